Background: an optimization exercise with open tools, aiming at small area. Do not read the settings as production practice.
RTL that was checked went through simulation tests only; none was proved equivalent to the original.
The runs stand in the order in which they began. Some may have run side by side, so a run need not build on the results above it, and the first need not be the original design.
Some runs may be left out. An edit can pass the tests and still lose a function that they never use.
The RTL of run 1 was laid out without a check of its function.
The flow treats the clock pin as an ideal source, which a real chip does not have.

File: design/flow/design.v
`timescale 1ns / 1ps
module hz_counter(
	input wire clk_100kHz,
	input wire rst,
	input wire sig_source,
	input wire tick_1Hz,
	output reg [13:0] sig_Hz
    );
	localparam [19:0] N = 20'd1000000;
	reg src_d;
	reg sig_state;
	reg [16:0] sig_Hz_reg;
	reg [16:0] sig_count;
	wire sig_rise = sig_source & ~src_d;
	wire [17:0] sig_period = {1'b0, sig_count} + 18'd1;
	wire [19:0] sig_quot = N / sig_period;
	always @ (posedge clk_100kHz) begin
		src_d <= sig_source;
	end 
	always @ (posedge clk_100kHz) begin
		if (rst) 
			sig_state <= 1'b0;
		else if (sig_rise) 
			sig_state <= ~sig_state;
	end 
	always @(posedge clk_100kHz) begin
		if (rst)
			sig_count <= 0;
		else if (sig_state) 
			sig_count <= sig_count + 1;
		else 
			sig_count <= 0;
	end 
	always @ (posedge clk_100kHz) begin 
		if (rst)
			sig_Hz_reg <= 0;
		else if (sig_rise && sig_state)
			sig_Hz_reg <= sig_quot[16:0];
	end 
	always @ (posedge clk_100kHz) begin
		if (rst)
			sig_Hz <= 0;
		else if (tick_1Hz)
			sig_Hz <= sig_Hz_reg / 10;
	end 
endmodule
File: design/flow/run.sh
#!/bin/bash
# synth_recipe.tcl (not shown) runs the flow's synth.tcl, then flattens the netlist and writes it again
# the make line also repeats each setting of config.mk as NAME=value (left out here)
make -C /OpenROAD-flow-scripts/flow DESIGN_CONFIG=/design/flow/config.mk WORK_HOME=/design/flow/orfs CLKGATE_MAP_FILE= SYNTH_SCRIPT=/design/flow/synth_recipe.tcl finish
File: design/flow/constraint.sdc
create_clock -name core_clock -period 50.0 [get_ports {clk_100kHz}]
set_input_delay 10.0000 -clock core_clock [delete_from_list [all_inputs] [get_ports {clk_100kHz}]]
set_output_delay 10.0000 -clock core_clock [all_outputs]
set_load 0.01 [all_outputs]
File: design/flow/config.mk
export PLATFORM = sky130hd
export DESIGN_NAME = hz_counter
export DESIGN_NICKNAME = hz_counter
export VERILOG_FILES = /design/flow/design.v
export SDC_FILE = /design/flow/constraint.sdc
export NUM_CORES = 4
export LEC_CHECK = 0
export CAP_MARGIN = 20
export CORE_MARGIN = 2
export CORE_UTILIZATION = 40
export SLEW_MARGIN = 20
==> summary.txt, run 1 <==
Worst hold path:
- The class of the most critical hold timing path is reg -> reg.

Floorplan:
- The core region is 0.0356 mm².
- The height of the die is 194 µm.
- The number of I/O pins is 18.
- In this run the core area contains 69 standard-cell rows.
- The die is around 190 µm wide.
- For this configuration, the core starts out at a cell density of about two fifths.
- The die footprint is 0.0376 mm².

STA:
- The transition time at the pin with the least slew margin is 1030 ps.
- The worst path meets setup with 6530 ps of slack.
- The final clock period utilization by the worst path is 86.9%.
- The max-slew violation count is 0.
- The worst pin sits at a relative slew slack of between 30 and 40%.
- On the final layout, the worst hold slack is ~480 ps.
- The sum of negative setup slack is 0 ps.
- After layout, the minimum clock period comes to 43470 ps.
- The number of endpoints with negative hold slack in the final report was 0.
- The fmax is 0.0230 GHz.
- Setup repair after global routing left no endpoint under its margin.
- The number of setup violations in the final report is 0.
- The setup clock skew after layout is 10.3 ps.

Detailed routing:
- The final routed DRC violation total is 0.
- The final route contains around 16000 vias.
- Dividing the detail-routed wire length by the instance count gives approximately 19 µm.
- The number of routed nets with antenna violations is 0.
- After the first detailed-routing iteration, the DRC count stood at 1492.
- Dividing the detail-routed via count by the number of cells gives 6.25.
- The total wire length is about 50000 µm.
- The first detailed-routing pass took 6 iterations.

Clocking:
- Counting the buffers created by CTS gives 5.
- Gates resized during post-CTS repair numbered 0.
- For the worst-skew pair, the clock arrives at the later sink with an insertion delay of 300 ps.
- The number of H-tree levels is 2.
- The maximum count of clock buffers along a single path is 2.
- In this run, post-CTS hold repair placed 0 buffers.
- CTS saw 49 sinks.
- The tree is rooted in a sky130_fd_sc_hd__clkbuf_16.
- TritonCTS built the clock tree.
- After clock tree synthesis, the clock-pin slew on the worst setup and hold paths is around 70 ps.
- Buffers added to address setup during post-CTS repair amount to 0.

Synthesis:
- The synthesized netlist occupies a cell area of 0.0144 mm².
- After synthesis, the most frequently instantiated cells are 217 x sky130_fd_sc_hd__nand2_1, 211 x sky130_fd_sc_hd__nor2_1, 187 x sky130_fd_sc_hd__a21oi_1, 173 x sky130_fd_sc_hd__ha_1, 153 x sky130_fd_sc_hd__o21ai_0.
- The share of synthesized area in the top cell type comes to 15.0%.
- The post-synth net total is 2275.
- In this run, synthesis inferred 0 flip-flops with an integrated enable.
- For this run, the number of Yosys warnings is 1.
- Of all flip-flops after synthesis, the portion carrying an async set or reset was 0%.
- The library cell with the largest summed area after synthesis is sky130_fd_sc_hd__ha_1.
- After synthesis, the cell types taking the most area are sky130_fd_sc_hd__ha_1 15%, sky130_fd_sc_hd__dfxtp_1 6.8%, sky130_fd_sc_hd__a21oi_1 6.5%, sky130_fd_sc_hd__nand2_1 5.7%, sky130_fd_sc_hd__xnor2_1 5.6%.
- The share of the Yosys chip area taken by registers is 6.81%.
- Dividing the synthesized area by the synthesized cell count gives 6.87 µm².
- In the synthesized netlist the dominant register cell turns out to be sky130_fd_sc_hd__dfxtp_1.
- The number of different library cells in the post-synthesis netlist is around 120.
- The number of standard cells after synthesis is 2098.
- The library cell with the highest instance count after synthesis is sky130_fd_sc_hd__nand2_1.
- The synthesized flop and latch total is 49.

GRT:
- The leftover overflow at the end of global routing is 0.
- The number of antenna violations at the first check in global routing is 0.
- The via count of the first global-routing pass is roughly 14000.
- The total global routing track utilization is 25.0%.
- The largest net degree at the start of global routing is 65.
- The first global-routing pass estimated 77800 µm of wire.

Worst setup path:
- The number of buffers and inverters on the critical path is 9.
- Data on the critical path arrives at its endpoint at 43660 ps.
- The kind of end point of the critical path is a flop.
- The peak fanout along the critical path is 25.
- In this design, the critical path's most frequently occurring cell is sky130_fd_sc_hd__o21ai_0.
- The slowest stage cell on the critical path is sky130_fd_sc_hd__o21bai_2.
- The critical path is of the reg -> reg type.
- The cell family contributing the most delay on the critical path is compound AO/OA/AOI/OAI gates.
- The data required time at the worst endpoint is 50190 ps.
- The largest stage delay on the critical path is approximately 860 ps.
- The worst setup path is launched from a flop.

Final layout:
- The number of flip-flops under the largest register name is 30.
- In the final design database the tool counted 2237 nets.
- From synthesis to final layout, the design area changed by 5.25%.
- The filler cell count is 3708.
- The post-route netlist has about 6.6% of its cells at a drive strength greater than 1.
- The number of inserted diodes is 0.
- The post-route cell area is 0.0152 mm².

Placed design:
- The cell area reported after detailed placement is about 0.015 mm².
- Buffers placed on the I/O ports in this run total 17.
- Routability-driven placement finished with a final weighted congestion of roughly 0.96.
- Detailed placement finished with a half-perimeter wire length of 37100 µm.
- At the placement stage, the worst setup path has a slack of between 7000 and 8000 ps.

Run status:
- The run finished with no timing, DRC or antenna violations.

Flow run:
- The number of maximum-capacitance constraint violations is 0.
==> layout make-up <==
| class | instances | area (µm²) | share of cell area (%) |
|---|---|---|---|
| clock inverter | 1 | 7.51 | 0.0495 |
| tap | 461 | 577 | 3.80 |
| sequential | 49 | 982 | 6.47 |
| inverter | 104 | 390 | 2.57 |
| clock buffer | 7 | 133 | 0.874 |
| multi-input combinational | 1853 | 12700 | 83.6 |
| timing repair buffer | 47 | 395 | 2.61 |
==> worst paths after layout <==
kind	slack [ps]	start	cells after the start	to
worst max-delay path	6530	sig_count[1]$_SDFF_PP0_	166	sig_Hz_reg[1]$_SDFFE_PP0P_
worst min-delay path	480	sig_Hz[13]$_SDFFE_PP0P_	2	sig_Hz[13]$_SDFFE_PP0P_
worst max register to register	6530	sig_count[1]$_SDFF_PP0_	166	sig_Hz_reg[1]$_SDFFE_PP0P_
worst min register to register	480	sig_Hz[13]$_SDFFE_PP0P_	2	sig_Hz[13]$_SDFFE_PP0P_
==> layout by cell type (no fill, tap or decap), types with 17 or more instances in the layout <==
| master | count |
|---|---|
| sky130_fd_sc_hd__clkdlybuf4s50_1 | 17 |
| sky130_fd_sc_hd__o21a_1 | 54 |
| sky130_fd_sc_hd__nor2_1 | 211 |
| sky130_fd_sc_hd__dfxtp_1 | 48 |
| sky130_fd_sc_hd__o211ai_1 | 24 |
| sky130_fd_sc_hd__mux2i_1 | 21 |
| sky130_fd_sc_hd__xor2_1 | 34 |
| sky130_fd_sc_hd__nor2b_1 | 20 |
| sky130_fd_sc_hd__a31oi_1 | 30 |
| sky130_fd_sc_hd__o21ai_0 | 153 |
| sky130_fd_sc_hd__nand2_1 | 217 |
| sky130_fd_sc_hd__mux2_2 | 29 |
| sky130_fd_sc_hd__nand4_1 | 28 |
| sky130_fd_sc_hd__inv_1 | 100 |
| sky130_fd_sc_hd__or3_1 | 18 |
| sky130_fd_sc_hd__a211oi_1 | 26 |
| sky130_fd_sc_hd__nand2b_1 | 25 |
| sky130_fd_sc_hd__buf_4 | 30 |
| sky130_fd_sc_hd__ha_1 | 173 |
| sky130_fd_sc_hd__nand3_1 | 53 |
| sky130_fd_sc_hd__a21oi_1 | 186 |
| sky130_fd_sc_hd__xnor2_1 | 88 |
| sky130_fd_sc_hd__nor3_1 | 55 |
| sky130_fd_sc_hd__and3_1 | 26 |
| sky130_fd_sc_hd__a21o_1 | 64 |
==> metal layers <==
layer  vias to the layer above  share of wire, %  GRT usage [%]
met3                        80               6.2           2.10
li1                       7737                 -              -
met2                       600                45           40.9
met4                         0               2.6           6.73
met1                      7348                46           35.1
met5                         -                 0              0
==> kinds of logic after synthesis <==
| logic type | Yosys count | synth area share (%) |
|---|---|---|
| mux | 52 | 3.98 |
| compound gates | 743 | 34.8 |
| xor+xnor | 133 | 8.24 |
| flops | 49 | 6.81 |
| simple gates | 751 | 25.4 |
| buf+inv | 196 | 5.63 |
| fa+ha+maj | 174 | 15.1 |
==> tightest hold or removal path, stage by stage, from the launching register on <==
cell	delay (ps)
sky130_fd_sc_hd__dfxtp_1	310
sky130_fd_sc_hd__nand2b_1	70
sky130_fd_sc_hd__a21oi_1	50
==> per-stage QoR <==
stage,std cells,utilization [%]
floorplan,2098,-
global placement,2514,42.3
detailed placement,2514,42.3
CTS,2522,42.6
global route,2522,42.6
finish,2522,42.6
Power of run 1 is left out: the tool's default activity adds up to more than one toggle a clock period on the data nets, which glitch-free logic cannot reach.
==> run 2: changes to the inputs <==
==> design/flow/design.v (replaced) <==
`timescale 1ns / 1ps
module hz_counter(
	input wire clk_100kHz,
	input wire rst,
	input wire sig_source,
	input wire tick_1Hz,
	output reg [13:0] sig_Hz
    );
	localparam [16:0] N = 17'd100000;
	reg src_d;
	reg sig_state;
	reg [16:0] cnt;
	reg [15:0] rem;
	reg [3:0] scnt;
	reg [3:0] step;
	reg [13:0] quot;
	wire sig_rise = sig_source & ~src_d;
	wire m_end   = ~rst & sig_rise & sig_state;
	wire m_start = ~rst & sig_rise & ~sig_state;
	wire busy = (step != 4'd0);
	wire last = (step == 4'd15);
	wire [3:0] bidx = 4'd15 - step;
	wire [16:0] t = {rem, N[bidx]};
	wire [17:0] diff = {1'b0, t} + {1'b0, ~cnt};
	wire ge = diff[17];
	wire [15:0] rem_nx = ge ? diff[15:0] : t[15:0];
	reg [13:0] small_q;
	always @(*) begin
		case (cnt[2:0])
			3'd0: small_q = 14'd8249;
			3'd1: small_q = 14'd10678;
			3'd2: small_q = 14'd7118;
			3'd3: small_q = 14'd11892;
			3'd4: small_q = 14'd6892;
			3'd5: small_q = 14'd3559;
			default: small_q = 14'd1178;
		endcase
	end
	wire is_small = (cnt[16:3] == 14'd0) && (cnt[2:0] != 3'd7);
	always @ (posedge clk_100kHz) begin
		src_d <= sig_source;
	end
	always @ (posedge clk_100kHz) begin
		if (rst)
			sig_state <= 1'b0;
		else if (sig_rise)
			sig_state <= ~sig_state;
	end
	always @(posedge clk_100kHz) begin
		if (m_end) begin
			if (busy)
				cnt <= {13'd0, scnt};
		end else if (busy && !last) begin
			cnt <= cnt;
		end else if (m_start) begin
			cnt <= 17'd0;
		end else if (sig_state) begin
			if (busy)
				cnt <= {13'd0, scnt} + 17'd1;
			else
				cnt <= cnt + 17'd1;
		end
	end
	always @(posedge clk_100kHz) begin
		if (m_start)
			scnt <= 4'd0;
		else
			scnt <= scnt + 4'd1;
	end
	always @(posedge clk_100kHz) begin
		if (rst)
			step <= 4'd0;
		else if (m_end)
			step <= 4'd1;
		else if (busy)
			step <= step + 4'd1;
	end
	always @(posedge clk_100kHz) begin
		if (m_end)
			rem <= N[16:15];
		else
			rem <= rem_nx;
	end
	always @(posedge clk_100kHz) begin
		if (rst)
			quot <= 14'd0;
		else if (busy) begin
			if (last && is_small)
				quot <= small_q;
			else
				quot <= {quot[12:0], ge};
		end
	end
	always @ (posedge clk_100kHz) begin
		if (rst)
			sig_Hz <= 0;
		else if (tick_1Hz)
			sig_Hz <= quot;
	end
endmodule
==> run 2 against run 1 <==
Effect of this change: utilization is 2.5 points higher; register-to-register slack gained 40000 ps; global-route usage fell by 7.7 points; worst setup slack improved by 32000 ps; sequential share of layout area up 28 points; clock-buffer cell count up 2; critical path depth is 159 lower; synthesized area fell by 71%; clock skew is essentially flat; cell area down 70%; cell count fell by 75%; highest routed layer unchanged.
==> summary.txt, run 2 <==
STA:
- On the final layout, the worst hold slack is 474 ps.
- The final worst-path setup slack is 38150 ps.
- Setup repair after global routing left no endpoint under its margin.
- After layout, the worst path uses 23.7% of the clock period.
- The sum of negative setup slack is 0 ps.
- The worst pin sits at a relative slew slack of 30.0%.
- The number of setup violations in the final report is 0.
- The number of endpoints with negative hold slack in the final report is 0.
- The fmax is 0.0844 GHz.
- The max-slew violation count is 0.
- Between clock sinks in the finished design, the worst skew comes to between 10 and 15 ps.
- For the pin with the worst max-slew slack, the measured transition is 1050 ps.
- The shortest clock period the worst path allows after layout is around 12000 ps.

Synthesis:
- The proportion of register bits with asynchronous set or reset after synthesis is 0%.
- After synthesis, the netlist uses 57 different library cells.
- The number of standard cells after synthesis is 489.
- The most instantiated flip-flop cell in the synthesis netlist is sky130_fd_sc_hd__dfxtp_1.
- Synthesis produced a netlist with a net count of 520.
- The library cell with the largest summed area after synthesis is sky130_fd_sc_hd__dfxtp_1.
- The synthesized netlist occupies a cell area of about 0.0042 mm².
- By instance count, the leading cell after synthesis is sky130_fd_sc_hd__dfxtp_1.
- The commonest cells after synthesis are 54 x sky130_fd_sc_hd__dfxtp_1, 48 x sky130_fd_sc_hd__nor2_1, 47 x sky130_fd_sc_hd__nand2_1, 36 x sky130_fd_sc_hd__a21oi_1.
- The synthesized flop and latch total is 71.
- Sequential elements use 38.0% of the synthesized area.
- The share of Yosys cell area claimed by the top area cell type is between 20% and 30%.
- Yosys attributes the largest share of cell area to sky130_fd_sc_hd__dfxtp_1 26%, sky130_fd_sc_hd__edfxtp_1 12%, sky130_fd_sc_hd__ha_1 7.8%, sky130_fd_sc_hd__a21oi_1 4.3%, sky130_fd_sc_hd__nor2_1 4.3%.
- For this run, the number of Yosys warnings is 1.
- The synthesized area divided by synthesized cell count is 8.56 µm².
- Yosys mapped a number of flops with a built-in enable equal to 17.

Clocking:
- The CTS tree is built.
- The H-tree generated during clock tree synthesis spans 3 levels.
- Post-CTS repair changed the size of 0 cells.
- The longest clock path from root to sink contains 2 buffers.
- The hold buffer count at CTS is 0.
- The post-CTS setup buffer count is 0.
- The cell at the root of the clock tree is sky130_fd_sc_hd__clkbuf_8.
- The clock latency on the worst-skew pair is around 350 ps.
- Clock-pin slew was measured on the worst setup and hold paths at 80 ps.
- The number of buffers inserted during clock tree synthesis is 9.
- The clock drives 71 sinks.

Final layout:
- The share of post-route cells with drive strength above 1 is 6.21%.
- The number of flip-flops under the largest register name is 17.
- The share of the core filled with cells in the final layout is 45.2%.
- The most common cell after layout, fill and taps aside is sky130_fd_sc_hd__dfxtp_1.
- In the layout the commonest cells are 54 x sky130_fd_sc_hd__dfxtp_1, 48 x sky130_fd_sc_hd__nor2_1, 47 x sky130_fd_sc_hd__nand2_1.
- The number of inserted diodes is 0.
- The final layout contains 525 nets.
- The largest registers in the layout are cnt: 17 flops, rem: 16 flops.
- Compared with the post-synthesis result, the final layout area differs by 10.4%.
- Ranked by flip-flop count, first place goes to cnt.

Worst setup path:
- The source of the worst register-to-register timing path is step[0]$_SDFFE_PP0P_.
- The endpoint of the worst-slack reg-to-reg timing path is rem[13]$_SDFF_PP0_.
- The worst reg-to-reg path cell count is 11.
- The peak fanout along the critical path is 17.
- STA classifies the critical path endpoint as a flop.
- The kind of launch point of the worst setup path is an input pin.
- STA puts the critical path data arrival time at 11940 ps.
- The reg-to-reg setup timing slack is 46680 ps.
- In this run the worst setup path begins at sig_source.
- The setup path with the least slack is of type in -> reg.
- The data required time at the worst endpoint is 50090 ps.

Placed design:
- The final HPWL from detailed placement is 6800 µm.
- Input and output buffers added on the ports amount to 17.
- The worst setup slack after placement is 37810 ps.
- The placer congestion estimate is ~0.83.

Detailed routing:
- The starting DRC count in detailed routing is 163.
- The number of routed nets with antenna violations is 0.
- The first TritonRoute pass finished after 5 iterations.
- The average wire per cell in the routed design is 14.6 µm.
- The total wire length is about 9300 µm.
- The average via count per standard cell is 5.40.
- The total via count in the routed design is 3426.
- For this run, design rule violations remaining after detail routing come to 0.

Floorplan:
- The height of the die is 106 µm.
- Row generation in the floorplan step produced 37 rows.
- Once the floorplan was initialized, standard cells occupied 40.9% of the core.
- The number of I/O pins is 18.
- The core area is 0.0102 mm².
- The die extent in x is 106 µm.
- The die footprint is 0.0113 mm².

Worst hold path:
- The worst hold path terminates at rem[9]$_SDFF_PP0_.
- The beginning of the worst hold path is rem[8]$_SDFF_PP0_.
- The path class of the tightest hold or removal check is reg -> reg.
- The cell depth of the worst hold path is 2.

GRT:
- The via count of the first global-routing pass came to 3194.
- The number of antenna violations at the first check in global routing is 0.
- Global routing used 17.2% of the available tracks.
- The leftover overflow at the end of global routing is 0.
- The first global-routing pass estimated roughly 16000 µm of wire.
- The largest net degree at the start of global routing is 36.

Flow run:
- The number of maximum-capacitance constraint violations is 0.

Run status:
- The flow ran to the end and the layout has no timing, DRC or antenna violations.
-- run 2: cell types whose count changed after synthesis, moves of 74 or more --
| cell | delta |
|---|---|
| sky130_fd_sc_hd__a21oi_1 | -151 |
| sky130_fd_sc_hd__ha_1 | -147 |
| sky130_fd_sc_hd__inv_1 | -74 |
| sky130_fd_sc_hd__nand2_1 | -170 |
| sky130_fd_sc_hd__nor2_1 | -163 |
| sky130_fd_sc_hd__o21ai_0 | -146 |
-- run 2: cell families (layout without fill, tap and decap cells) --
kind of cell / after synthesis / after routing / synth area share [%]
simple gates: 177 / 177 / 20.7
compound gates: 120 / 120 / 18.9
flops: 71 / 71 / 38.0
buf+inv: 52 / 62 / 4.81
fa+ha+maj: 27 / 27 / 8.25
xor+xnor: 24 / 24 / 5.02
mux: 18 / 18 / 4.33
-- run 2: layer usage --
metal,up-vias,wire (µm),GRT usage [%]
li1,1775,-,-
met1,1599,4650,23.9
met2,46,4200,27.1
met3,6,325,2.58
met4,0,88,6.48
met5,-,0,0
-- run 2: metrics by stage --
step	area [µm²]	instances
6_report	4620	635
5_1_grt	4620	635
4_1_cts	4620	635
3_5_place_dp	4450	619
3_3_place_gp	4450	619
2_1_floorplan	4190	489
-- run 2: cell type report --
| class | instances | area (µm²) |
|---|---|---|
| Clock buffer | 9 | 124 |
| Clock inverter | 7 | 48.8 |
| Fill cell | 1015 | 5610 |
| Inverter | 26 | 97.6 |
| Multi-Input combinational cell | 366 | 2400 |
| Sequential cell | 71 | 1590 |
| Tap cell | 136 | 170 |
| Timing Repair Buffer | 20 | 193 |
-- run 2: how the worst max path moves through the flow --
stage                       endpoint  cells past startpoint
2_1_floorplan       cnt[0]$_DFFE_PP_                      6
3_3_place_gp   cnt[12]$_SDFFCE_PP0P_                      7
3_5_place_dp   cnt[15]$_SDFFCE_PP0P_                      7
4_1_cts        cnt[15]$_SDFFCE_PP0P_                      7
5_1_grt         cnt[4]$_SDFFCE_PP0P_                      7
6_report       cnt[15]$_SDFFCE_PP0P_                      7
-- run 2: worst max-delay path: stages --
cell and delay (ps):
sky130_fd_sc_hd__clkdlybuf4s50_1 470, sky130_fd_sc_hd__nor2b_1 230, sky130_fd_sc_hd__nor2b_1 320, sky130_fd_sc_hd__nand2_1 340, sky130_fd_sc_hd__o21ai_0 260, sky130_fd_sc_hd__a21oi_1 90
sky130_fd_sc_hd__buf_4 220
Power of run 2 is not shown: the default activity estimate is doubtful for this run.
==> run 3: changes to the inputs <==
==> design/flow/design.v (replaced) <==
`timescale 1ns / 1ps
module hz_counter(
	input wire clk_100kHz,
	input wire rst,
	input wire sig_source,
	input wire tick_1Hz,
	output reg [13:0] sig_Hz
    );
	reg src_d;
	reg sig_state;
	reg [16:0] cnt;
	reg [3:0] scnt;
	reg [15:0] rem;
	reg [14:0] quot;
	wire sig_rise = sig_source & ~src_d;
	wire m_end = ~rst & sig_rise & sig_state;
	wire busy = ~quot[14];
	wire last = busy & quot[13];
	wire z9 = ~|quot[13:9];
	wire z7 = z9 & ~quot[8] & ~quot[7];
	wire z5 = z7 & ~quot[6] & ~quot[5];
	wire z4 = z5 & ~quot[4];
	wire nbit = (z9 & quot[8]) | (z7 & quot[6]) | (z5 & quot[4]) | (z4 & quot[3]);
	wire [16:0] t = {rem, nbit};
	wire [16:0] b = busy ? ~t : 17'd0;
	wire [17:0] c;
	wire [16:0] s;
	assign c[0] = ~busy;
	genvar i;
	generate for (i = 0; i < 17; i = i + 1) begin : add
		assign s[i] = cnt[i] ^ b[i] ^ c[i];
		assign c[i+1] = (cnt[i] & b[i]) | (c[i] & (cnt[i] ^ b[i]));
	end endgenerate
	wire ge = ~c[17];                        
	wire [15:0] rem_nx = ge ? ~s[15:0] : t[15:0];
	wire [3:0] scnt_nx = sig_state ? scnt + 4'd1 : 4'd0;
	reg [13:0] small_q;
	always @(*) begin
		case (cnt[2:0])
			3'd0: small_q = 14'd0;
			3'd1: small_q = 14'd8249;
			3'd2: small_q = 14'd10678;
			3'd3: small_q = 14'd7118;
			3'd4: small_q = 14'd11892;
			3'd5: small_q = 14'd6892;
			3'd6: small_q = 14'd3559;
			default: small_q = 14'd1178;
		endcase
	end
	wire is_small = ~|cnt[16:3];
	reg [14:0] quot_nx;
	always @(*) begin
		if (rst)
			quot_nx = 15'h4000;
		else if (m_end)
			quot_nx = 15'd1;
		else if (last && is_small)
			quot_nx = {1'b1, small_q};
		else if (busy)
			quot_nx = {quot[13:0], ge};
		else
			quot_nx = quot;
	end
	always @ (posedge clk_100kHz) begin
		src_d <= sig_source;
	end
	always @ (posedge clk_100kHz) begin
		if (rst)
			sig_state <= 1'b0;
		else if (sig_rise)
			sig_state <= ~sig_state;
	end
	always @(posedge clk_100kHz) begin
		if (busy) begin
			if (m_end || last)
				cnt <= {13'd0, scnt_nx};
		end else if (sig_state)
			cnt <= s[16:0];
		else
			cnt <= 17'd0;
	end
	always @(posedge clk_100kHz) begin
		scnt <= scnt_nx;
	end
	always @(posedge clk_100kHz) begin
		if (m_end)
			rem <= 16'd6;
		else
			rem <= rem_nx;
	end
	always @(posedge clk_100kHz) begin
		quot <= quot_nx;
	end
	always @ (posedge clk_100kHz) begin
		if (rst || tick_1Hz)
			sig_Hz <= quot_nx[13:0];
	end
endmodule
==> run 3 against run 2 <==
Effect of this change: first-iteration DRC count fell by 48%; cell area down 22%; global-route usage shrank 2.7 points; via count decreased by 44%; non-clock buffer count decreased by 1; synthesized area fell by 23%; critical path depth is 3 lower; sequential share of layout area rose by 12 points; cell count fell by 37%; flip-flop and latch count fell by 3; critical path type unchanged; critical endpoint is now cnt[13]$_SDFFCE_PN0P_.
==> summary.txt, run 3 <==
Worst setup path:
- STA classifies the critical path startpoint as an input pin.
- The data required time at the worst endpoint is 49970 ps.
- The kind of end point of the critical path is a flop.
- Of all nets on the critical path, the largest fanout is 17.
- By startpoint and endpoint, the worst setup path is classified as in -> reg.
- For flop-to-flop paths, the worst setup slack is slightly above 40000 ps.
- Data arrives at the worst endpoint at between 10000 and 15000 ps.

Synthesis:
- The number of flops mapped to enable cells by yosys is 31.
- By count the netlist is led by 38 x sky130_fd_sc_hd__nor2_1, 37 x sky130_fd_sc_hd__dfxtp_1, 31 x sky130_fd_sc_hd__edfxtp_1, 31 x sky130_fd_sc_hd__mux2i_1, 18 x sky130_fd_sc_hd__or2_2.
- After synthesis, the mean cell area works out to 11.7 µm².
- The synthesized flop and latch total is 68.
- The library cell with the highest instance count after synthesis is sky130_fd_sc_hd__nor2_1.
- By area the synthesized netlist is led by sky130_fd_sc_hd__edfxtp_1 29%, sky130_fd_sc_hd__dfxtp_1 23%, sky130_fd_sc_hd__fa_1 9.9%, sky130_fd_sc_hd__mux2i_1 9.6%, sky130_fd_sc_hd__nor2_1 4.4%.
- The library cell with the largest summed area after synthesis is sky130_fd_sc_hd__edfxtp_1.
- After synthesis the cells add up to 0.00323 mm².
- The post-synth net total is between 200 and 300.
- For this run, the number of Yosys warnings is 1.
- The synthesized design devotes to its leading area cell type 28.8% of total area.
- The sequential cell area fraction in the yosys report is between 50% and 60%.
- The cell count after synthesis came out at 277.
- The most instantiated flip-flop cell in the synthesis netlist is sky130_fd_sc_hd__dfxtp_1.
- In the synthesized netlist the async set-or-reset flop fraction comes to 0%.
- The number of different library cells in the post-synthesis netlist is 37.

STA:
- The sum of negative setup slack is 0 ps.
- In this run the tightest slew margin relative to its limit is slightly below 30%.
- The fmax is 0.0870 GHz.
- The max-slew violation count is 0.
- The setup clock skew after layout is approximately 8.4 ps.
- The number of endpoints with negative hold slack in the final report is 0.
- The shortest clock period the worst path allows after layout is 11490 ps.
- Hold timing on the final database bottoms out at a slack of 474 ps.
- The worst path uses 23.0% of the clock period.
- Setup repair after global routing left no endpoint under its margin.
- The transition time at the pin with the least slew margin is 1050 ps.
- After layout, the worst setup slack is 38510 ps.
- Setup violations remaining at the end of the flow were counted as 0.

Final layout:
- The number of flip-flops under the largest register name is 17.
- The most common cell after layout, fill and taps aside is sky130_fd_sc_hd__nor2_1.
- The largest registers in the layout are cnt: 17 flops, rem: 16 flops, quot: 15 flops.
- After the last flow step, the layout net total stands at 313.
- The synthesis-to-layout area growth is 11.7%.
- The share of post-route cells with drive strength above 1 is 12.9%.
- The register containing the most flip-flops in the final layout is cnt.
- The multi-input gate area in the final layout is 0.00141 mm².
- In the layout the commonest cells are 38 x sky130_fd_sc_hd__nor2_1, 37 x sky130_fd_sc_hd__dfxtp_1, 31 x sky130_fd_sc_hd__mux2i_1, 31 x sky130_fd_sc_hd__edfxtp_1, 18 x sky130_fd_sc_hd__or2_2.
- The sequential cells in the finished layout cover a total of 0.00167 mm².
- The repair_antennas step left the layout with diodes totalling 0.
- Fill cells in the final layout number 719.

Worst hold path:
- The class of the most critical hold timing path is reg -> reg.

Detailed routing:
- The total wire length is 5550 µm.
- The starting DRC count in detailed routing is 84.
- Before antenna repair, the detailed router went through 4 iterations.
- The detailed-route wire length on metal 1 is 3030 µm.
- The highest metal layer with signal wires is met4.
- The average wire per cell in the routed design is approximately 14 µm.
- The total via count in the routed design is 1908.
- The detail route stage leaves a number of antenna-violating nets equal to 0.
- In the detailed route, the total length drawn on met2 is 2230 µm.
- The wire length on met3 is around 150 µm.
- The final routed DRC violation total is 0.
- The average via count per standard cell is 4.81.

Clocking:
- Clock-pin slew was measured on the worst setup and hold paths at around 60 ps.
- The maximum count of clock buffers along a single path is 2.
- The post-cts gate resize count is 0.
- The clock reaches the later pin of the worst-skew pair after ~340 ps.
- The cell at the root of the clock tree is sky130_fd_sc_hd__clkbuf_8.
- The clock net in this run drives a total of 68 sinks.
- The number of H-tree levels is 3.
- The number of buffers inserted during clock tree synthesis is 9.
- The hold buffer count at CTS is 0.
- Buffers added to address setup during post-CTS repair amount to 0.
- TritonCTS built the clock tree.

GRT:
- The via count of the first global-routing pass is 1934.
- The number of antenna violations at the first check in global routing is 0.
- The first global-routing pass estimated 9600 µm of wire.
- The leftover overflow at the end of global routing is 0.
- The largest net degree at the start of global routing is 25.
- The total global routing track utilization is 14.5%.

Placed design:
- The port buffer count is 17.
- After legalization and detailed placement, the total HPWL measured 3910 µm.
- The worst setup slack after placement is between 30000 and 40000 ps.
- The placer congestion estimate is 0.751.

Floorplan:
- The initial utilization of the core area, before any placement, comes to 41.6%.
- The die is 93.9 µm tall.
- The core area is 0.00777 mm².
- 18 I/O pins were placed.
- The die extent in x is 93.9 µm.
- The die footprint is 0.00882 mm².
- The cell row count is 32.

Run status:
- The flow ran to the end and the layout has no timing, DRC or antenna violations.

Flow run:
- The number of maximum-capacitance constraint violations is 0.
-- run 3: cell types whose count changed after synthesis, sizes merged, moves of 15 or more --
cell,before,now
o211ai,20,0
o21ai,18,1
ha,26,2
or2,0,18
fa,1,16
dfxtp,54,37
xnor2,20,5
nand3,25,2
nand2,47,10
a21oi,38,9
-- run 3: cell families after synthesis --
| group | share of synthesized area (%) |
|---|---|
| and+or+nand+nor | 14.5 |
| adders and majority gates | 10.7 |
| xor gates and xnor gates | 1.90 |
| buffers and inverters | 4.68 |
| muxes | 11.0 |
| AOI/OAI and AO/OA | 5.61 |
| DFF | 51.7 |
-- run 3: routing by layer --
layer	vias to the layer above	global-route usage [%]
met5	-	0
met4	0	7.25
met3	10	3.21
met2	23	20.1
met1	902	21.3
li1	973	-
-- run 3: cell type report --
type / instances / area share (%)
Clock buffer: 11 / 3.64
Inverter: 17 / 1.77
Sequential cell: 68 / 46.3
Tap cell: 102 / 3.53
Multi-Input combinational cell: 176 / 39.1
Clock inverter: 4 / 0.485
Timing Repair Buffer: 19 / 5.23
-- run 3: metrics by stage --
step                      util [%]  area [µm²]  instances
after floorplan                  -        3230        277
after global placement        44.4        3450        381
after detailed placement      44.6        3460        382
after CTS                     46.5        3610        397
after global routing          46.5        3610        397
final                         46.5        3610        397
-- run 3: critical path: stages --
cell                              delay (ps)
sky130_fd_sc_hd__clkdlybuf4s50_1         490
sky130_fd_sc_hd__nand3b_1                120
sky130_fd_sc_hd__or2_2                   330
sky130_fd_sc_hd__nand2_1                 510
-- run 3: path summary, 6_finish.rpt --
path	start	endpoint	cells after the start
setup reg to reg	quot[14]$_SDFF_PP1_	sig_Hz[0]$_DFFE_PP_	21
hold reg to reg	scnt[0]$_DFF_P_	scnt[0]$_DFF_P_	1
hold / removal	scnt[0]$_DFF_P_	scnt[0]$_DFF_P_	1
setup / recovery	sig_source	cnt[13]$_SDFFCE_PN0P_	4
Power of run 3 is not shown: the default activity estimate is doubtful for this run.
==> run 4: changes to the inputs <==
==> design/flow/flow/run.sh (new file) <==
#!/bin/bash
# Own layout flow: the standard ORFS flow (standard.sh) with
#  - synthesis: standard script, ABC with an area-oriented script
#  - port buffers: smallest buffer cell
#  - clock tree: settings in cts_args.txt
# Each tool's output goes to the ORFS logs under orfs/logs; make's output
# to flow_make.log here.
set -eo pipefail
F=$PWD/flow
CTS="$(cat $F/cts_args.txt)"
bash standard.sh \
  SYNTH_SCRIPT=$F/my_synth.tcl \
  MY_ABC_SCRIPT=$F/abc_area.script \
  "BUFFER_PORTS_ARGS=-buffer_cell sky130_fd_sc_hd__buf_1" \
  "CTS_ARGS=$CTS" \
  finish > flow_make.log 2>&1
==> design/flow/flow/abc_area.script (new file) <==
strash
dch
map -a
topo
==> design/flow/flow/cts_args.txt (new file) <==
-sink_clustering_enable -repair_clock_nets -buf_list sky130_fd_sc_hd__clkbuf_8 -root_buf sky130_fd_sc_hd__clkbuf_8 -sink_clustering_size 40 -sink_clustering_max_diameter 300 -dont_use_dummy_load
==> design/flow/flow/my_synth.tcl (new file) <==
# Standard synthesis (synth_recipe.tcl) with one change: ABC maps the
# combinational logic with the area-oriented script in MY_ABC_SCRIPT.
# Flip-flops are mapped by dfflibmap before ABC runs, so the registers
# (names, count, cell types) are those of the standard synthesis.
proc synth {args} { yosys synth -nofsm -noshare {*}$args }
proc abc {args} {
  set i [lsearch -exact $args -script]
  if { $i >= 0 } { lset args [expr {$i + 1}] $::env(MY_ABC_SCRIPT) }
  yosys abc {*}$args
}
source $::env(SCRIPTS_DIR)/synth.tcl
# left out here: clear keep_hierarchy, flatten, clean up, hide names made inside functions, write 1_2_yosys.v
==> design/flow/standard.sh (new file) <==
#!/bin/bash
# synth_recipe.tcl (not shown) runs the flow's synth.tcl, then flattens the netlist and writes it again
# the make line also repeats each setting of config.mk as NAME=value (left out here)
make -C /OpenROAD-flow-scripts/flow DESIGN_CONFIG=/design/flow/config.mk WORK_HOME=/design/flow/orfs CLKGATE_MAP_FILE= SYNTH_SCRIPT=/design/flow/synth_recipe.tcl "${@:-finish}"
removed: design/flow/run.sh
==> run 4 against run 3 <==
Effect of this change: synthesized area fell by 6.2%; critical path depth rose by 3; wire length rose by 5.9%; clock skew rose by 9.3 ps; critical path type unchanged; highest routed layer unchanged.
==> summary.txt, run 4 <==
GRT:
- For this run the aggregate overflow at the end of global routing stands at 0.
- The via count of the first global-routing pass is 2137.
- The largest net degree at the start of global routing is 24.
- The first global-routing pass estimated approximately 10000 µm of wire.
- Global routing consumed, over all layers together, 15.3% of the routing resources.
- The number of antenna violations at the first check in global routing came to 0.

Final layout:
- The largest registers in the layout are cnt: 17 flops, rem: 16 flops, quot: 15 flops.
- Once layout is complete, the cells apart from fillers number around 430.
- For this run, the post-layout net count is 359.
- In the layout the commonest cells are 60 x sky130_fd_sc_hd__nand2_1, 39 x sky130_fd_sc_hd__clkinv_1, 37 x sky130_fd_sc_hd__nor2_1, 37 x sky130_fd_sc_hd__dfxtp_1, 31 x sky130_fd_sc_hd__edfxtp_1.
- The share of post-route cells with drive strength above 1 is 7.46%.
- The most common cell after layout, fill and taps aside is sky130_fd_sc_hd__nand2_1.
- The synthesis-to-layout area growth is 10.5%.
- The number of inserted diodes is 0.
- The register with the most flip-flops in the layout has 17 of them.
- Counting flops per register, the top entry is cnt.

STA:
- The fmax is ~0.09 GHz.
- The worst path meets setup with about 39000 ps of slack.
- Adding up every negative setup slack in the final design gives 0 ps.
- The transition time at the pin with the least slew margin is 727 ps.
- The number of endpoints with negative hold slack in the final report is 0.
- Subtracting the final worst setup slack from the clock period gives around 11000 ps.
- Of the available clock period, the critical path in the final layout requires 22.4%.
- The worst slew margin relative to its limit is 51.4%.
- Setup violations remaining at the end of the flow were counted as 0.
- The max-slew violation count is 0.
- On the final layout, the worst clock skew is 17.7 ps.
- Hold timing on the final database bottoms out at a slack of 449 ps.
- Setup repair after global routing left no endpoint under its margin.

Clocking:
- The tree built by TritonCTS fans out to between 60 and 70 sinks.
- Counting along the longest clock path gives a buffer depth of 2.
- At the later pin of the worst-skew pair, clock insertion delay measures 330 ps.
- The post-cts gate resize count is 0.
- Clock tree synthesis selected as its root buffer the cell sky130_fd_sc_hd__clkbuf_8.
- Clock-pin slew was measured on the worst setup and hold paths at 60 ps.
- Once the clock tree was built, the setup fixing pass inserted 0 buffers.
- In this run, CTS created clock tree buffers numbering 9.
- The number of H-tree levels is 3.
- In this run, post-CTS hold repair placed 0 buffers.
- TritonCTS built the clock tree.

Synthesis:
- The library cell with the highest instance count after synthesis is sky130_fd_sc_hd__nand2_1.
- Summed over its instances, the top area cell type makes up 30.7% of the synthesized netlist area.
- The library cell with the largest summed area after synthesis is sky130_fd_sc_hd__edfxtp_1.
- The most instantiated flip-flop cell in the synthesis netlist is sky130_fd_sc_hd__dfxtp_1.
- The number of standard cells after synthesis is 308.
- The synthesized flop and latch total is 68.
- The netlist area before placement is between 0.003 and 0.004 mm².
- For this run, the number of Yosys warnings is 1.
- The proportion of register bits with asynchronous set or reset after synthesis is 0%.
- The number of nets handed over by synthesis was 330.
- Sorting the synthesized cells by area gives the leading types as sky130_fd_sc_hd__edfxtp_1 31%, sky130_fd_sc_hd__dfxtp_1 24%, sky130_fd_sc_hd__fa_1 11%, sky130_fd_sc_hd__nand2_1 7.4%, sky130_fd_sc_hd__a21oi_1 4.9%.
- The number of flops mapped to enable cells by yosys is 31.
- The sequential cell area fraction in the yosys report is 55.1%.
- By count the netlist is led by 60 x sky130_fd_sc_hd__nand2_1, 39 x sky130_fd_sc_hd__clkinv_1, 37 x sky130_fd_sc_hd__dfxtp_1, 37 x sky130_fd_sc_hd__nor2_1, 31 x sky130_fd_sc_hd__edfxtp_1.
- The synthesized netlist contains 23 unique library cells.
- The synthesized area divided by synthesized cell count is 9.86 µm².

Detailed routing:
- The final routed DRC violation total is 0.
- The average wire per cell in the routed design is 13.5 µm.
- In the routed layout, each cell is associated on average with a via count of 4.94.
- The starting DRC count in detailed routing is 83.
- The total via count in the routed design is 2143.
- The total wire length is 5880 µm.
- The first detailed-routing pass took 4 iterations.
- The number of routed nets with antenna violations is 0.

Floorplan:
- The floorplan step defined a die boundary enclosing 0.00830 mm².
- The core area is about 0.0073 mm².
- Row generation in the floorplan step produced 31 rows.
- The starting utilization of the core area is between 40% and 50%.
- The number of I/O pins is 18.
- The height of the die is 91.1 µm.
- The die extent in x is between 90 and 100 µm.

Worst setup path:
- The category of the critical setup timing path is in -> reg.
- The kind of launch point of the worst setup path is an input pin.
- The first element of the critical path is sig_source.
- The data required time at the worst endpoint is approximately 50000 ps.
- The startpoint identified for the worst register-to-register timing path is quot[14]$_SDFF_PP1_.
- The peak fanout along the critical path is 17.
- The worst setup path is captured at a flop.
- The data arrival time of the critical path is 11180 ps.

Placed design:
- The number of instances in the placed design is 425.
- During placement, the flow inserted port buffers numbering 17.
- Routability-driven placement finished with a final weighted congestion of 0.871.
- Summed over all nets, the half-perimeter wirelength after detailed placement is 4160 µm.
- The worst setup slack after placement is 38380 ps.

Worst hold path:
- The worst hold path begins at rem[3]$_SDFF_PP0_.
- The tightest min-delay check is of the reg -> reg type.

Flow run:
- The number of maximum-capacitance constraint violations is 0.

Run status:
- The run finished with no timing, DRC or antenna violations.
run 4: changes by cell type after synthesis, sizes merged, moves of 4 or more:
| cell | previous run | this run |
|---|---|---|
| a31oi | 0 | 4 |
| nand2 | 10 | 60 |
| and2 | 5 | 0 |
| buf | 10 | 0 |
| o21ai | 1 | 11 |
| mux2 | 4 | 0 |
| clkinv | 0 | 39 |
| a21oi | 9 | 30 |
| mux2i | 31 | 1 |
| a211oi | 9 | 5 |
| clkbuf | 6 | 0 |
| inv | 17 | 0 |
| xnor2 | 5 | 0 |
run 4: logic make-up after synthesis:
family | after synthesis | share of synthesized area (%)
adders and majority gates | 18 | 11.4
muxes | 1 | 0.330
DFF | 68 | 55.1
and+or+nand+nor | 123 | 17.1
buffers and inverters | 39 | 4.82
AOI/OAI and AO/OA | 58 | 11.0
xor gates and xnor gates | 1 | 0.289
run 4: final timing paths:
kind | to | slack (ps) | depth (start not counted)
setup / recovery | cnt[0]$_DFFE_PP_ | 38780 | 7
setup reg to reg | sig_Hz[0]$_DFFE_PP_ | 41080 | 22
hold / removal | rem[4]$_SDFF_PP0_ | 450 | 2
hold reg to reg | rem[4]$_SDFF_PP0_ | 450 | 2
run 4: layout make-up:
cell class	instances	area [µm²]
fillers	691	3940
flip-flops and latches	68	1670
multi-input cells	201	1220
inverters	39	146
clock buffers	9	124
well taps	99	124
repair buffers	18	71.3
run 4: critical path, stage by stage:
cell and delay [ps]:
sky130_fd_sc_hd__buf_1 90, sky130_fd_sc_hd__clkinv_1 60, sky130_fd_sc_hd__nor2_1 90, sky130_fd_sc_hd__clkinv_1 80
sky130_fd_sc_hd__nor2_1 180, sky130_fd_sc_hd__nand2_1 140, sky130_fd_sc_hd__nand2_1 540
run 4: through the flow:
stage,instance area (µm²),utilization (%)
4_1_cts,3350,46.0
3_5_place_dp,3230,44.3
6_report,3350,46.0
3_3_place_gp,3230,44.3
2_1_floorplan,3040,-
5_1_grt,3350,46.0
run 4: per-layer routing:
layer / up-vias / wire length (µm) / GRT usage [%]
li1: 1084 / - / -
met1: 1015 / 2830 / 20.2
met2: 37 / 2730 / 24.4
met3: 7 / 234 / 4.07
met4: 0 / 80 / 5.18
met5: - / 0 / 0
Power of run 4 is not shown: the default activity estimate is doubtful for this run.
==> run 5: changes to the inputs <==
==> design/flow/flow/run.sh (replaced) <==
#!/bin/bash
# Own layout flow: the standard ORFS flow (standard.sh) with
#  - synthesis: the standard script, but ABC maps with the area-oriented
#    script abc_area.script (registers are mapped before ABC, unchanged)
#  - port buffers: the smallest buffer cell
#  - clock: instead of TritonCTS's H-tree, clock_buf.tcl (run just before
#    CTS) drives the flip-flops from MYCLKN buffers placed at the centres of
#    position clusters of the clock pins; CTS then finds the clock already
#    buffered and leaves it.
# Each tool's output goes to its ORFS log under orfs/logs; make's output to
# flow_make.log here.
set -eo pipefail
F=$PWD/flow
export MYCLKN=${MYCLKN:-4}
export MYCLKBUF=${MYCLKBUF:-sky130_fd_sc_hd__clkbuf_8}
bash standard.sh \
  SYNTH_SCRIPT=$F/my_synth.tcl \
  MY_ABC_SCRIPT=$F/abc_area.script \
  "BUFFER_PORTS_ARGS=-buffer_cell sky130_fd_sc_hd__buf_1" \
  PRE_CTS_TCL=$F/clock_buf.tcl \
  finish > flow_make.log 2>&1
==> design/flow/flow/clock_buf.tcl (new file) <==
# Clock buffering: split the clock pins into MYCLKN groups by position
# (k-means) and drive each group from its own buffer at the group's centre.
set dbu [[ord::get_db_tech] getDbUnitsPerMicron]
set pins {}
foreach p [get_pins */CLK] {
  set inst [[sta::sta_to_db_pin $p] getInst]
  set bb [$inst getBBox]
  lappend pins [list $p [expr {([$bb xMin] + [$bb xMax]) / 2.0 / $dbu}] [expr {([$bb yMin] + [$bb yMax]) / 2.0 / $dbu}]]
}
set k $::env(MYCLKN)
# initial centres: spread along x
set sorted [lsort -real -index 1 $pins]
set n [llength $sorted]
set cents {}
for {set i 0} {$i < $k} {incr i} {
  set e [lindex $sorted [expr {int(($i + 0.5) * $n / $k)}]]
  lappend cents [list [lindex $e 1] [lindex $e 2]]
}
for {set it 0} {$it < 30} {incr it} {
  set groups {}
  for {set i 0} {$i < $k} {incr i} { lappend groups {} }
  foreach e $pins {
    set best 0; set bd 1e18
    for {set i 0} {$i < $k} {incr i} {
      set c [lindex $cents $i]
      set d [expr {abs([lindex $e 1] - [lindex $c 0]) + abs([lindex $e 2] - [lindex $c 1])}]
      if {$d < $bd} { set bd $d; set best $i }
    }
    lset groups $best [concat [lindex $groups $best] [list $e]]
  }
  set cents {}
  foreach g $groups {
    set sx 0; set sy 0
    foreach e $g { set sx [expr {$sx + [lindex $e 1]}]; set sy [expr {$sy + [lindex $e 2]}] }
    set m [llength $g]; if {$m == 0} { set m 1 }
    lappend cents [list [expr {$sx / $m}] [expr {$sy / $m}]]
  }
}
for {set i 0} {$i < $k} {incr i} {
  set g [lindex $groups $i]
  if {[llength $g] == 0} continue
  set loads {}
  foreach e $g { lappend loads [lindex $e 0] }
  set c [lindex $cents $i]
  puts "clock buffer $i at $c drives [llength $g] pins"
  insert_buffer -buffer_cell $::env(MYCLKBUF) -net clk_100kHz -load_pins $loads -buffer_name clkbuf_leaf_$i -net_name clknet_leaf_$i -location $c
}
--- a/design/flow/config.mk
+++ b/design/flow/config.mk
@@ -8,4 +8,4 @@
 export CAP_MARGIN = 20
 export CORE_MARGIN = 2
-export CORE_UTILIZATION = 40
+export CORE_UTILIZATION = 70
 export SLEW_MARGIN = 20
removed: design/flow/flow/cts_args.txt
==> run 5 against run 4 <==
Effect of this change: critical path depth unchanged; via count up 0.61%; critical path type unchanged; still clean; die area down 41%; cell area down 3.9%.
==> summary.txt, run 5 <==
Run status:
- The flow ran to the end and the layout has no timing, DRC or antenna violations.

Synthesis:
- Averaged over all synthesized cells, the footprint is 9.86 µm².
- By area the synthesized netlist is led by sky130_fd_sc_hd__edfxtp_1 31%, sky130_fd_sc_hd__dfxtp_1 24%, sky130_fd_sc_hd__fa_1 11%, sky130_fd_sc_hd__nand2_1 7.4%, sky130_fd_sc_hd__a21oi_1 4.9%.
- For this run, the number of Yosys warnings is 1.
- Summing every instance area after synthesis gives between 0.003 and 0.004 mm².
- Sequential elements use 55.1% of the synthesized area.
- The share of Yosys cell area claimed by the top area cell type is 30.7%.
- The number of nets handed over by synthesis was between 300 and 400.
- The library cell with the largest summed area after synthesis is sky130_fd_sc_hd__edfxtp_1.
- Sorting the synthesized cells by how often they occur yields 60 x sky130_fd_sc_hd__nand2_1, 39 x sky130_fd_sc_hd__clkinv_1, 37 x sky130_fd_sc_hd__dfxtp_1, 37 x sky130_fd_sc_hd__nor2_1, 31 x sky130_fd_sc_hd__edfxtp_1.
- The synthesized flop and latch total is 68.
- In the synthesized netlist the dominant register cell turns out to be sky130_fd_sc_hd__dfxtp_1.
- The proportion of register bits with asynchronous set or reset after synthesis is 0%.
- The library cell with the highest instance count after synthesis is sky130_fd_sc_hd__nand2_1.
- The number of different library cells in the post-synthesis netlist is 23.
- The number of flops mapped to enable cells by yosys is 31.
- The cell count after synthesis came out at 308.

Final layout:
- Counting flops per register, the top entry is cnt.
- In the final layout, the share of cells above drive strength 1 is a little over 6%.
- In the layout the commonest cells are 60 x sky130_fd_sc_hd__nand2_1, 39 x sky130_fd_sc_hd__clkinv_1, 37 x sky130_fd_sc_hd__nor2_1, 37 x sky130_fd_sc_hd__dfxtp_1, 31 x sky130_fd_sc_hd__edfxtp_1.
- In the final layout, the registers with the most flip-flops are cnt: 17 flops, rem: 16 flops, quot: 15 flops.
- For this run, the number of standard cells in the final layout without fillers is 380.
- The register with the most flip-flops in the layout has 17 of them.
- The number of inserted diodes is 0.
- The synthesis-to-layout area growth is 6.22%.
- Leaving out fill and tap cells, the most frequent cell in the layout is sky130_fd_sc_hd__nand2_1.
- The final layout contains 354 nets.

Worst setup path:
- The worst setup path is launched from an input pin.
- The data required time at the worst endpoint is 49800 ps.
- The worst setup path is captured at a flop.
- For the worst setup path, the data arrival time is roughly 11000 ps.
- The source of the worst register-to-register timing path is quot[4]$_DFF_P_.
- The worst reg-to-reg path cell count is 27.
- The reg-to-reg setup timing slack is around 40000 ps.
- The category of the critical setup timing path is in -> reg.
- In this run the critical register-to-register path is captured at sig_Hz[0]$_DFFE_PP_.
- Of all nets on the critical path, the largest fanout is 17.

Clocking:
- The post-CTS setup buffer count is 0.
- Clock-pin slew was measured on the worst setup and hold paths at 100 ps.
- The clock latency on the worst-skew pair is 160 ps.
- The post-cts gate resize count is 0.
- Hold repair after CTS inserted 0 buffers.

STA:
- The transition time at the pin with the least slew margin is around 770 ps.
- The number of endpoints with negative hold slack in the final report is 0.
- Between clock sinks in the finished design, the worst skew comes to 22.9 ps.
- The shortest clock period the worst path allows after layout is roughly 11000 ps.
- Of the available clock period, the critical path in the final layout requires 22.7%.
- The sum of negative setup slack is 0 ps.
- The fmax is 0.0880 GHz.
- The worst slew margin relative to its limit is between 40 and 50%.
- Setup repair after global routing left no endpoint under its margin.
- Setup slack on the critical path of the routed design comes to 38640 ps.
- The max-slew violation count came to 0.
- The number of setup violations in the final report is 0.

Floorplan:
- The die footprint is slightly below 0.005 mm².
- In this run the horizontal extent of the chip is around 70 µm.
- The cell row count is 23.
- For this configuration, the core starts out at a cell density of 74.3%.
- 18 I/O pins were placed.
- In this run the standard cell core region covers 0.00409 mm².
- The height of the die is 69.9 µm.

Worst hold path:
- For hold timing, the worst endpoint is rem[9]$_SDFF_PP0_.
- The class of the most critical hold timing path is reg -> reg.
- The worst hold path begins at rem[8]$_SDFF_PP0_.
- Counting instances, the worst hold path has a depth of 2.

Detailed routing:
- The iteration count of the initial detailed-routing pass is 5.
- The final routed DRC violation total is 0.
- After detailed routing, the number of vias per cell comes to 5.67.
- The number of routed nets with antenna violations is 0.
- The total wire length is between 5000 and 6000 µm.
- The average wire per cell in the routed design is 14.8 µm.
- The total via count in the routed design is 2156.
- The starting DRC count in detailed routing is 152.

Placed design:
- Once placement completed, the tool counted placed cells totaling 376.
- The placer congestion estimate is 0.912.
- Input and output buffers added on the ports amount to 17.
- Summed over all nets, the half-perimeter wirelength after detailed placement is 4080 µm.
- At the placement stage, the worst setup path has a slack of between 30000 and 40000 ps.

Flow run:
- The number of maximum-capacitance constraint violations is 0.

GRT:
- The via count of the first global-routing pass came to between 2000 and 2500.
- The leftover overflow at the end of global routing is 0.
- The number of antenna violations at the first check in global routing is 0.
- Entering global routing, the biggest net connects 28 pins.
- The total global routing track utilization is 24.5%.
- The first global-routing pass estimated roughly 9700 µm of wire.
## run 5: stage by stage
| step | utilization (%) | area [µm²] | hold WS (ps) |
|---|---|---|---|
| 2_1_floorplan | - | 3040 | 430 |
| 3_3_place_gp | 77.6 | 3170 | 444 |
| 3_5_place_dp | 77.6 | 3170 | 446 |
| 4_1_cts | 78.9 | 3220 | 449 |
| 5_1_grt | 78.9 | 3220 | 481 |
| 6_report | 78.9 | 3220 | 458 |
## run 5: logic make-up (layout without fill, tap and decap cells)
group                      count (synthesis)  in the layout  synth area share [%]
and+or+nand+nor                          123            123                  17.1
muxes                                      1              1                 0.330
AOI/OAI and AO/OA                         58             58                  11.0
DFF                                       68             68                  55.1
adders and majority gates                 18             18                  11.4
xor gates and xnor gates                   1              1                 0.289
buffers and inverters                     39             61                  4.82
## run 5: worst max-delay path by stage
stage               startpoint                     to  slack (ps)  cells after the start
detailed placement  sig_source  cnt[11]$_SDFFCE_PN0P_       38460                      7
finish              sig_source   cnt[8]$_SDFFCE_PN0P_       38640                      7
global placement    sig_source  cnt[14]$_SDFFCE_PN0P_       38530                      7
global route        sig_source   cnt[8]$_SDFFCE_PN0P_       38430                      7
floorplan           sig_source       cnt[0]$_DFFE_PP_       38780                      6
CTS                 sig_source  cnt[12]$_SDFFCE_PN0P_       38440                      7
## run 5: layout make-up, without the clock buffers
cell class	instances	area, µm²
fillers	287	862
inverters	39	146
multi-input cells	201	1220
flip-flops and latches	68	1670
well taps	50	62.6
repair buffers	18	71.3
## run 5: critical path: stages
cell and delay [ps]:
sky130_fd_sc_hd__buf_1 90, sky130_fd_sc_hd__clkinv_1 60, sky130_fd_sc_hd__nor2_1 100, sky130_fd_sc_hd__clkinv_1 80, sky130_fd_sc_hd__nor2_1 150, sky130_fd_sc_hd__nand2_1 140, sky130_fd_sc_hd__nand2_1 530
## run 5: layer usage
| layer | global-route usage [%] | vias to the layer above | share of wire (%) |
|---|---|---|---|
| met1 | 39.7 | 1023 | 49 |
| li1 | - | 1074 | - |
| met4 | 3.21 | 0 | 1.3 |
| met3 | 1.15 | 5 | 4.6 |
| met2 | 38.4 | 54 | 45 |
| met5 | 0 | - | 0 |
Power of run 5 is not shown: the default activity estimate is doubtful for this run.
==> run 6: changes to the inputs <==
--- a/design/flow/design.v
+++ b/design/flow/design.v
@@ -35,31 +35,19 @@
 	wire [15:0] rem_nx = ge ? ~s[15:0] : t[15:0];
 	wire [3:0] scnt_nx = sig_state ? scnt + 4'd1 : 4'd0;
-	reg [13:0] small_q;
-	always @(*) begin
-		case (cnt[2:0])
-			3'd0: small_q = 14'd0;
-			3'd1: small_q = 14'd8249;
-			3'd2: small_q = 14'd10678;
-			3'd3: small_q = 14'd7118;
-			3'd4: small_q = 14'd11892;
-			3'd5: small_q = 14'd6892;
-			3'd6: small_q = 14'd3559;
-			default: small_q = 14'd1178;
-		endcase
-	end
+	wire [13:0] small_q =
+		(cnt[2:0] == 3'd0) ? 14'd0 :
+		(cnt[2:0] == 3'd1) ? 14'd8249 :
+		(cnt[2:0] == 3'd2) ? 14'd10678 :
+		(cnt[2:0] == 3'd3) ? 14'd7118 :
+		(cnt[2:0] == 3'd4) ? 14'd11892 :
+		(cnt[2:0] == 3'd5) ? 14'd6892 :
+		(cnt[2:0] == 3'd6) ? 14'd3559 :
+		                      14'd1178;
 	wire is_small = ~|cnt[16:3];
-	reg [14:0] quot_nx;
-	always @(*) begin
-		if (rst)
-			quot_nx = 15'h4000;
-		else if (m_end)
-			quot_nx = 15'd1;
-		else if (last && is_small)
-			quot_nx = {1'b1, small_q};
-		else if (busy)
-			quot_nx = {quot[13:0], ge};
-		else
-			quot_nx = quot;
-	end
+	wire [14:0] quot_nx =
+		rst   ? 15'h4000 :
+		m_end ? 15'd1 :
+		busy  ? ({quot[13:0], ge & ~is_small} | {1'b0, small_q & {14{last & is_small}}}) :
+		        quot;
 	always @ (posedge clk_100kHz) begin
 		src_d <= sig_source;
@@ -71,12 +59,9 @@
 			sig_state <= ~sig_state;
 	end
+	wire c_load = busy & (m_end | last);
+	wire c_hold = busy & ~(m_end | last);
+	wire c_inc = ~busy & sig_state;
 	always @(posedge clk_100kHz) begin
-		if (busy) begin
-			if (m_end || last)
-				cnt <= {13'd0, scnt_nx};
-		end else if (sig_state)
-			cnt <= s[16:0];
-		else
-			cnt <= 17'd0;
+		cnt <= ({17{c_hold}} & cnt) | ({17{c_inc}} & s[16:0]) | ({17{c_load}} & {13'd0, scnt_nx});
 	end
 	always @(posedge clk_100kHz) begin
==> design/flow/flow/abc_area.script (replaced) <==
strash
dc2
dch -f
map -a
topo
==> run 6 against run 5 <==
Effect of this change: synthesized cell count is 1.9% lower; via count shrank 0.14%; wire length down 1.2%; first-iteration DRC count shrank 3.3%; fmax fell by 1.5%; hold slack improved by 1.9 ps; cell count fell by 1.1%; cell area decreased by 4.4%; critical path type unchanged.
==> summary.txt, run 6 <==
Clocking:
- Clock latency on the worst-skew pair, taken at its later pin, is 160 ps.
- The hold buffer count at CTS is 0.
- After clock tree synthesis, the repair step resized 0 gates.
- The post-CTS setup buffer count is 0.
- Clock-pin slew was measured on the worst setup and hold paths at 100 ps.

Synthesis:
- The post-synth net total is 324.
- After synthesis the cells add up to approximately 0.0029 mm².
- After Yosys synthesis, full adders, half adders and majority gates account for between 10% and 20% of the synthesized area.
- In the post-synthesis netlist, the biggest area contributors are sky130_fd_sc_hd__dfxtp_1 38%, sky130_fd_sc_hd__edfxtp_1 15%, sky130_fd_sc_hd__fa_1 11%, sky130_fd_sc_hd__nand2_1 5.7%, sky130_fd_sc_hd__clkinv_1 5.3%.
- The library cell with the highest instance count after synthesis is sky130_fd_sc_hd__dfxtp_1.
- The post-synthesis share of cell area spent on and, or, nand and nor gates is 15.3%.
- The most instantiated flip-flop cell in the synthesis netlist is sky130_fd_sc_hd__dfxtp_1.
- The sequential cell area fraction in the yosys report is a little over half.
- The share of Yosys cell area claimed by the top area cell type is 37.5%.
- Of the post-synthesis cell area, the part taken by muxes is 0%.
- In the synthesized netlist the async set-or-reset flop fraction comes to 0%.
- Ranked by instance count, the synthesized netlist is headed by 54 x sky130_fd_sc_hd__dfxtp_1, 44 x sky130_fd_sc_hd__nand2_1, 41 x sky130_fd_sc_hd__clkinv_1, 27 x sky130_fd_sc_hd__nor2_1, 26 x sky130_fd_sc_hd__a21oi_1.
- Yosys mapped a number of flops with a built-in enable equal to 14.
- In this run, synthesis produced a sequential element count of 68.
- The synthesized netlist devotes roughly 15% of its cell area to compound gates.
- The largest family of logic cells by synthesized area is simple AND/OR/NAND/NOR gates.
- After synthesis, the netlist uses 22 different library cells.
- The synthesized area divided by synthesized cell count is 9.53 µm².
- After Yosys synthesis, XOR and XNOR cells account for 0.304% of the synthesized area.
- The number of standard cells after synthesis is 302.
- sky130_fd_sc_hd__dfxtp_1 takes more of the synthesized area than any other cell.
- For this run, the number of Yosys warnings is 1.

Floorplan:
- The die extent in x is a little under 70 µm.
- The die covers approximately 0.0046 mm².
- The number of I/O pins is 18.
- The starting utilization of the core area is 72.5%.
- The die is 68.1 µm tall.
- The floorplan has 23 rows.
- The core area is 0.00397 mm².

Final layout:
- The most common cell after layout, fill and taps aside is sky130_fd_sc_hd__dfxtp_1.
- The register containing the most flip-flops in the final layout is cnt.
- The repair_antennas step left the layout with diodes totalling 0.
- At the end of the flow, the number of nets in the layout was 350.
- The synthesis-to-layout area growth is 7.08%.
- In the final layout, the registers with the most flip-flops are cnt: 17 flops, rem: 16 flops, quot: 15 flops.
- The number of flip-flops under the largest register name is 17.
- In the final layout, the share of cells above drive strength 1 is under 10%.
- In the layout the commonest cells are 54 x sky130_fd_sc_hd__dfxtp_1, 44 x sky130_fd_sc_hd__nand2_1, 41 x sky130_fd_sc_hd__clkinv_1.

Worst setup path:
- The source of the worst register-to-register timing path is quot[3]$_DFF_P_.
- STA classifies the critical path startpoint as an input pin.
- Setup slack on the worst reg-to-reg path comes out at 41160 ps.
- The peak fanout along the critical path is 16.
- The slowest stage cell on the critical path is sky130_fd_sc_hd__nand2_1.
- The category of the critical setup timing path is in -> reg.
- Broken down by cell family, the worst path's largest delay share belongs to simple AND/OR/NAND/NOR gates.
- The critical path goes through buf_1 -> nand2_1 -> nor2_1 -> clkinv_1 -> nor2_1 -> buf_4 -> clkinv_1 -> nand2_1 -> o221ai_1.
- The data arrival time of the critical path is 11560 ps.
- STA classifies the critical path endpoint as a flop.
- STA puts the critical path data required time at 50030 ps.
- Counting both buffers and inverters, the worst setup path holds a total of 4.
- In this design, the stage delay of the slowest critical-path cell is about 480 ps.
- In this run the worst setup path begins at sig_source.

Detailed routing:
- After detailed routing, the total wire length is between 5000 and 6000 µm.
- For this block, the initial DRC count from the detailed router was 147.
- The average wire per cell in the routed design is 14.8 µm.
- The iteration count of the initial detailed-routing pass is 4.
- The average via count per standard cell is around 5.7.
- The final routed DRC violation total is 0.
- Once detail routing completed, the nets flagged for antenna violations numbered 0.
- Across all layers, the routed design uses approximately 2200 vias.

GRT:
- Global routing used 26.2% of the available tracks.
- The largest net degree at the start of global routing is 21.
- The number of antenna violations at the first check in global routing was 0.
- The leftover overflow at the end of global routing is 0.
- The global-route wire length before repair is 9450 µm.
- The via count of the first global-routing pass was 2090.

Worst hold path:
- The tightest min-delay check is of the reg -> reg type.
- The beginning of the worst hold path is rem[11]$_SDFF_PP0_.

STA:
- The max-slew violation count came to 0.
- The fmax is 0.0867 GHz.
- The setup clock skew after layout is between 15 and 20 ps.
- The number of endpoints with negative hold slack in the final report is 0.
- The shortest clock period the worst path allows after layout is 11530 ps.
- The sum of negative setup slack is 0 ps.
- Setup repair after global routing left no endpoint under its margin.
- The final clock period utilization by the worst path is 23.1%.
- The transition time at the pin with the least slew margin is 641 ps.
- Measured against its own limit, the worst slew margin works out to 57.0%.
- Setup violations remaining at the end of the flow were counted as 0.

Placed design:
- The congestion estimate from routability-driven global placement came to around 0.86.
- Buffers placed on the I/O ports in this run total 17.
- Detailed placement finished with a half-perimeter wire length of around 4000 µm.

Flow run:
- The number of maximum-capacitance constraint violations is 0.

Run status:
- The flow ran to the end and the layout has no timing, DRC or antenna violations.
==> run 6: cell types whose count changed after synthesis, moves of 3 or more <==
cell and delta:
sky130_fd_sc_hd__dfxtp_1 +17, sky130_fd_sc_hd__edfxtp_1 -17, sky130_fd_sc_hd__a21oi_1 -4, sky130_fd_sc_hd__nor3_1 +3
sky130_fd_sc_hd__a211oi_1 -4, sky130_fd_sc_hd__nor4_1 -5, sky130_fd_sc_hd__o21ai_0 +6, sky130_fd_sc_hd__nand3_1 +3
sky130_fd_sc_hd__o22ai_1 +12, sky130_fd_sc_hd__o221ai_1 +4, sky130_fd_sc_hd__nor2_1 -10, sky130_fd_sc_hd__nand2_1 -16
==> run 6: logic make-up after synthesis <==
group | after synthesis
compound gates | 73
buf+inv | 41
flops | 68
fa+ha+maj | 18
xor+xnor | 1
simple gates | 101
==> run 6: final timing paths <==
check / endpoint / cells after the start
setup reg to reg: sig_Hz[0]$_DFFE_PP_ / 29
hold / removal: rem[12]$_SDFF_PP0_ / 2
setup / recovery: cnt[0]$_DFF_P_ / 9
hold reg to reg: rem[12]$_SDFF_PP0_ / 2
==> run 6: final cells by class, without the clock buffers <==
cell class	instances	area (µm²)
inverters	41	154
well taps	50	62.6
flip-flops and latches	68	1500
repair buffers	20	86.3
multi-input cells	193	1220
fillers	283	888
==> run 6: worst register-to-register path, delay by kind of cell (launching register included) <==
family / cells / cell delay (ps)
and+or+nand+nor: 1 / 100
buffers and inverters: 4 / 610
AOI/OAI and AO/OA: 7 / 800
DFF: 1 / 340
adders and majority gates: 17 / 6740
==> run 6: stage by stage <==
stage                     hold WS (ps)  cells  utilization, %  setup slack (ps)  cell area (µm²)
final                              460    376            77.6             38470             3080
after global routing               469    376            77.6             38270             3080
after CTS                          452    376            77.6             38300             3080
after detailed placement           452    372            76.2             38290             3030
after global placement             449    372            76.2             38370             3030
after floorplan                    430    302               -             38290             2880
==> run 6: layer usage <==
metal | wire length, µm | vias to the layer above | global-route usage (%)
met4 | 97 | 0 | 5.75
met2 | 2960 | 45 | 49.6
met3 | 172 | 9 | 1.32
met1 | 2330 | 1028 | 32.7
met5 | 0 | - | 0
li1 | - | 1071 | -
Power of run 6 is not shown: the default activity estimate is doubtful for this run.
==> run 7: changes to the inputs <==
==> design/flow/flow/run.sh (replaced) <==
#!/bin/bash
# Own layout flow: the standard ORFS flow (standard.sh) with these changes.
#  - Synthesis: the standard script (my_synth.tcl = synth_recipe.tcl plus an
#    override of ABC's script). Flip-flops are mapped before ABC runs, so the
#    registers (names, count, cell types) are the standard synthesis's. The
#    synthesis is tried with each area-oriented ABC script abc_*.script (in
#    try_<name>/, log try_<name>.log) and the one giving the smallest cell
#    area is used for the layout.
#  - Port buffers: the smallest buffer cell (sky130_fd_sc_hd__buf_1).
#  - Clock: instead of TritonCTS's H-tree, clock_buf.tcl (run just before
#    CTS) drives the flip-flops from MYCLKN buffers, each at the centre of a
#    position cluster of clock pins; CTS then finds the clock already
#    buffered and leaves it.
# Each tool's output goes to its ORFS log under orfs/logs (try_*/logs for
# the synthesis trials); make's output to flow_make.log / try_<name>.log.
set -eo pipefail
F=$PWD/flow
export MYCLKN=${MYCLKN:-4}
export MYCLKBUF=${MYCLKBUF:-sky130_fd_sc_hd__clkbuf_8}

best=""
best_area=""
for sc in "$F"/abc_*.script; do
  name=$(basename "$sc" .script)
  if bash standard.sh SYNTH_SCRIPT="$F/my_synth.tcl" MY_ABC_SCRIPT="$sc" \
      WORK_HOME="$PWD/try_$name" synth > "try_$name.log" 2>&1; then
    stat="$PWD/try_$name/reports/$FLOW_PLATFORM/hz_counter/base/synth_stat.txt"
    area=$(sed -n "s/.*Chip area for module.*: *\([0-9.]*\).*/\1/p" "$stat" | tail -1)
    echo "$name $area" >> synth_trials.txt
    if [[ -n "$area" ]] && { [[ -z "$best_area" ]] || awk -v a="$area" -v b="$best_area" 'BEGIN{exit !(a < b)}'; }; then
      best=$sc
      best_area=$area
    fi
  else
    echo "$name failed" >> synth_trials.txt
  fi
done
echo "chosen $(basename "$best") $best_area" >> synth_trials.txt

bash standard.sh \
  SYNTH_SCRIPT="$F/my_synth.tcl" \
  MY_ABC_SCRIPT="$best" \
  "BUFFER_PORTS_ARGS=-buffer_cell sky130_fd_sc_hd__buf_1" \
  PRE_CTS_TCL="$F/clock_buf.tcl" \
  finish > flow_make.log 2>&1
==> design/flow/flow/abc_a1.script (new file) <==
strash
dch
map -a
topo
==> design/flow/flow/abc_b1.script (new file) <==
strash
dch -f
map -a
topo
==> design/flow/flow/abc_b3.script (new file) <==
strash
dc2
dch -f
map -a
topo
==> design/flow/flow/abc_b5.script (new file) <==
strash
&get -n
&st
&dch -f
&nf -a -R 1000
&put
topo
==> design/flow/flow/abc_c1.script (new file) <==
strash
dch -f
amap
topo
==> design/flow/flow/abc_c2.script (new file) <==
strash
dc2
dch -f
map -a
strash
dch -f
map -a
topo
==> design/flow/flow/abc_c6.script (new file) <==
strash
ifraig
dc2
dch -f
map -a
topo
removed: design/flow/flow/abc_area.script
==> run 7 against run 6 <==
Effect of this change: first-iteration DRC count rose by 24%; utilization fell by 0.51 points; flip-flop and latch count did not move.
==> summary.txt, run 7 <==
Run status:
- The run finished with no timing, DRC or antenna violations.

STA:
- The setup clock skew after layout is 23.3 ps.
- The fmax is between 0.08 and 0.09 GHz.
- Setup violations remaining at the end of the flow were counted as 0.
- The final clock period utilization by the worst path is 23.1%.
- The number of endpoints with negative hold slack in the final report is 0.
- The worst slew margin relative to its limit is 37.0%.
- In the final timing run, aggregate negative setup slack is 0 ps.
- The max-slew violation count is 0.
- The shortest clock period the worst path allows after layout is ~12000 ps.
- Setup repair after global routing left no endpoint under its margin.
- For the pin with the worst max-slew slack, the measured transition is around 950 ps.

Detailed routing:
- The average via count per standard cell is 5.78.
- The iteration count of the initial detailed-routing pass is 4.
- In the final routed layout, each cell accounts on average for 15.2 µm.
- The starting DRC count in detailed routing is 182.
- The count of nets left with antenna violations once routing finished came out at 0.
- In the routed design, unresolved DRC markers number 0.
- The total wire length is 5350 µm.
- The final route contains 2041 vias.

Worst setup path:
- The kind of launch point of the worst setup path is an input pin.
- At the worst endpoint, the arrival time is 11520 ps.
- The critical path goes through buf_1 -> nor2b_1 -> a21oi_1 -> clkinv_1 -> a211oi_1.
- The kind of end point of the critical path is a flop.
- The category of the critical setup timing path is in -> reg.
- Along the worst path, the maximum fanout reaches 9.
- The slowest stage cell on the critical path is sky130_fd_sc_hd__a21oi_1.
- The largest stage delay on the critical path is 500 ps.
- The data required time at the worst endpoint is ~50000 ps.

Clocking:
- The clock latency on the worst-skew pair is about 160 ps.
- The post-CTS setup buffer count is 0.
- The clock-pin slew on the worst setup and hold paths is 110 ps.
- The hold buffer count at CTS is 0.
- The post-cts gate resize count is 0.

Floorplan:
- The die extent in x is 67.7 µm.
- Measured along the y axis, the die boundary spans 67.7 µm.
- The floorplan has 23 rows.
- The die footprint is 0.00459 mm².
- During I/O placement, the number of pins put on the boundary was 18.
- The initial utilization of the core area, before any placement, comes to between 70 and 80%.
- After floorplanning, the core was sized to cover 0.00394 mm².

Final layout:
- The number of inserted diodes is 0.
- In the layout the commonest cells are 54 x sky130_fd_sc_hd__dfxtp_1, 44 x sky130_fd_sc_hd__nor2_1, 31 x sky130_fd_sc_hd__clkinv_1.
- cnt holds more flip-flops than any other register.
- The filler cell count is about 280.
- From synthesis to final layout, the design area changed by 6.91%.
- The library cell used most frequently in the layout, excluding fill and tap cells, is sky130_fd_sc_hd__dfxtp_1.
- Once layout is complete, the cells apart from fillers number 353.
- The register with the most flip-flops in the layout has 17 of them.
- The final net count is roughly 330.
- In the final layout, the registers with the most flip-flops are cnt: 17 flops, rem: 16 flops, quot: 15 flops.
- Cells with a size suffix above 1 make up 1.98% of the layout.

Placed design:
- Detailed placement finished with a half-perimeter wire length of 3770 µm.
- Routability-driven placement finished with a final weighted congestion of roughly 0.87.
- In this run, placement finished with an instance count of between 300 and 400.
- The port buffer count is 17.

Synthesis:
- For this run, the number of Yosys warnings is 1.
- The commonest cells after synthesis are 54 x sky130_fd_sc_hd__dfxtp_1, 44 x sky130_fd_sc_hd__nor2_1, 31 x sky130_fd_sc_hd__clkinv_1, 17 x sky130_fd_sc_hd__a21oi_1, 16 x sky130_fd_sc_hd__fa_1.
- The share of Yosys cell area claimed by the top area cell type is 38.0%.
- The number of standard cells after synthesis is 280.
- The number of flops mapped to enable cells by yosys is 14.
- The netlist area before placement is 0.00284 mm².
- The library cell with the highest instance count after synthesis is sky130_fd_sc_hd__dfxtp_1.
- The synthesized flop and latch total is 68.
- Each instance of the synthesized netlist takes up on average 10.2 µm².
- In this run, distinct cell masters in the synthesized netlist total 25.
- The proportion of register bits with asynchronous set or reset after synthesis is 0%.
- The largest total area in the synthesized netlist belongs to sky130_fd_sc_hd__dfxtp_1.
- Among all flip-flop cells after synthesis, the most frequent one is sky130_fd_sc_hd__dfxtp_1.
- Sequential cells were found to cover between 50% and 60% of the synthesized design area.
- Yosys attributes the largest share of cell area to sky130_fd_sc_hd__dfxtp_1 38%, sky130_fd_sc_hd__edfxtp_1 15%, sky130_fd_sc_hd__fa_1 11%, sky130_fd_sc_hd__nor2_1 5.8%, sky130_fd_sc_hd__clkinv_1 4.1%.
- The post-synth net total is just over 300.

GRT:
- Summed over all layers, the global routing overflow is 0.
- The via count of the first global-routing pass came to 2023.
- The number of antenna violations at the first check in global routing came to 0.
- The first global-routing pass estimated between 9000 and 10000 µm of wire.
- Entering global routing, the biggest net connects 40 pins.
- The total global routing track utilization is 25.7%.

Worst hold path:
- The class of the most critical hold timing path is reg -> reg.

Flow run:
- The tool flagged a number of max-cap violations equal to 0.
run 7: area by class of cell, without the clock buffers:
cell class                 instances  area (µm²)  area share (%)
tap                               50        62.6            2.06
timing repair buffer              19        78.8            2.59
inverter                          31         116            3.83
sequential                        68        1500            49.4
multi-input combinational        181        1230            40.3
run 7: worst max-delay path, delay by kind of cell:
family / cells / cell delay [ps]
simple gates: 1 / 150
compound gates: 2 / 920
buf+inv: 2 / 450
run 7: metal layers:
metal	GRT usage [%]	routed length [µm]
met1	35.8	2360
met2	43.4	2640
met3	2.17	206
met4	6.12	144
met5	0	0
run 7: path summary, 6_finish.rpt:
path	start	endpoint	slack (ps)	cells after the start
max	sig_source	sig_Hz[3]$_DFFE_PP_	38440	5
min reg2reg	scnt[3]$_DFF_P_	scnt[3]$_DFF_P_	460	2
max reg2reg	quot[4]$_DFF_P_	rem[6]$_SDFF_PP0_	41300	31
min	scnt[3]$_DFF_P_	scnt[3]$_DFF_P_	460	2
run 7: per-stage QoR:
step,setup WS (ps),util (%),instance area [µm²],hold slack (ps)
detailed placement,38380,75.7,2990,450
finish,38440,77.1,3040,456
floorplan,38430,-,2840,428
CTS,38340,77.1,3040,450
global route,38330,77.1,3040,487
global placement,38460,75.7,2990,450
run 7: kinds of logic (layout without fill, tap and decap cells):
logic type	Yosys count	in the layout	share of synthesized area (%)
AO/OA/AOI/OAI	73	73	16.5
AND/OR/NAND/NOR	90	90	14.4
flip-flops	68	68	52.8
buffers and inverters	31	54	4.09
adder cells (fa/ha/maj)	18	18	12.1
Power of run 7 is not shown: the default activity estimate is doubtful for this run.
==> run 8: changes to the inputs <==
--- a/design/flow/flow/run.sh
+++ b/design/flow/flow/run.sh
@@ -5,6 +5,7 @@
 #    registers (names, count, cell types) are the standard synthesis's. The
 #    synthesis is tried with each area-oriented ABC script abc_*.script (in
-#    try_<name>/, log try_<name>.log) and the one giving the smallest cell
-#    area is used for the layout.
+#    try_<name>/, log try_<name>.log; abc_ds* run ABC's deepsyn with
+#    different seeds) and the one giving the smallest cell area is used for
+#    the layout.
 #  - Port buffers: the smallest buffer cell (sky130_fd_sc_hd__buf_1).
 #  - Clock: instead of TritonCTS's H-tree, clock_buf.tcl (run just before
@@ -19,22 +20,30 @@
 export MYCLKBUF=${MYCLKBUF:-sky130_fd_sc_hd__clkbuf_8}
 
-best=""
-best_area=""
-for sc in "$F"/abc_*.script; do
+# the trials run NUM_CORES at a time
+trial() {
+  local sc=$1 name
   name=$(basename "$sc" .script)
   if bash standard.sh SYNTH_SCRIPT="$F/my_synth.tcl" MY_ABC_SCRIPT="$sc" \
       WORK_HOME="$PWD/try_$name" synth > "try_$name.log" 2>&1; then
     stat="$PWD/try_$name/reports/$FLOW_PLATFORM/hz_counter/base/synth_stat.txt"
-    area=$(sed -n "s/.*Chip area for module.*: *\([0-9.]*\).*/\1/p" "$stat" | tail -1)
-    echo "$name $area" >> synth_trials.txt
-    if [[ -n "$area" ]] && { [[ -z "$best_area" ]] || awk -v a="$area" -v b="$best_area" 'BEGIN{exit !(a < b)}'; }; then
-      best=$sc
-      best_area=$area
-    fi
-  else
-    echo "$name failed" >> synth_trials.txt
+    area=$(sed -n "s/.*Chip area for.*: *\([0-9.]*\).*/\1/p" "$stat" | tail -1)
+    echo "$area $sc" > "try_$name.area"
   fi
+}
+n=0
+for sc in "$F"/abc_*.script; do
+  trial "$sc" &
+  n=$((n + 1))
+  if (( n % ${NUM_CORES:-4} == 0 )); then wait; fi
 done
+wait
+cat try_*.area | sort -g > synth_trials.txt
+best=$(head -1 synth_trials.txt | cut -d' ' -f2)
+best_area=$(head -1 synth_trials.txt | cut -d' ' -f1)
 echo "chosen $(basename "$best") $best_area" >> synth_trials.txt
+# continue from the chosen trial's synthesis (deepsyn stops on a timeout, so
+# a rerun could differ)
+mkdir -p orfs
+cp -a "try_$(basename "$best" .script)/." orfs/
 
 bash standard.sh \
==> design/flow/flow/abc_ds1.script (new file) <==
strash
&get -n
&deepsyn -T 60 -S 1
&put
dch -f
amap
topo
==> design/flow/flow/abc_ds2.script (new file) <==
strash
&get -n
&deepsyn -T 60 -S 2
&put
dch -f
amap
topo
==> design/flow/flow/abc_ds3.script (new file) <==
strash
&get -n
&deepsyn -T 60 -S 3
&put
dch -f
amap
topo
==> design/flow/flow/abc_ds4.script (new file) <==
strash
&get -n
&deepsyn -T 60 -S 4
&put
dch -f
amap
topo
==> design/flow/flow/abc_ds5.script (new file) <==
strash
&get -n
&deepsyn -T 60 -S 5
&put
dch -f
amap
topo
==> design/flow/flow/abc_ds6.script (new file) <==
strash
&get -n
&deepsyn -T 60 -S 6
&put
dch -f
amap
topo
==> design/flow/flow/abc_ds7.script (new file) <==
strash
&get -n
&deepsyn -T 60 -S 7
&put
dch -f
amap
topo
==> design/flow/flow/abc_ds8.script (new file) <==
strash
&get -n
&deepsyn -T 60 -S 8
&put
dch -f
amap
topo
removed: design/flow/flow/abc_b3.script
removed: design/flow/flow/abc_b5.script
removed: design/flow/flow/abc_c6.script
==> run 8 against run 7 <==
Effect of this change: still clean; clock skew grew 7.7 ps; cell area is 2.3% lower; sequential share of layout area increased by 1.2 points; critical path depth rose by 6; flip-flop and latch count stayed put; hold slack got worse by 16 ps; via count shrank 1.4%; critical path type unchanged; largest cell class unchanged.
==> summary.txt, run 8 <==
STA:
- The max-slew violation count is 0.
- For this run, the top clock speed supported by timing is 0.0850 GHz.
- The sum of negative setup slack is 0 ps.
- The final clock period utilization by the worst path is 23.5%.
- On the final layout, the worst clock skew is 31.1 ps.
- The final worst-path setup slack is between 30000 and 40000 ps.
- Setup violations remaining at the end of the flow were counted as 0.
- The transition time at the pin with the least slew margin is ~1000 ps.
- The shortest clock period the worst path allows after layout is 11770 ps.
- Setup repair after global routing left no endpoint under its margin.
- The number of endpoints with negative hold slack in the final report is 0.
- The worst slew margin relative to its limit is between 30% and 40%.
- The tightest hold path in the finished design has a slack of 439 ps.

Final layout:
- The number of inserted diodes is 0.
- The largest registers in the layout are cnt: 17 flops, rem: 16 flops, quot: 15 flops.
- Leaving out fill and tap cells, the most frequent cells in the layout are 57 x sky130_fd_sc_hd__clkinv_1, 54 x sky130_fd_sc_hd__dfxtp_1, 25 x sky130_fd_sc_hd__nor2_1, 25 x sky130_fd_sc_hd__nand2_1, 25 x sky130_fd_sc_hd__o22ai_1.
- The most common cell after layout, fill and taps aside is sky130_fd_sc_hd__clkinv_1.
- The share of post-route cells with drive strength above 1 is under 10%.
- The register with the most flip-flops in the layout has 17 of them.
- The register containing the most flip-flops in the final layout is cnt.
- The synthesis-to-layout area growth is 6.41%.
- After the last flow step, the layout net total stands at 322.

Detailed routing:
- Summed over all nets, wire length on met3 after detailed routing comes to 194 µm.
- The highest metal layer with signal wires is met4.
- Detailed routing placed a total of 2630 µm of wire on met2.
- Once detail routing completed, the nets flagged for antenna violations numbered 0.
- The total via count in the routed design is 2013.
- The average wire per cell in the routed design is 15.6 µm.
- The final routed DRC violation total is 0.
- The starting DRC count in detailed routing is 207.
- The detailed-route wire length on metal 1 is 2530 µm.
- In the routed layout, each cell is associated on average with a via count of 5.82.
- The total wire length is 5400 µm.
- The iteration count of the initial detailed-routing pass is 4.

Run status:
- The flow ran to the end and the layout has no timing, DRC or antenna violations.

Synthesis:
- The sequential cell area fraction in the yosys report is 53.8%.
- For this run, the number of Yosys warnings is 1.
- After synthesis the cells add up to ~0.0028 mm².
- Yosys attributes the largest share of cell area to sky130_fd_sc_hd__dfxtp_1 39%, sky130_fd_sc_hd__edfxtp_1 15%, sky130_fd_sc_hd__fa_1 11%, sky130_fd_sc_hd__clkinv_1 7.7%, sky130_fd_sc_hd__o22ai_1 5.6%.
- In this run the mean area of a mapped cell was 10.1 µm².
- After synthesis, the most frequently instantiated cells are 57 x sky130_fd_sc_hd__clkinv_1, 54 x sky130_fd_sc_hd__dfxtp_1, 25 x sky130_fd_sc_hd__nand2_1, 25 x sky130_fd_sc_hd__nor2_1, 25 x sky130_fd_sc_hd__o22ai_1.
- In the post-synthesis netlist, the cell with the most instances is sky130_fd_sc_hd__clkinv_1.
- The number of standard cells after synthesis is 277.
- The number of flops mapped to enable cells by yosys is 14.
- The share of Yosys cell area claimed by the top area cell type is roughly two fifths.
- When the netlist entered floorplanning its net count stood at 299.
- After synthesis the netlist holds a flip-flop and latch count of just under 70.
- The library cell with the largest summed area after synthesis is sky130_fd_sc_hd__dfxtp_1.
- After synthesis, the share of flip-flops with an asynchronous set or reset is 0%.
- The number of different library cells in the post-synthesis netlist is 27.
- The most instantiated flip-flop cell in the synthesis netlist is sky130_fd_sc_hd__dfxtp_1.

GRT:
- Global routing finished with a remaining overflow of 0.
- The number of antenna violations at the first check in global routing came to 0.
- The via count of the first global-routing pass is 2023.
- Global routing used 26.2% of the available tracks.
- The first global-routing pass estimated 9160 µm of wire.
- Entering global routing, the biggest net connects 25 pins.

Worst setup path:
- The source of the worst register-to-register timing path is quot[3]$_DFF_P_.
- The worst setup path is captured at a flop.
- For the worst setup path, the data arrival time is 11810 ps.
- Data on the critical path is required at its endpoint by 50040 ps.
- In this run the worst setup path begins at sig_source.
- The category of the critical setup timing path is in -> reg.
- The reg-to-reg setup timing slack is 41290 ps.
- STA classifies the critical path startpoint as an input pin.
- Of all nets on the critical path, the largest fanout is 14.

Clocking:
- Post-CTS repair changed the size of 0 cells.
- Clock latency on the worst-skew pair, taken at its later pin, is 170 ps.
- Hold repair after CTS inserted 0 buffers.
- After clock tree synthesis, the clock-pin slew on the worst setup and hold paths is 120 ps.
- The post-CTS setup buffer count is 0.

Floorplan:
- The core area is 0.00374 mm².
- The cell row count is 22.
- The floorplan step defined a die boundary enclosing 0.00451 mm².
- The die is 67.2 µm wide.
- Measured along the y axis, the die boundary spans 67.2 µm.
- Pin placement for this block handled 18 I/O pins.
- The starting utilization of the core area is 74.6%.

Worst hold path:
- In this run the most critical hold path is launched from rem[5]$_SDFF_PP0_.
- The worst hold path belongs to the class reg -> reg.

Placed design:
- In this run the tool buffered the top-level ports with 17 buffer cells.
- The placer congestion estimate is 0.812.
- The final HPWL from detailed placement is 3950 µm.
- The worst setup slack after placement is 38100 ps.

Flow run:
- The tool flagged a number of max-cap violations equal to 0.
## run 8: final timing paths
path / to / depth (start not counted)
max: cnt[0]$_DFF_P_ / 11
min: rem[6]$_SDFF_PP0_ / 2
max reg2reg: rem[4]$_SDFF_PP0_ / 29
min reg2reg: rem[6]$_SDFF_PP0_ / 2
## run 8: layout make-up, without the clock buffers
cell class / count / area, µm²
Multi-Input combinational cell: 152 / 1080
Tap cell: 48 / 60.1
Timing Repair Buffer: 17 / 63.8
Inverter: 57 / 214
Sequential cell: 68 / 1500
Fill cell: 232 / 773
## run 8: worst max-delay path, stage by stage
cell	delay [ps]
sky130_fd_sc_hd__buf_1	80
sky130_fd_sc_hd__nor2b_1	160
sky130_fd_sc_hd__nand2_1	80
sky130_fd_sc_hd__nor2_1	130
sky130_fd_sc_hd__clkinv_1	130
sky130_fd_sc_hd__nand2_1	400
sky130_fd_sc_hd__clkinv_1	250
sky130_fd_sc_hd__nor2_1	220
sky130_fd_sc_hd__clkinv_1	110
sky130_fd_sc_hd__o21ai_0	190
sky130_fd_sc_hd__a21oi_1	60
## run 8: metal layers
layer  vias to the layer above  global-route usage [%]
met2                        44                    46.2
met4                         0                    3.32
met3                         6                    2.00
met5                         -                       0
met1                       982                    36.9
li1                        981                       -
## run 8: cell families (layout without fill, tap and decap cells)
family / after synthesis / in the layout / share of synthesized area (%)
AND/OR/NAND/NOR: 71 / 71 / 11.1
flip-flops: 68 / 68 / 53.8
AO/OA/AOI/OAI: 63 / 63 / 15.1
buffers and inverters: 57 / 78 / 7.66
adder cells (fa/ha/maj): 18 / 18 / 12.4
## run 8: metrics by stage
stage	instances	utilization (%)	cell area, µm²
global placement	342	77.9	2920
global route	346	79.3	2970
finish	346	79.3	2970
CTS	346	79.3	2970
detailed placement	342	77.9	2920
floorplan	277	-	2790
Power of run 8 is not shown: the default activity estimate is doubtful for this run.
==> run 9: changes to the inputs <==
==> design/flow/flow/clock_buf.tcl (replaced) <==
# Clock buffering in place of TritonCTS: split the flip-flop clock pins into
# MYCLKN (a power of 2) groups of equal size by recursive bisection of their
# positions (each cut at the median, across the longer side of the group's
# bounding box), and drive each group from its own MYCLKBUF buffer placed at
# the group's centre. The clock port then drives only the MYCLKN buffers.
set dbu [[ord::get_db_tech] getDbUnitsPerMicron]
set pins {}
foreach p [get_pins */CLK] {
  set inst [[sta::sta_to_db_pin $p] getInst]
  set bb [$inst getBBox]
  lappend pins [list $p [expr {([$bb xMin] + [$bb xMax]) / 2.0 / $dbu}] \
                     [expr {([$bb yMin] + [$bb yMax]) / 2.0 / $dbu}]]
}

proc bisect { group parts } {
  if { $parts <= 1 || [llength $group] < 2 } { return [list $group] }
  set xs {}; set ys {}
  foreach e $group { lappend xs [lindex $e 1]; lappend ys [lindex $e 2] }
  set xs [lsort -real $xs]; set ys [lsort -real $ys]
  set w [expr {[lindex $xs end] - [lindex $xs 0]}]
  set h [expr {[lindex $ys end] - [lindex $ys 0]}]
  set idx [expr {$w >= $h ? 1 : 2}]
  set sorted [lsort -real -index $idx $group]
  set half [expr {[llength $sorted] / 2}]
  return [concat [bisect [lrange $sorted 0 [expr {$half - 1}]] [expr {$parts / 2}]] \
                 [bisect [lrange $sorted $half end] [expr {$parts / 2}]]]
}

set i 0
foreach g [bisect $pins $::env(MYCLKN)] {
  set loads {}; set sx 0; set sy 0
  foreach e $g {
    lappend loads [lindex $e 0]
    set sx [expr {$sx + [lindex $e 1]}]; set sy [expr {$sy + [lindex $e 2]}]
  }
  set c [list [expr {$sx / [llength $g]}] [expr {$sy / [llength $g]}]]
  puts "clock buffer $i at $c drives [llength $g] pins"
  insert_buffer -buffer_cell $::env(MYCLKBUF) -net clk_100kHz -load_pins $loads \
    -buffer_name clkbuf_leaf_$i -net_name clknet_leaf_$i -location $c
  incr i
}
==> run 9 against run 8 <==
Effect of this change: still clean; critical path depth stayed put; fmax hardly changed; hold slack better by 26 ps; via count is 0.35% lower; clock skew is 23 ps lower; die area stayed put; sequential share of layout area stayed put; critical endpoint unchanged.
==> summary.txt, run 9 <==
STA:
- The worst pin sits at a relative slew slack of 33.9%.
- The sum of negative setup slack is 0 ps.
- Derived from the worst setup path, the maximum achievable clock frequency is 0.0849 GHz.
- Setup violations remaining at the end of the flow were counted as 0.
- Subtracting the final worst setup slack from the clock period gives around 12000 ps.
- The final clock period utilization by the worst path is 23.6%.
- The setup clock skew after layout is around 8.3 ps.
- The number of endpoints with negative hold slack in the final report is 0.
- The max-slew violation count is 0.
- The transition time at the pin with the least slew margin is between 900 and 1000 ps.
- Setup repair after global routing left no endpoint under its margin.

Synthesis:
- By area, the combinational part of the netlist is dominated by compound AO/OA/AOI/OAI gates.
- For this run, the number of Yosys warnings is 1.
- Summing the sequential cell areas from Yosys gives between 50% and 60% of the chip area.
- After synthesis, the cell types taking the most area are sky130_fd_sc_hd__dfxtp_1 39%, sky130_fd_sc_hd__edfxtp_1 15%, sky130_fd_sc_hd__fa_1 11%, sky130_fd_sc_hd__clkinv_1 7.7%, sky130_fd_sc_hd__o22ai_1 5.6%.
- In the synthesized netlist the dominant register cell turns out to be sky130_fd_sc_hd__dfxtp_1.
- The fraction of the mapped netlist area in compound gates is between 15 and 20%.
- The commonest cells after synthesis are 57 x sky130_fd_sc_hd__clkinv_1, 54 x sky130_fd_sc_hd__dfxtp_1, 25 x sky130_fd_sc_hd__nand2_1, 25 x sky130_fd_sc_hd__nor2_1, 25 x sky130_fd_sc_hd__o22ai_1.
- The synthesized design devotes to its leading area cell type 38.7% of total area.
- In the synthesized netlist, mux cells make up 0% of the area.
- Counting every instance in the synthesized netlist gives 277.
- The synthesized design contains 68 register bits.
- The post-synth net total is 299.
- After synthesis, the mean cell area works out to 10.1 µm².
- The synthesized design contains 14 enable-type register cells.
- The proportion of register bits with asynchronous set or reset after synthesis is 0%.
- The post-synthesis share of cell area spent on and, or, nand and nor gates is 11.1%.
- The share of the synthesized netlist area taken by xor and xnor gates is 0%.
- The number of different library cells in the post-synthesis netlist is 27.
- The netlist area before placement is approximately 0.0028 mm².
- Summing the areas of all fa, ha and maj instances in the mapped netlist gives 12.4% of the synthesized area.
- The library cell with the largest summed area after synthesis is sky130_fd_sc_hd__dfxtp_1.
- In the post-synthesis netlist, the cell with the most instances is sky130_fd_sc_hd__clkinv_1.

Final layout:
- The multi-input gate area in the final layout is 0.00108 mm².
- The library cells used most frequently in the layout, excluding fill and tap cells, are 57 x sky130_fd_sc_hd__clkinv_1, 54 x sky130_fd_sc_hd__dfxtp_1, 25 x sky130_fd_sc_hd__nor2_1, 25 x sky130_fd_sc_hd__nand2_1, 25 x sky130_fd_sc_hd__o22ai_1.
- 0 antenna diodes ended up in the layout.
- The sequential cells in the finished layout cover a total of 0.00150 mm².
- The register with the most flip-flops in the final layout is cnt.
- Leaving out fill and tap cells, the most frequent cell in the layout is sky130_fd_sc_hd__clkinv_1.
- The final net count is 322.
- The share of post-route cells with drive strength above 1 is under 10%.
- The synthesis-to-layout area growth is 6.41%.
- The largest registers in the layout are cnt: 17 flops, rem: 16 flops, quot: 15 flops.
- The number of flip-flops under the largest register name is 17.
- Counting the fill cells in the layout gives 231.

Detailed routing:
- Once detail routing completed, the nets flagged for antenna violations numbered 0.
- Summed over all layers, the routed wires come to roughly 5400 µm.
- The detailed router finished its first iteration with 192 violations.
- Dividing the detail-routed wire length by the instance count gives 15.5 µm.
- Using the TritonRoute via totals, the vias-per-cell ratio works out to 5.80.
- The total via count in the routed design is 2006.
- The iteration count of the initial detailed-routing pass is 4.
- The final routed DRC violation total is 0.

Flow run:
- Across the run, the number of max-cap violations was 0.

Clocking:
- Post-CTS timing repair inserted 0 buffers for setup.
- The clock-pin slew on the worst setup and hold paths is 100 ps.
- The post-cts gate resize count is 0.
- For this design, the CTS-stage hold fixing added 0 buffers.
- The later pin in the worst-skew pair is clocked with a latency of about 160 ps.

Placed design:
- The placer congestion estimate is around 0.8.
- The final HPWL from detailed placement is slightly below 4000 µm.
- In this run the tool buffered the top-level ports with 17 buffer cells.

Worst setup path:
- The category of the critical setup timing path is in -> reg.
- The worst register-to-register path ends at rem[4]$_SDFF_PP0_.
- The number of logic stages on the critical path including buffering is 11.
- The kind of launch point of the worst setup path is an input pin.
- STA classifies the critical path endpoint as a flop.
- Data on the critical path arrives at its endpoint at 11840 ps.
- The dominant cell type by count on the critical path is sky130_fd_sc_hd__clkinv_1.
- The reg-to-reg setup timing slack is 41260 ps.
- Counting cells, the worst reg-to-reg path comes to 29.
- The largest stage delay on the critical path is 400 ps.
- The first element of the critical path is sig_source.
- The worst path buffer plus inverter count is 4.
- The category of cells accounting for the largest share of critical-path delay is simple AND/OR/NAND/NOR gates.
- In this run the worst setup path terminates at cnt[0]$_DFF_P_.
- The peak fanout along the critical path is 14.
- At the worst endpoint, the required time is ~50000 ps.
- For this design, the slowest cell found on the critical path is sky130_fd_sc_hd__nand2_1.
- Traced cell by cell, the critical path runs through buf_1 -> nor2b_1 -> nand2_1 -> nor2_1 -> clkinv_1 -> nand2_1 -> clkinv_1 -> nor2_1 -> clkinv_1 -> o21ai_0 -> a21oi_1.
- The source of the worst register-to-register timing path is quot[3]$_DFF_P_.

Floorplan:
- After floorplanning, the core was sized to cover 0.00374 mm².
- The floorplan step set the die height to approximately 67 µm.
- The initialized floorplan defines 22 standard-cell rows.
- Once the floorplan was initialized, standard cells occupied 74.6% of the core.
- The die covers 0.00451 mm².
- The number of I/O pins is 18.
- From left edge to right edge, the die measures 67.2 µm.

GRT:
- Global routing used 26.1% of the available tracks.
- The global-route wire length before repair is 9110 µm.
- The leftover overflow at the end of global routing is 0.
- Entering global routing, the biggest net connects 25 pins.
- The number of antenna violations at the first check in global routing was 0.
- The via count of the first global-routing pass is 2028.

Run status:
- The flow ran to the end and the layout has no timing, DRC or antenna violations.

Worst hold path:
- The cell depth of the worst hold path is 2.
- The class of the most critical hold timing path is reg -> reg.
-- run 9: metal layers --
metal	up-vias	routed length (µm)	global-route usage, %	part of all wire (%)
met5	-	0	0	0
met4	0	96	4.34	1.8
met3	10	237	1.50	4.4
met2	53	2510	46.0	47
met1	961	2510	36.7	47
li1	982	-	-	-
-- run 9: how the worst min path moves through the flow --
| stage | from | to | slack, ps |
|---|---|---|---|
| floorplan | rem[4]$_SDFF_PP0_ | rem[5]$_SDFF_PP0_ | 440 |
| global placement | rem[4]$_SDFF_PP0_ | rem[5]$_SDFF_PP0_ | 440 |
| detailed placement | rem[5]$_SDFF_PP0_ | rem[6]$_SDFF_PP0_ | 450 |
| CTS | rem[5]$_SDFF_PP0_ | rem[6]$_SDFF_PP0_ | 450 |
| global route | rem[4]$_SDFF_PP0_ | rem[5]$_SDFF_PP0_ | 500 |
| finish | rem[5]$_SDFF_PP0_ | rem[6]$_SDFF_PP0_ | 470 |
-- run 9: worst register-to-register path: cells and delay by family, from the launching register on --
family	cells	cell delay [ps]
DFF	1	320
adders and majority gates	17	6550
and+or+nand+nor	4	750
AOI/OAI and AO/OA	4	740
buffers and inverters	4	300
-- run 9: layout make-up, without the clock buffers --
type / count / share of cell area (%)
timing repair buffer: 17 / 2.15
sequential: 68 / 50.5
tap: 48 / 2.02
inverter: 57 / 7.20
multi-input combinational: 152 / 36.2
-- run 9: logic make-up after synthesis --
family / after synthesis
flops: 68
compound gates: 63
simple gates: 71
buf+inv: 57
fa+ha+maj: 18
-- run 9: per-stage QoR --
step                      instance area [µm²]  hold slack (ps)  std cells  util, %  setup slack [ps]
after floorplan                          2790              438        277        -             38510
after global placement                   2920              443        342     77.9             38190
after detailed placement                 2920              453        342     77.9             38100
after CTS                                2970              452        346     79.3             38080
final                                    2970              466        346     79.3             38220
after global routing                     2970              499        346     79.3             38040
Power of run 9 is not shown: the default activity estimate is doubtful for this run.
==> run 10: changes to the inputs <==
--- a/design/flow/config.mk
+++ b/design/flow/config.mk
@@ -8,4 +8,4 @@
 export CAP_MARGIN = 20
 export CORE_MARGIN = 2
-export CORE_UTILIZATION = 70
+export CORE_UTILIZATION = 85
 export SLEW_MARGIN = 20
==> run 10 against run 9 <==
Effect of this change: the run now fails in clock tree synthesis (4_1_cts); synthesized area did not move; synthesized cell count unchanged.
==> summary.txt, run 10 <==
Synthesis:
- The netlist area before placement is about 0.0028 mm².
- The fraction of the mapped netlist area in compound gates is 15.1%.
- Of the total synthesized cell area, the portion taken by XOR and XNOR cells is 0%.
- Yosys attributes the largest share of cell area to sky130_fd_sc_hd__dfxtp_1 39%, sky130_fd_sc_hd__edfxtp_1 15%, sky130_fd_sc_hd__fa_1 11%, sky130_fd_sc_hd__clkinv_1 7.7%, sky130_fd_sc_hd__o22ai_1 5.6%.
- The number of different library cells in the post-synthesis netlist is 27.
- Yosys mapped a number of flops with a built-in enable equal to 14.
- Ranked by instance count, the synthesized netlist is headed by 57 x sky130_fd_sc_hd__clkinv_1, 54 x sky130_fd_sc_hd__dfxtp_1, 25 x sky130_fd_sc_hd__nand2_1, 25 x sky130_fd_sc_hd__nor2_1, 25 x sky130_fd_sc_hd__o22ai_1.
- Counting every net in the synthesized netlist gives 299.
- The synthesized flop and latch total is 68.
- The synthesized area divided by synthesized cell count is just over 10 µm².
- The share of Yosys cell area claimed by the top area cell type is 38.7%.
- The proportion of register bits with asynchronous set or reset after synthesis is 0%.
- Of the total synthesized cell area, the portion taken by AND, OR, NAND and NOR gates is between 10% and 20%.
- The library cell with the largest summed area after synthesis is sky130_fd_sc_hd__dfxtp_1.
- For this run, the number of Yosys warnings is 1.
- The number of standard cells after synthesis is about 280.
- In the synthesized netlist, mux cells make up 0% of the area.
- The most instantiated flip-flop cell in the synthesis netlist is sky130_fd_sc_hd__dfxtp_1.
- The adder and majority cell fraction of the synthesized area is 12.4%.
- The largest family of logic cells by synthesized area is compound AO/OA/AOI/OAI gates.
- Among all cell types in the netlist, the one instantiated most often is sky130_fd_sc_hd__clkinv_1.
- The sequential cell area fraction in the yosys report is 53.8%.

Floorplan:
- In this run the core area contains 20 standard-cell rows.
- The floorplan step set the die height to 61.3 µm.
- The floorplan step set the die width to 61.3 µm.
- The number of I/O pins is 18.
- The starting utilization of the core area is a little over 90%.

Clocking:
- In this run the post-CTS setup repair buffer count came out at 0.
- Once the clock tree was built, the resizer swapped 0 gates to a different size.
- For this design, the CTS-stage hold fixing added 0 buffers.

Placed design:
- The cell area reported after detailed placement is approximately 0.0029 mm².
- The port buffer count is 17.
- The placer congestion estimate is 0.911.
- The final HPWL from detailed placement is 4780 µm.

Run status:
- The tool reported: "[ERROR DPL-0033] detailed placement checks failed during check placement".
- The stage where the run ended is clock tree synthesis (4_1_cts).
- The run stopped with a tool error.
## run 10: cell counts after synthesis
No cell type changed its count.
## run 10: worst min path at each step
stage                                  from                end  slack [ps]  cells past startpoint
after floorplan           rem[4]$_SDFF_PP0_  rem[5]$_SDFF_PP0_         440                      2
after global placement    rem[5]$_SDFF_PP0_  rem[6]$_SDFF_PP0_         450                      2
after detailed placement  rem[8]$_SDFF_PP0_  rem[9]$_SDFF_PP0_         460                      2
## run 10: metrics by stage
stage / hold WS, ps / utilization, % / cells / setup WS (ps)
detailed placement: 458 / 94.6 / 338 / 37740
global placement: 447 / 94.6 / 338 / 38200
floorplan: 438 / - / 277 / 38510
## run 10: cell families after synthesis
family	count (synthesis)
simple gates	71
buf+inv	57
fa+ha+maj	18
flops	68
compound gates	63
==> run 11: changes to the inputs <==
--- a/design/flow/flow/run.sh
+++ b/design/flow/flow/run.sh
@@ -5,5 +5,5 @@
 #    registers (names, count, cell types) are the standard synthesis's. The
 #    synthesis is tried with each area-oriented ABC script abc_*.script (in
-#    try_<name>/, log try_<name>.log; abc_ds* run ABC's deepsyn with
+#    try_<name>/, log try_<name>.log; abc_ds* and abc_dn* run ABC's deepsyn with
 #    different seeds) and the one giving the smallest cell area is used for
 #    the layout.
==> design/flow/flow/abc_dn1.script (new file) <==
strash
&get -n
&deepsyn -T 60 -S 12
&dch -f
&nf -a -R 1000
&put
topo
==> design/flow/flow/abc_dn2.script (new file) <==
strash
&get -n
&deepsyn -T 60 -S 13
&dch -f
&nf -a -R 1000
&put
topo
==> design/flow/flow/abc_dn3.script (new file) <==
strash
&get -n
&deepsyn -T 60 -S 14
&dch -f
&nf -a -R 1000
&put
topo
==> design/flow/flow/abc_dn4.script (new file) <==
strash
&get -n
&deepsyn -T 60 -S 15
&dch -f
&nf -a -R 1000
&put
topo
==> design/flow/flow/abc_dn5.script (new file) <==
strash
&get -n
&deepsyn -T 60 -S 16
&dch -f
&nf -a -R 1000
&put
topo
==> design/flow/flow/abc_dn6.script (new file) <==
strash
&get -n
&deepsyn -T 60 -S 17
&dch -f
&nf -a -R 1000
&put
topo
==> design/flow/flow/abc_dn7.script (new file) <==
strash
&get -n
&deepsyn -T 60 -S 18
&dch -f
&nf -a -R 1000
&put
topo
==> design/flow/flow/abc_dn8.script (new file) <==
strash
&get -n
&deepsyn -T 60 -S 19
&dch -f
&nf -a -R 1000
&put
topo
==> design/flow/flow/abc_ds10.script (new file) <==
strash
&get -n
&deepsyn -T 60 -S 10
&put
dch -f
amap
topo
==> design/flow/flow/abc_ds11.script (new file) <==
strash
&get -n
&deepsyn -T 60 -S 11
&put
dch -f
amap
topo
==> design/flow/flow/abc_ds12.script (new file) <==
strash
&get -n
&deepsyn -T 60 -S 12
&put
dch -f
amap
topo
==> design/flow/flow/abc_ds13.script (new file) <==
strash
&get -n
&deepsyn -T 60 -S 13
&put
dch -f
amap
topo
==> design/flow/flow/abc_ds14.script (new file) <==
strash
&get -n
&deepsyn -T 60 -S 14
&put
dch -f
amap
topo
==> design/flow/flow/abc_ds15.script (new file) <==
strash
&get -n
&deepsyn -T 60 -S 15
&put
dch -f
amap
topo
==> design/flow/flow/abc_ds16.script (new file) <==
strash
&get -n
&deepsyn -T 60 -S 16
&put
dch -f
amap
topo
==> design/flow/flow/abc_ds9.script (new file) <==
strash
&get -n
&deepsyn -T 60 -S 9
&put
dch -f
amap
topo
--- a/design/flow/config.mk
+++ b/design/flow/config.mk
@@ -8,4 +8,4 @@
 export CAP_MARGIN = 20
 export CORE_MARGIN = 2
-export CORE_UTILIZATION = 85
+export CORE_UTILIZATION = 70
 export SLEW_MARGIN = 20
removed: design/flow/flow/abc_b1.script
removed: design/flow/flow/abc_c2.script
==> run 11 against run 10 <==
Effect of this change: the run now finishes clean; synthesized cell count decreased by 11%; synthesized area down 0.45%.
==> summary.txt, run 11 <==
Run status:
- The flow ran to the end and the layout has no timing, DRC or antenna violations.

Clocking:
- In this run, post-CTS hold repair placed 0 buffers.
- For the worst-skew pair, the clock arrives at the later sink with an insertion delay of 160 ps.
- Gates resized during post-CTS repair numbered 0.
- The post-CTS setup buffer count is 0.
- The clock-pin slew on the worst setup and hold paths is about 100 ps.

Synthesis:
- The share of Yosys cell area claimed by the top area cell type is 38.9%.
- By count the netlist is led by 54 x sky130_fd_sc_hd__dfxtp_1, 21 x sky130_fd_sc_hd__clkinv_1, 20 x sky130_fd_sc_hd__nor2_1, 17 x sky130_fd_sc_hd__nand2_1.
- The synthesized netlist contains 34 unique library cells.
- In the synthesized netlist the dominant register cell turns out to be sky130_fd_sc_hd__dfxtp_1.
- After synthesis the netlist holds a flip-flop and latch count of 68.
- For this run, the number of Yosys warnings is 1.
- The post-synth net total is about 270.
- In the synthesized netlist the async set-or-reset flop fraction comes to 0%.
- By area the synthesized netlist is led by sky130_fd_sc_hd__dfxtp_1 39%, sky130_fd_sc_hd__edfxtp_1 15%, sky130_fd_sc_hd__fa_1 12%, sky130_fd_sc_hd__a22o_1 3.8%, sky130_fd_sc_hd__or2_0 3.6%.
- Of the synthesized area, sequential elements account for 54.0%.
- The library cell with the largest summed area after synthesis is sky130_fd_sc_hd__dfxtp_1.
- The netlist area before placement is around 0.0028 mm².
- The number of standard cells after synthesis is 246.
- Each instance of the synthesized netlist takes up on average between 10 and 15 µm².
- The number of flops mapped to enable cells by yosys is 14.
- In the post-synthesis netlist, the cell with the most instances is sky130_fd_sc_hd__dfxtp_1.

Floorplan:
- The die extent in x is 67.0 µm.
- The height of the die is 67.0 µm.
- The total area inside the core boundary comes to 0.00374 mm².
- The starting utilization of the core area is 74.2%.
- The number of I/O pins is 18.
- The floorplan has 22 rows.
- The die footprint is approximately 0.0045 mm².

Detailed routing:
- The count of nets left with antenna violations once routing finished came out at 0.
- The average wire per cell in the routed design is 16.8 µm.
- The iteration count of the initial detailed-routing pass is 4.
- The routed layout has 1919 vias.
- The final layout contains routed wiring with a total length of 5320 µm.
- The average via count per standard cell is 6.05.
- For this run, design rule violations remaining after detail routing come to 0.
- The starting DRC count in detailed routing is 182.

Placed design:
- In this run the cell area measured after placement is 0.00292 mm².
- The worst setup slack after placement is ~38000 ps.
- Port buffering added 17 buffers.
- The congestion estimate from routability-driven global placement came to a little under 0.9.
- Once detailed placement completed, the half-perimeter wirelength came to 3790 µm.

GRT:
- The number of antenna violations at the first check in global routing is 0.
- The via count of the first global-routing pass was about 2000.
- The total global routing track utilization is 26.7%.
- The leftover overflow at the end of global routing is 0.
- The largest net degree at the start of global routing is 32.
- The first global-routing pass estimated between 9000 and 10000 µm of wire.

Worst setup path:
- The first element of the critical path is sig_source.
- The category of the critical setup timing path is in -> reg.
- The source of the worst register-to-register timing path is quot[4]$_DFF_P_.
- Walking the worst path, the cells encountered are buf_1 -> nor2b_1 -> and2_0 -> nor3_1 -> buf_4 -> and2_0 -> nand2_1 -> nor2_1 -> nor2_1 -> a21boi_0 -> a222oi_1 -> clkinv_1.
- The kind of launch point of the worst setup path is an input pin.
- The worst setup path is captured at a flop.
- Setup slack on the worst reg-to-reg path comes out at 41130 ps.
- The slowest stage cell on the critical path is sky130_fd_sc_hd__a222oi_1.
- The largest stage delay on the critical path is 340 ps.
- Following the worst setup path forward leads to its endpoint at sig_Hz[13]$_DFFE_PP_.
- The worst reg-to-reg path cell count is 30.
- At the worst endpoint, the required time is 49890 ps.
- For the worst setup path, the data arrival time is 12090 ps.
- The peak fanout along the critical path is 15.
- The endpoint of the worst-slack reg-to-reg timing path is rem[5]$_SDFF_PP0_.

STA:
- The final clock period utilization by the worst path is 24.4%.
- The transition time at the pin with the least slew margin is 1010 ps.
- Headroom to the max-slew limit came out at 32.5%.
- The number of endpoints with negative hold slack in the final report is 0.
- The shortest clock period the worst path allows after layout is 12210 ps.
- Across all setup checks in the final design, the least slack found is roughly 38000 ps.
- Static timing analysis puts the maximum clock frequency at 0.0819 GHz.
- The max-slew violation count is 0.
- Setup repair after global routing left no endpoint under its margin.
- Setup violations remaining at the end of the flow were counted as 0.
- Across the routed clock network, the largest skew measured is about 8.4 ps.
- Setup total negative slack on the finished layout was measured at 0 ps.

Flow run:
- Max-cap violations in this run came to 0.

Final layout:
- In the layout the commonest cells are 54 x sky130_fd_sc_hd__dfxtp_1, 21 x sky130_fd_sc_hd__clkinv_1, 20 x sky130_fd_sc_hd__nor2_1.
- The most common cell after layout, fill and taps aside is sky130_fd_sc_hd__dfxtp_1.
- In the final layout, the registers with the most flip-flops are cnt: 17 flops, rem: 16 flops, quot: 15 flops.
- The number of flip-flops under the largest register name is 17.
- The share of post-route cells with drive strength above 1 is 2.23%.
- Fill cells in the final layout number around 230.
- The number of inserted diodes is 0.
- In the final design database the tool counted ~300 nets.
- Counting flops per register, the top entry is cnt.
- After routing the design area is 0.00297 mm².
- At the end of the flow the core is filled with cells to 79.4%.
- The synthesis-to-layout area growth is 6.98%.

Worst hold path:
- The class of the most critical hold timing path is reg -> reg.
-- run 11: changes by cell type after synthesis, sizes merged, moves of 4 or more --
cell,delta
clkinv,-36
or2,+12
a22oi,+7
o22ai,-14
a221o,+4
nor4,+4
and2,+5
nor3,-5
nand2,-8
a22o,+10
nor2,-5
-- run 11: worst min path at each step --
stage          slack [ps]                  to  cells after the start          startpoint
6_report              480  rem[11]$_SDFF_PP0_                      1  rem[10]$_SDFF_PP0_
5_1_grt               490  rem[11]$_SDFF_PP0_                      1  rem[10]$_SDFF_PP0_
4_1_cts               460  rem[11]$_SDFF_PP0_                      1  rem[10]$_SDFF_PP0_
3_5_place_dp          450  rem[12]$_SDFF_PP0_                      1  rem[11]$_SDFF_PP0_
3_3_place_gp          440   rem[5]$_SDFF_PP0_                      2   rem[4]$_SDFF_PP0_
2_1_floorplan         430   rem[5]$_SDFF_PP0_                      2   rem[4]$_SDFF_PP0_
-- run 11: per-layer routing --
layer	up-vias	part of all wire (%)	track usage [%]
met5	-	0	0
met4	0	3.1	7.40
met3	16	5.1	2.53
met2	55	49	45.8
met1	920	42	36.3
li1	928	-	-
-- run 11: layout make-up, without the clock buffers --
type / instances / area, µm² / share of cell area [%]
Timing Repair Buffer: 19 / 78.8 / 2.65
Multi-Input combinational cell: 157 / 1200 / 40.3
Sequential cell: 68 / 1500 / 50.5
Inverter: 21 / 78.8 / 2.65
Tap cell: 48 / 60.1 / 2.02
-- run 11: cells by family (layout without fill, tap and decap cells) --
group	Yosys count	after routing	share of synthesized area, %
XOR/XNOR	3	3	0.946
AO/OA/AOI/OAI	61	61	16.4
AND/OR/NAND/NOR	75	75	13.4
adder cells (fa/ha/maj)	18	18	12.4
flip-flops	68	68	54.0
buffers and inverters	21	44	2.84
-- run 11: worst max-delay path, delay by kind of cell --
kind / cells / cell delay [ps]
compound gates: 2 / 480
buf+inv: 3 / 480
simple gates: 7 / 1130
-- run 11: through the flow --
stage | hold slack (ps) | std cells
floorplan | 426 | 246
global placement | 439 | 313
detailed placement | 446 | 313
CTS | 458 | 317
global route | 493 | 317
finish | 479 | 317
Power of run 11 is not shown: the default activity estimate is doubtful for this run.
==> run 12: changes to the inputs <==
--- a/design/flow/flow/run.sh
+++ b/design/flow/flow/run.sh
@@ -6,6 +6,7 @@
 #    synthesis is tried with each area-oriented ABC script abc_*.script (in
 #    try_<name>/, log try_<name>.log; abc_ds* and abc_dn* run ABC's deepsyn with
-#    different seeds) and the one giving the smallest cell area is used for
-#    the layout.
+#    different seeds; the abc_ds* scripts are also tried without the
+#    full-adder extraction) and the one giving the smallest cell area is
+#    used for the layout.
 #  - Port buffers: the smallest buffer cell (sky130_fd_sc_hd__buf_1).
 #  - Clock: instead of TritonCTS's H-tree, clock_buf.tcl (run just before
@@ -22,16 +23,19 @@
 # the trials run NUM_CORES at a time
 trial() {
-  local sc=$1 name
-  name=$(basename "$sc" .script)
-  if bash standard.sh SYNTH_SCRIPT="$F/my_synth.tcl" MY_ABC_SCRIPT="$sc" \
+  local sc=$1 nofa=$2 name
+  name=$(basename "$sc" .script)_fa$((1 - nofa))
+  if bash standard.sh SYNTH_SCRIPT="$F/my_synth.tcl" MY_ABC_SCRIPT="$sc" MY_NO_FA=$nofa \
       WORK_HOME="$PWD/try_$name" synth > "try_$name.log" 2>&1; then
     stat="$PWD/try_$name/reports/$FLOW_PLATFORM/hz_counter/base/synth_stat.txt"
     area=$(sed -n "s/.*Chip area for.*: *\([0-9.]*\).*/\1/p" "$stat" | tail -1)
-    echo "$area $sc" > "try_$name.area"
+    echo "$area $name $sc $nofa" > "try_$name.area"
   fi
 }
 n=0
-for sc in "$F"/abc_*.script; do
-  trial "$sc" &
+jobs_list=()
+for sc in "$F"/abc_*.script; do jobs_list+=("$sc:0"); done
+for sc in "$F"/abc_ds*.script; do jobs_list+=("$sc:1"); done
+for t in "${jobs_list[@]}"; do
+  trial "${t%:*}" "${t##*:}" &
   n=$((n + 1))
   if (( n % ${NUM_CORES:-4} == 0 )); then wait; fi
@@ -39,15 +43,14 @@
 wait
 cat try_*.area | sort -g > synth_trials.txt
-best=$(head -1 synth_trials.txt | cut -d' ' -f2)
-best_area=$(head -1 synth_trials.txt | cut -d' ' -f1)
-echo "chosen $(basename "$best") $best_area" >> synth_trials.txt
+read -r best_area best_name best best_nofa < synth_trials.txt
+echo "chosen $best_name $best_area" >> synth_trials.txt
 # continue from the chosen trial's synthesis (deepsyn stops on a timeout, so
 # a rerun could differ)
 mkdir -p orfs
-cp -a "try_$(basename "$best" .script)/." orfs/
+cp -a "try_$best_name/." orfs/
 
 bash standard.sh \
   SYNTH_SCRIPT="$F/my_synth.tcl" \
-  MY_ABC_SCRIPT="$best" \
+  MY_ABC_SCRIPT="$best" MY_NO_FA="$best_nofa" \
   "BUFFER_PORTS_ARGS=-buffer_cell sky130_fd_sc_hd__buf_1" \
   PRE_CTS_TCL="$F/clock_buf.tcl" \
==> design/flow/flow/my_synth.tcl (replaced) <==
# Standard synthesis (synth_recipe.tcl) with two changes: ABC maps the
# combinational logic with the script in MY_ABC_SCRIPT, and when MY_NO_FA is
# 1 the full-adder extraction is skipped (ABC then maps the adder too).
# Flip-flops are mapped by dfflibmap before ABC runs, so the registers
# (names, count, cell types) are those of the standard synthesis.
proc synth {args} { yosys synth -nofsm -noshare {*}$args }
proc abc {args} {
  set i [lsearch -exact $args -script]
  if { $i >= 0 } { lset args [expr {$i + 1}] $::env(MY_ABC_SCRIPT) }
  yosys abc {*}$args
}
proc extract_fa {args} {
  if { ![info exists ::env(MY_NO_FA)] || !$::env(MY_NO_FA) } {
    yosys extract_fa {*}$args
  }
}
source $::env(SCRIPTS_DIR)/synth.tcl
# left out here: clear keep_hierarchy, flatten, clean up, hide names made inside functions, write 1_2_yosys.v
==> run 12 against run 11 <==
Effect of this change: still clean on timing, DRC and antenna; critical path depth down 7; largest cell class unchanged; utilization decreased by 0.39 points; global-route usage grew 0.13 points; synthesized area decreased by 1.0%; fmax grew 4.8%; sequential share of layout area up 0.62 points; cell area decreased by 1.2%; clock skew up 2.0 ps; synthesized cell count is 33% higher; cell count is 25% higher.
==> summary.txt, run 12 <==
Flow run:
- The number of maximum-capacitance constraint violations is 0.

Synthesis:
- The commonest cells after synthesis are 54 x sky130_fd_sc_hd__dfxtp_1, 52 x sky130_fd_sc_hd__o21ai_0, 48 x sky130_fd_sc_hd__nor2_1, 44 x sky130_fd_sc_hd__nand2_1, 42 x sky130_fd_sc_hd__clkinv_1.
- The netlist area before placement is 0.00275 mm².
- The synthesized flop and latch total is 68.
- The average instance in the mapped netlist occupies 8.41 µm².
- The number of flops mapped to enable cells by yosys is 14.
- The number of different library cells in the post-synthesis netlist is 25.
- The library cell with the largest summed area after synthesis is sky130_fd_sc_hd__dfxtp_1.
- The number of standard cells after synthesis is 327.
- For this run, the number of Yosys warnings is 1.
- Sorting the synthesized cells by area gives the leading types as sky130_fd_sc_hd__dfxtp_1 39%, sky130_fd_sc_hd__edfxtp_1 15%, sky130_fd_sc_hd__o21ai_0 9.5%, sky130_fd_sc_hd__nor2_1 6.6%, sky130_fd_sc_hd__o22ai_1 6.4%.
- Counting flops with an async set or reset pin after synthesis yields a share of 0%.
- For this run, the register share of the synthesized area comes to 54.6%.
- The post-synth net total is 331.
- The library cell with the highest instance count after synthesis is sky130_fd_sc_hd__dfxtp_1.
- In the synthesized netlist the dominant register cell turns out to be sky130_fd_sc_hd__dfxtp_1.
- The share of Yosys cell area claimed by the top area cell type is 39.3%.

Clocking:
- The clock-pin slew on the worst setup and hold paths is 100 ps.
- The post-CTS setup buffer count is 0.
- The later pin in the worst-skew pair is clocked with a latency of 160 ps.
- In this run, post-CTS hold repair placed 0 buffers.
- The post-cts gate resize count is 0.

Final layout:
- Summing all flip-flop and latch instances after layout gives 0.00150 mm².
- The share of the core filled with cells in the final layout is 79.0%.
- The share of post-route cells with drive strength above 1 is 1.43%.
- The library cells used most frequently in the layout, excluding fill and tap cells, are 54 x sky130_fd_sc_hd__dfxtp_1, 52 x sky130_fd_sc_hd__o21ai_0, 48 x sky130_fd_sc_hd__nor2_1.
- The final net count is 355.
- The most common cell after layout, fill and taps aside is sky130_fd_sc_hd__dfxtp_1.
- The filler cell count is 273.
- The number of inserted diodes is 0.
- Once layout is done, the placed cells without fillers occupy 0.00294 mm².
- The largest registers in the layout are cnt: 17 flops, rem: 16 flops, quot: 15 flops.
- The multi-input gate area in the final layout is roughly 0.0011 mm².
- cnt holds more flip-flops than any other register.
- Relative to the synthesized area, the layout overhead comes to 6.78%.
- The register with the most flip-flops in the layout has 17 of them.

Floorplan:
- The floorplan step defined a die boundary enclosing 0.00445 mm².
- For this configuration, the core starts out at a cell density of about three quarters.
- The cell row count is 22.
- From left edge to right edge, the die measures 66.7 µm.
- The die is 66.7 µm tall.
- The core area is 0.00372 mm².
- 18 I/O pins were placed.

GRT:
- The leftover overflow at the end of global routing is 0.
- The number of antenna violations at the first check in global routing was 0.
- Entering global routing, the biggest net connects 27 pins.
- The met1 usage in global routing is 38.5%.
- met2 is the most crowded layer.
- The via count of the first global-routing pass is between 2000 and 2500.
- In the global route stage, met3 resource usage came out at 1.52%.
- The met2 capacity usage during global routing is approximately 46%.
- The first global-routing pass estimated approximately 9500 µm of wire.
- Across every metal layer, demand over resource in global routing totals 26.9%.

STA:
- The number of setup violations in the final report is 0.
- The fmax is between 0.08 and 0.09 GHz.
- The number of endpoints with negative hold slack in the final report is 0.
- The final clock period utilization by the worst path is between 20% and 30%.
- At the pin with the least slew margin, the transition time is 718 ps.
- The worst pin sits at a relative slew slack of 52.0%.
- Clock skew on the completed layout was measured at 10.4 ps.
- Setup repair after global routing left no endpoint under its margin.
- The max-slew violation count is 0.
- The shortest clock period the worst path allows after layout is 11650 ps.
- The sum of negative setup slack is 0 ps.

Worst setup path:
- The worst reg-to-reg path cell count is 44.
- The slowest stage of the critical path is the sky130_fd_sc_hd__a21oi_1 cell.
- The category of cells accounting for the largest share of critical-path delay is compound AO/OA/AOI/OAI gates.
- The endpoint identified for the worst register-to-register timing path is rem[7]$_SDFF_PP0_.
- In this run the worst path has a maximum fanout of 10.
- The number of buffers and inverters on the critical path is 2.
- The critical path is of the in -> reg type.
- At the worst endpoint, the arrival time is between 10000 and 15000 ps.
- The largest single stage delay on the critical path is 560 ps.
- In this run the critical register-to-register path is launched from quot[4]$_DFF_P_.
- The signal on the critical path passes through buf_1 -> nor2b_1 -> a21oi_1 -> clkinv_1 -> a211oi_1.
- STA classifies the critical path startpoint as an input pin.
- The worst register-to-register path has a setup slack of 39570 ps.
- For the worst setup path, the data required time is 49930 ps.
- The kind of end point of the critical path is a flop.

Detailed routing:
- The iteration count of the initial detailed-routing pass is 5.
- In this run, the number of DRC markers left after iteration 0 of detailed routing was about 250.
- Using the TritonRoute via totals, the vias-per-cell ratio works out to 5.92.
- Detailed routing inserted a total of 2350 vias.
- Dividing the detail-routed wire length by the instance count gives around 14 µm.
- The total wire length is 5600 µm.
- The count of nets left with antenna violations once routing finished came out at 0.
- The final routed DRC violation total is 0.

Worst hold path:
- The beginning of the worst hold path is scnt[0]$_DFF_P_.
- Counting instances, the worst hold path has a depth of 1.
- The path with the worst hold slack has its endpoint at scnt[0]$_DFF_P_.
- The class of the most critical hold timing path is reg -> reg.

Placed design:
- Port buffering added 17 buffers.
- Detailed placement finished with a half-perimeter wire length of 3940 µm.
- The cell area reported after detailed placement is 0.00288 mm².
- The placer congestion estimate is 0.944.

Run status:
- The flow ran to the end and the layout has no timing, DRC or antenna violations.
[run 12: changes by cell type in the layout (fill, tap and decap cells not counted), sizes merged, moves of 5 or more]
cell | before | now
nand2 | 17 | 44
nor2 | 20 | 48
fa | 16 | 0
o21ai | 8 | 52
a22oi | 8 | 0
clkinv | 21 | 42
a22o | 12 | 0
and2 | 5 | 0
a21oi | 4 | 11
o22ai | 11 | 28
or2 | 16 | 1
[run 12: area by class of cell, without the clock buffers]
class	instances	area share, %
Multi-Input combinational cell	217	37.2
Tap cell	48	2.05
Timing Repair Buffer	18	2.43
Sequential cell	68	51.1
Inverter	42	5.37
[run 12: routing by layer]
layer,part of all wire [%],vias to the layer above
met5,0,-
met1,46,1065
met4,1.2,0
met3,5.3,8
met2,48,68
li1,-,1209
[run 12: worst max-delay path by stage]
stage,from,depth (start not counted),slack [ps],end
2_1_floorplan,sig_source,4,38780,sig_Hz[5]$_DFFE_PP_
3_3_place_gp,sig_source,5,38430,sig_Hz[9]$_DFFE_PP_
3_5_place_dp,sig_source,5,38250,sig_Hz[9]$_DFFE_PP_
4_1_cts,sig_source,5,38240,sig_Hz[9]$_DFFE_PP_
5_1_grt,sig_source,5,38210,sig_Hz[9]$_DFFE_PP_
6_report,sig_source,5,38350,sig_Hz[9]$_DFFE_PP_
[run 12: kinds of logic (layout without fill, tap and decap cells)]
logic type      count (synthesis)  count (layout)  share of synthesized area [%]
flops                          68              68                           54.6
compound gates                112             112                           24.4
simple gates                  105             105                           15.3
buf+inv                        42              64                           5.73
[run 12: through the flow]
| stage | std cells | setup slack (ps) | hold WS [ps] |
|---|---|---|---|
| after CTS | 397 | 38240 | 452 |
| final | 397 | 38350 | 460 |
| after floorplan | 327 | 38780 | 415 |
| after global routing | 397 | 38210 | 480 |
| after global placement | 393 | 38430 | 427 |
| after detailed placement | 393 | 38250 | 450 |
[run 12: worst register-to-register path: cells and delay by family (launching register included)]
family	cells	cell delay (ps)
AO/OA/AOI/OAI	33	8410
buffers and inverters	1	130
flip-flops	1	340
AND/OR/NAND/NOR	10	1430
Power of run 12 is not shown: the default activity estimate is doubtful for this run.
==> run 13: changes to the inputs <==
--- a/design/flow/flow/run.sh
+++ b/design/flow/flow/run.sh
@@ -4,9 +4,8 @@
 #    override of ABC's script). Flip-flops are mapped before ABC runs, so the
 #    registers (names, count, cell types) are the standard synthesis's. The
-#    synthesis is tried with each area-oriented ABC script abc_*.script (in
-#    try_<name>/, log try_<name>.log; abc_ds* and abc_dn* run ABC's deepsyn with
-#    different seeds; the abc_ds* scripts are also tried without the
-#    full-adder extraction) and the one giving the smallest cell area is
-#    used for the layout.
+#    synthesis is tried with several area-oriented ABC scripts (in
+#    try_<name>/, log try_<name>.log): abc_*.script here, and ABC's deepsyn
+#    with different seeds, also without the full-adder extraction; the one
+#    giving the smallest cell area is used for the layout.
 #  - Port buffers: the smallest buffer cell (sky130_fd_sc_hd__buf_1).
 #  - Clock: instead of TritonCTS's H-tree, clock_buf.tcl (run just before
@@ -33,7 +32,17 @@
 }
 n=0
+# ABC scripts: the fixed ones in flow/, and deepsyn runs with seeds 1..N
+# (written to abc_gen/), each tried with and without the full-adder
+# extraction up to seed NFA and without it above
+NDS=${NDS:-32}
+NFA=${NFA:-16}
+mkdir -p abc_gen
 jobs_list=()
 for sc in "$F"/abc_*.script; do jobs_list+=("$sc:0"); done
-for sc in "$F"/abc_ds*.script; do jobs_list+=("$sc:1"); done
+for k in $(seq 1 "$NDS"); do
+  printf 'strash\n&get -n\n&deepsyn -T 60 -S %d\n&put\ndch -f\namap\ntopo\n' "$k" > "abc_gen/abc_ds$k.script"
+  if (( k <= NFA )); then jobs_list+=("$PWD/abc_gen/abc_ds$k.script:0"); fi
+  jobs_list+=("$PWD/abc_gen/abc_ds$k.script:1")
+done
 for t in "${jobs_list[@]}"; do
   trial "${t%:*}" "${t##*:}" &
--- a/design/flow/config.mk
+++ b/design/flow/config.mk
@@ -9,3 +9,4 @@
 export CORE_MARGIN = 2
 export CORE_UTILIZATION = 70
+export GPL_TIMING_DRIVEN = 0
 export SLEW_MARGIN = 20
removed: design/flow/flow/abc_dn1.script
removed: design/flow/flow/abc_dn2.script
removed: design/flow/flow/abc_dn3.script
removed: design/flow/flow/abc_dn4.script
removed: design/flow/flow/abc_dn5.script
removed: design/flow/flow/abc_dn6.script
removed: design/flow/flow/abc_dn7.script
removed: design/flow/flow/abc_dn8.script
removed: design/flow/flow/abc_ds1.script
removed: design/flow/flow/abc_ds10.script
removed: design/flow/flow/abc_ds11.script
removed: design/flow/flow/abc_ds12.script
removed: design/flow/flow/abc_ds13.script
removed: design/flow/flow/abc_ds14.script
removed: design/flow/flow/abc_ds15.script
removed: design/flow/flow/abc_ds16.script
removed: design/flow/flow/abc_ds2.script
removed: design/flow/flow/abc_ds3.script
removed: design/flow/flow/abc_ds4.script
removed: design/flow/flow/abc_ds5.script
removed: design/flow/flow/abc_ds6.script
removed: design/flow/flow/abc_ds7.script
removed: design/flow/flow/abc_ds8.script
removed: design/flow/flow/abc_ds9.script
==> run 13 against run 12 <==
Effect of this change: still clean on timing, DRC and antenna; sequential share of layout area increased by 0.13 points; synthesized area stayed put; fmax is essentially flat; die area is the same; global-route usage up 2.1 points; critical path type unchanged.
==> summary.txt, run 13 <==
Detailed routing:
- The first TritonRoute pass finished after 5 iterations.
- After detailed routing, the average wire length per cell comes to roughly 15 µm.
- The detailed router finished its first iteration with 336 violations.
- After detailed routing, the total wire length is about 5800 µm.
- The total via count in the routed design is ~2400.
- The average via count per standard cell is 6.08.
- The final routed DRC violation total is 0.
- The number of routed nets with antenna violations is 0.

STA:
- At the pin with the least slew margin, the transition time is 1000 ps.
- In this run the tightest slew margin relative to its limit is 33.0%.
- The shortest clock period the worst path allows after layout is 11650 ps.
- The fmax is 0.0859 GHz.
- Setup repair after global routing left no endpoint under its margin.
- The number of endpoints with negative hold slack in the final report is 0.
- Between clock sinks in the finished design, the worst skew comes to 9.69 ps.
- The max-slew violation count is 0.
- The final clock period utilization by the worst path is 23.3%.
- The sum of negative setup slack is 0 ps.
- Setup violations remaining at the end of the flow were counted as 0.

Synthesis:
- The proportion of register bits with asynchronous set or reset after synthesis is 0%.
- The total of warnings raised by yosys is 1.
- Yosys mapped a number of flops with a built-in enable equal to 14.
- In this run the cell area of the synthesized design comes to 0.00275 mm².
- In the synthesized netlist, the number of instances is 327.
- By instance count, the leading cell after synthesis is sky130_fd_sc_hd__dfxtp_1.
- The post-synth net total is 331.
- In the post-synthesis netlist, the biggest area contributors are sky130_fd_sc_hd__dfxtp_1 39%, sky130_fd_sc_hd__edfxtp_1 15%, sky130_fd_sc_hd__o21ai_0 9.5%, sky130_fd_sc_hd__nor2_1 6.6%, sky130_fd_sc_hd__o22ai_1 6.4%.
- The library cell with the largest summed area after synthesis is sky130_fd_sc_hd__dfxtp_1.
- The synthesized flop and latch total is 68.
- The most instantiated flip-flop cell in the synthesis netlist is sky130_fd_sc_hd__dfxtp_1.
- The sequential cell area fraction in the yosys report is a little over half.
- By count the netlist is led by 54 x sky130_fd_sc_hd__dfxtp_1, 52 x sky130_fd_sc_hd__o21ai_0, 48 x sky130_fd_sc_hd__nor2_1, 44 x sky130_fd_sc_hd__nand2_1, 42 x sky130_fd_sc_hd__clkinv_1.
- The number of different library cells in the post-synthesis netlist is 25.
- The share of Yosys cell area claimed by the top area cell type is around two fifths.
- After synthesis, the mean cell area works out to 8.41 µm².

Worst setup path:
- STA classifies the critical path endpoint as a flop.
- The slowest stage cell on the critical path is sky130_fd_sc_hd__a21oi_1.
- The kind of launch point of the worst setup path is an input pin.
- The reg-to-reg setup timing slack is between 30000 and 40000 ps.
- The peak fanout along the critical path is 10.
- STA puts the critical path data required time at 49950 ps.
- The critical path goes through buf_1 -> nor2b_1 -> a21oi_1 -> clkinv_1 -> a211oi_1.
- For the worst flop-to-flop path, the logic depth is 39.
- The source of the worst register-to-register timing path is quot[14]$_SDFF_PP1_.
- The critical path in this run is classified as in -> reg.
- At the worst endpoint, the arrival time is approximately 12000 ps.
- In this run the worst setup path terminates at sig_Hz[9]$_DFFE_PP_.
- The largest stage delay on the critical path is 610 ps.
- In this run the critical register-to-register path is captured at rem[7]$_SDFF_PP0_.
- The first element of the critical path is sig_source.

Final layout:
- The library cell used most frequently in the layout, excluding fill and tap cells, is sky130_fd_sc_hd__dfxtp_1.
- In the final layout, the share of cells above drive strength 1 is approximately 1.1%.
- The largest registers in the layout are cnt: 17 flops, rem: 16 flops, quot: 15 flops.
- Leaving out fill and tap cells, the most frequent cells in the layout are 54 x sky130_fd_sc_hd__dfxtp_1, 52 x sky130_fd_sc_hd__o21ai_0, 48 x sky130_fd_sc_hd__nor2_1.
- The number of inserted diodes is 0.
- The final net count is ~350.
- The register with the most flip-flops in the layout has 17 of them.
- From synthesis to final layout, the design area changed by 6.51%.
- The register containing the most flip-flops in the final layout is cnt.

Clocking:
- After clock tree synthesis, the clock-pin slew on the worst setup and hold paths is 90 ps.
- The clock reaches the later pin of the worst-skew pair after between 150 and 200 ps.
- Hold repair after CTS inserted 0 buffers.
- The post-CTS setup buffer count is 0.
- The post-cts gate resize count is 0.

Placed design:
- Routability-driven placement finished with a final weighted congestion of 0.896.
- The final HPWL from detailed placement is a little over 4000 µm.
- The port buffer count is 17.

GRT:
- The largest net degree at the start of global routing is 28.
- The leftover overflow at the end of global routing is 0.
- The total global routing track utilization is between 20% and 30%.
- The number of antenna violations at the first check in global routing was 0.
- The global-route wire length before repair is 10000 µm.
- The via count of the first global-routing pass is 2202.

Floorplan:
- The core area is 0.00372 mm².
- The cell row count is 22.
- The die footprint is 0.00445 mm².
- The die is 66.7 µm tall.
- The die extent in x is 66.7 µm.
- The number of I/O pins is 18.
- The initial utilization of the core area, before any placement, comes to 74.0%.

Worst hold path:
- Along the worst hold path, the cell count comes to 1.
- In this run the worst hold path is classified as reg -> reg.

Run status:
- The run finished with no timing, DRC or antenna violations.

Flow run:
- The number of maximum-capacitance constraint violations is 0.
run 13: kinds of logic (layout without fill, tap and decap cells):
kind of cell    count (synthesis)  in the layout  share of synthesized area (%)
buf+inv                        42             63                           5.73
flops                          68             68                           54.6
simple gates                  105            105                           15.3
compound gates                112            112                           24.4
run 13: area by class of cell, without the clock buffers:
type | count | area (µm²)
multi-input cells | 217 | 1090
fillers | 267 | 787
inverters | 42 | 158
well taps | 48 | 60.1
flip-flops and latches | 68 | 1500
repair buffers | 17 | 63.8
run 13: worst min path at each step:
stage / from / end
after floorplan: scnt[3]$_DFF_P_ / scnt[3]$_DFF_P_
after global placement: scnt[3]$_DFF_P_ / scnt[3]$_DFF_P_
after detailed placement: scnt[3]$_DFF_P_ / scnt[3]$_DFF_P_
after CTS: scnt[3]$_DFF_P_ / scnt[3]$_DFF_P_
after global routing: scnt[3]$_DFF_P_ / scnt[3]$_DFF_P_
final: scnt[0]$_DFF_P_ / scnt[0]$_DFF_P_
run 13: metrics by stage:
step	hold slack (ps)	setup WS (ps)	area (µm²)	utilization (%)	instances
global route	475	37810	2930	78.8	396
CTS	446	38220	2930	78.8	396
detailed placement	446	38210	2870	77.3	392
global placement	430	38290	2870	77.3	392
finish	467	38350	2930	78.8	396
floorplan	415	38780	2750	-	327
run 13: per-layer routing:
layer / track usage [%] / vias to the layer above / wire length, µm
met5: 0 / - / 0
met1: 41.0 / 1094 / 2580
met3: 2.70 / 11 / 349
li1: - / 1204 / -
met4: 6.63 / 0 / 113
met2: 48.5 / 99 / 2790
run 13: critical path: cells and delay by family:
family / cells / cell delay (ps)
AOI/OAI and AO/OA: 2 / 1000
and+or+nand+nor: 1 / 150
buffers and inverters: 2 / 460
Power of run 13 is not shown: the default activity estimate is doubtful for this run.

-- what the ideal ports hide --
The results above use ideal ports. As a check the final layouts listed here were re-extracted and re-timed, cells and wires unchanged.
Step 1 sets driving cells, clkbuf_16 on the clock port and buf_2 on the other inputs (assumed; they add their load-dependent delay and slew).
Step 2 times the ports against the registers' clock, not the clock port: input delays grow and output delays shrink by t, the midpoint of the rising clock arrivals with the driver on.
Slacks: ideal / step 1 / step 2; pairs: ideal / step 1.
run	t, ns	setup WS [ns]	hold WS [ns]	worst setup path at the end
run 1	0.332	6.532 / 6.532 / 6.532	0.478 / 0.478 / 0.478	register to register
run 2	0.376	38.152 / 38.161 / 37.785	0.474 / 0.474 / 0.474	input to register
run 3	0.362	38.510 / 38.518 / 38.156	0.474 / 0.474 / 0.474	input to register
run 4	0.355	38.776 / 38.785 / 38.430	0.449 / 0.449 / 0.449	input to register
run 5	0.211	38.635 / 38.666 / 38.455	0.458 / 0.458 / 0.458	input to register
run 6	0.213	38.466 / 38.500 / 38.287	0.460 / 0.460 / 0.460	input to register
run 7	0.213	38.436 / 38.476 / 38.263	0.456 / 0.456 / 0.456	input to register
run 8	0.215	38.231 / 38.264 / 38.050	0.439 / 0.440 / 0.440	input to register
run 9	0.213	38.219 / 38.256 / 38.043	0.466 / 0.466 / 0.466	input to register
run 11	0.213	37.792 / 37.832 / 37.619	0.479 / 0.479 / 0.479	input to register
run 12	0.208	38.353 / 38.380 / 38.173	0.460 / 0.460 / 0.460	input to register
run 13	0.211	38.355 / 38.389 / 38.178	0.467 / 0.467 / 0.467	input to register
After both steps every run listed still meets setup and hold. The setup slack of run 2, which loses most, moves by +0.009 ns with the drivers and by -0.367 ns with both steps.
